From an optimization exercise on the open Yosys and OpenROAD flow, aimed at small area, a short achievable clock period and few clock cycles; shortcuts taken in it are not production practice.
Where RTL was checked, it was by simulation tests only, not by an equivalence proof against the original.
Order is by start time. A run may have started before the one above it ended, and the first run may already hold edits.
Not every run is shown, and edits may drop behaviour that the tests do not exercise.
For run 3, only the layout was checked, not whether the RTL still works.
Power is estimated from default activity; no workload was simulated.

--- design/flow/config.mk ---
export PLATFORM = sky130hd
export DESIGN_NAME = PLProc
export DESIGN_NICKNAME = PLProc
export VERILOG_FILES = /design/flow/design.v
export SDC_FILE = /design/flow/constraint.sdc
export NUM_CORES = 4
export LEC_CHECK = 0
export CAP_MARGIN = 20
export CORE_MARGIN = 2
export CORE_UTILIZATION = 40
export SLEW_MARGIN = 20
--- design/flow/constraint.sdc ---
create_clock -name core_clock -period 8.5 [get_ports {clk}]
set_input_delay 1.7000 -clock core_clock [delete_from_list [all_inputs] [get_ports {clk}]]
set_output_delay 1.7000 -clock core_clock [all_outputs]
set_load 0.01 [all_outputs]
--- design/flow/design.v ---
module Adder(a, b, out);
   parameter bitwidth = 32;
   input[bitwidth-1: 0] a,b;
   output[bitwidth-1:0] out;
   reg[bitwidth-1:0] out;
   always @(a,b) begin
      out = a+b;
   end
endmodule
module Alu(a,b,alu_func, cmp_func, flag, out);
   parameter bitwidth = 32;
   input signed [bitwidth-1:0]a,b;
   input[3:0] alu_func;
   input[3:0] cmp_func;
   output flag;
   reg flag;
   output signed [bitwidth-1:0] out;
   reg signed [bitwidth-1:0] out;
   always @(a,b,alu_func) begin
      case(alu_func)
        4'b0111: out = a + b;      
        4'b0110: out = a - b;      
        4'b0000: out = a & b;      
        4'b0001: out = a | b;      
        4'b0010: out = a ^ b;      
        4'b1000: out = ~(a & b);   
        4'b1001: out = ~(a | b);   
        4'b1010: out = ~(a ^ b);   
        4'b1111: out = (b<<(bitwidth/2));  
        default: out = {bitwidth{1'b0}};
      endcase  
   end  
   always @(out, cmp_func) begin
      case(cmp_func)
        4'b0000: flag = 1'b1;               
        4'b0011: flag = 1'b0;               
        4'b0101: flag = (out != {bitwidth{1'b0}}) ? 1'b1 : 1'b0;    
        4'b0110: flag = (out == {bitwidth{1'b0}}) ? 1'b1 : 1'b0;    
        4'b1001:
          flag = ($signed(out) < $signed({bitwidth{1'b0}}))  ? 1'b1 : 1'b0;    
        4'b1010:
          flag = ($signed(out) >= $signed({bitwidth{1'b0}})) ? 1'b1 : 1'b0;    
        4'b1100:
          flag = ($signed(out) <= $signed({bitwidth{1'b0}})) ? 1'b1 : 1'b0;    
        4'b1111:
          flag = ($signed(out) > $signed({bitwidth{1'b0}}))  ? 1'b1 : 1'b0;    
        default: flag = 1'b0;
      endcase  
   end  
endmodule
module Decoder(inst, op_code, func_code, rd, rs1, rs2, imm);
      parameter bitwidth=32;
      input[bitwidth-1:0] inst;
      output[3:0] op_code,func_code,rd,rs1,rs2;
      reg[3:0] op_code,func_code,rd,rs1,rs2;
      output[15:0] imm;
      reg[15:0] imm;
      always @(inst) 
      begin
         op_code = inst[31:28];
         func_code = inst[27:24];
         rd  = inst[23:20];
         rs1 = inst[19:16];
         rs2 = inst[15:12];
         imm = inst[15:0];
      end
endmodule
module SignExtension(dIn, dOut);
  parameter IN_BIT_WIDTH = 16;
  parameter OUT_BIT_WIDTH = 32;
  input [(IN_BIT_WIDTH-1):0]  dIn;
  output[(OUT_BIT_WIDTH-1):0] dOut;
  assign dOut = {{(OUT_BIT_WIDTH - IN_BIT_WIDTH){dIn[IN_BIT_WIDTH-1]}}, dIn};
endmodule
module Shiftbit(din,dout);
   parameter bitwidth = 32;
   parameter shift_by = 2;
   input[bitwidth-1:0] din;
   output[bitwidth-1:0] dout;
   reg[bitwidth-1:0] dout;
   always @(din) begin
      dout = din<<shift_by;
   end
endmodule
module Multiplexer2bit(a,b,selector,out);
   parameter bitwidth = 32;
   input[bitwidth-1:0] a;
   input[bitwidth-1:0] b;
   input selector;
   output[bitwidth-1:0] out;
   reg[bitwidth-1:0] out;
   always @ (a,b,selector,out)
     begin
        case (selector)
          1'b0 : out = a;
          1'b1 : out = b;
          default: out = {bitwidth{1'b0}};
        endcase  
     end  
endmodule
module Multiplexer4bit(a,b,c,d,selector,out);
   parameter bitwidth = 32;
   input[bitwidth-1:0] a;
   input[bitwidth-1:0] b;
   input[bitwidth-1:0] c;
   input[bitwidth-1:0] d;
   input[1:0] selector;
   output[bitwidth-1:0] out;
   reg[bitwidth-1:0] out;
   always @ (a,b,c,d,selector,out)
     begin
        case (selector)
          4'b00 : out = a;
          4'b01 : out = b;
          4'b10 : out = c;
          4'b11 : out = d;
          default: out = {bitwidth{1'b0}};
        endcase  
     end  
endmodule
module Register(clk, reset, wrtEn, dataIn, dataOut);
	parameter BIT_WIDTH = 32;
	parameter RESET_VALUE = 0;
	input clk, reset, wrtEn;
	input[BIT_WIDTH - 1: 0] dataIn;
	output[BIT_WIDTH - 1: 0] dataOut;
    reg[BIT_WIDTH - 1: 0] dataOut;
	always @(posedge clk) begin
		if (reset == 1'b1)
			dataOut <= RESET_VALUE;
		else if (wrtEn == 1'b1)
			dataOut <= dataIn;
	end
endmodule
module RegisterFile(clk, reset, reg_wr_en, wr_select, reg_select1, reg_select2,
                    reg_data1, reg_data2, wr_data);
   parameter bitwidth = 32;
   input clk, reset, reg_wr_en;
   input[3:0] reg_select1, reg_select2 , wr_select;
   input[bitwidth-1:0] wr_data;
   output[bitwidth - 1:0] reg_data1, reg_data2;
   reg[bitwidth - 1:0] reg_data1, reg_data2;
   wire[bitwidth-1:0] regout[0:15];   
   Register #(bitwidth,0) R0(clk, reset, (wr_select == 4'd0) & reg_wr_en, wr_data, regout[0]);
   Register #(bitwidth,0) R1(clk, reset, (wr_select == 4'd1) & reg_wr_en, wr_data, regout[1]);
   Register #(bitwidth,0) R2(clk, reset, (wr_select == 4'd2) & reg_wr_en, wr_data, regout[2]);
   Register #(bitwidth,0) R3(clk, reset, (wr_select == 4'd3) & reg_wr_en, wr_data, regout[3]);
   Register #(bitwidth,0) R4(clk, reset, (wr_select == 4'd4) & reg_wr_en, wr_data, regout[4]);
   Register #(bitwidth,0) R5(clk, reset, (wr_select == 4'd5) & reg_wr_en, wr_data, regout[5]);
   Register #(bitwidth,0) R6(clk, reset, (wr_select == 4'd6) & reg_wr_en, wr_data, regout[6]);
   Register #(bitwidth,0) R7(clk, reset, (wr_select == 4'd7) & reg_wr_en, wr_data, regout[7]);
   Register #(bitwidth,0) R8(clk, reset, (wr_select == 4'd8) & reg_wr_en, wr_data, regout[8]);
   Register #(bitwidth,0) R9(clk, reset, (wr_select == 4'd9) & reg_wr_en, wr_data, regout[9]);
   Register #(bitwidth,0) R10(clk, reset, (wr_select == 4'd10) & reg_wr_en, wr_data, regout[10]);
   Register #(bitwidth,0) R11(clk, reset, (wr_select == 4'd11) & reg_wr_en, wr_data, regout[11]);
   Register #(bitwidth,0) R12(clk, reset, (wr_select == 4'd12) & reg_wr_en, wr_data, regout[12]);
   Register #(bitwidth,0) R13(clk, reset, (wr_select == 4'd13) & reg_wr_en, wr_data, regout[13]);
   Register #(bitwidth,0) R14(clk, reset, (wr_select == 4'd14) & reg_wr_en, wr_data, regout[14]);
   Register #(bitwidth,0) R15(clk, reset, (wr_select == 4'd15) & reg_wr_en, wr_data, regout[15]);
   always @* begin
      case(reg_select1)
        4'b0000: reg_data1 = regout[0];
        4'b0001: reg_data1 = regout[1];
        4'b0010: reg_data1 = regout[2];
        4'b0011: reg_data1 = regout[3];
        4'b0100: reg_data1 = regout[4];
        4'b0101: reg_data1 = regout[5];
        4'b0110: reg_data1 = regout[6];
        4'b0111: reg_data1 = regout[7];
        4'b1000: reg_data1 = regout[8];
        4'b1001: reg_data1 = regout[9];
        4'b1010: reg_data1 = regout[10];
        4'b1011: reg_data1 = regout[11];
        4'b1100: reg_data1 = regout[12];
        4'b1101: reg_data1 = regout[13];
        4'b1110: reg_data1 = regout[14];
        4'b1111: reg_data1 = regout[15];
      endcase  
   end  
   always @* begin
      case(reg_select2)
        4'b0000: reg_data2 = regout[0];
        4'b0001: reg_data2 = regout[1];
        4'b0010: reg_data2 = regout[2];
        4'b0011: reg_data2 = regout[3];
        4'b0100: reg_data2 = regout[4];
        4'b0101: reg_data2 = regout[5];
        4'b0110: reg_data2 = regout[6];
        4'b0111: reg_data2 = regout[7];
        4'b1000: reg_data2 = regout[8];
        4'b1001: reg_data2 = regout[9];
        4'b1010: reg_data2 = regout[10];
        4'b1011: reg_data2 = regout[11];
        4'b1100: reg_data2 = regout[12];
        4'b1101: reg_data2 = regout[13];
        4'b1110: reg_data2 = regout[14];
        4'b1111: reg_data2 = regout[15];
      endcase  
   end  
endmodule  
module SCProcController(opcode, func, allowBr, brBaseMux, rs1Mux, rs2Mux,
                        alu2Mux, aluOp, cmpOp, wrReg, wrMem, dstRegMux);
   input [3:0] opcode;
   input [3:0] func;
   output allowBr;
   output brBaseMux;
   output rs1Mux;
   output [1:0] rs2Mux;
   output [1:0] alu2Mux;
   output [3:0] aluOp;
   output [3:0] cmpOp;
   output wrReg;
   output wrMem;
   output [1:0] dstRegMux;
   wire [7:0] inputSignals;
   reg [18:0] outputSignals;
   assign inputSignals = {{opcode}, {func}};
   assign allowBr = outputSignals[18];
   assign brBaseMux = outputSignals[17];
   assign rs1Mux = outputSignals[16];
   assign rs2Mux = outputSignals[15:14];
   assign alu2Mux = outputSignals[13:12];
   assign aluOp = outputSignals[11:8];
   assign cmpOp = outputSignals[7:4];
   assign wrReg = outputSignals[3];
   assign wrMem = outputSignals[2];
   assign dstRegMux = outputSignals[1:0];
   always @ (inputSignals) begin
      case (inputSignals)
        8'b11000111: outputSignals = 19'b0_0_0_00_00_0111_0000_1_0_00;
        8'b11000110: outputSignals = 19'b0_0_0_00_00_0110_0000_1_0_00;
        8'b11000000: outputSignals = 19'b0_0_0_00_00_0000_0000_1_0_00;
        8'b11000001: outputSignals = 19'b0_0_0_00_00_0001_0000_1_0_00;
        8'b11000010: outputSignals = 19'b0_0_0_00_00_0010_0000_1_0_00;
        8'b11001000: outputSignals = 19'b0_0_0_00_00_1000_0000_1_0_00;
        8'b11001001: outputSignals = 19'b0_0_0_00_00_1001_0000_1_0_00;
        8'b11001010: outputSignals = 19'b0_0_0_00_00_1010_0000_1_0_00;
        8'b01000111: outputSignals = 19'b0_0_0_00_01_0111_0000_1_0_00;
        8'b01000110: outputSignals = 19'b0_0_0_00_01_0110_0000_1_0_00;
        8'b01000000: outputSignals = 19'b0_0_0_00_01_0000_0000_1_0_00;
        8'b01000001: outputSignals = 19'b0_0_0_00_01_0001_0000_1_0_00;
        8'b01000010: outputSignals = 19'b0_0_0_00_01_0010_0000_1_0_00;
        8'b01001000: outputSignals = 19'b0_0_0_00_01_1000_0000_1_0_00;
        8'b01001001: outputSignals = 19'b0_0_0_00_01_1001_0000_1_0_00;
        8'b01001010: outputSignals = 19'b0_0_0_00_01_1010_0000_1_0_00;
        8'b01001111: outputSignals = 19'b0_0_0_00_01_1111_0000_1_0_00;
        8'b11010000: outputSignals = 19'b0_0_0_00_00_0110_0000_1_0_11;
        8'b11010011: outputSignals = 19'b0_0_0_00_00_0110_0011_1_0_11;
        8'b11010101: outputSignals = 19'b0_0_0_00_00_0110_0101_1_0_11;
        8'b11010110: outputSignals = 19'b0_0_0_00_00_0110_0110_1_0_11;
        8'b11011001: outputSignals = 19'b0_0_0_00_00_0110_1001_1_0_11;
        8'b11011010: outputSignals = 19'b0_0_0_00_00_0110_1010_1_0_11;
        8'b11011100: outputSignals = 19'b0_0_0_00_00_0110_1100_1_0_11;
        8'b11011111: outputSignals = 19'b0_0_0_00_00_0110_1111_1_0_11;
        8'b01010000: outputSignals = 19'b0_0_0_00_01_0110_0000_1_0_11;
        8'b01010011: outputSignals = 19'b0_0_0_00_01_0110_0011_1_0_11;
        8'b01010101: outputSignals = 19'b0_0_0_00_01_0110_0101_1_0_11;
        8'b01010110: outputSignals = 19'b0_0_0_00_01_0110_0110_1_0_11;
        8'b01011001: outputSignals = 19'b0_0_0_00_01_0110_1001_1_0_11;
        8'b01011010: outputSignals = 19'b0_0_0_00_01_0110_1010_1_0_11;
        8'b01011100: outputSignals = 19'b0_0_0_00_01_0110_1100_1_0_11;
        8'b01011111: outputSignals = 19'b0_0_0_00_01_0110_1111_1_0_11;
        8'b01110000: outputSignals = 19'b0_0_0_00_01_0111_0000_1_0_01;
        8'b00110000: outputSignals = 19'b0_0_0_01_01_0111_0000_0_1_00;
        8'b00100000: outputSignals = 19'b1_0_1_10_00_0110_0000_0_0_00;
        8'b00100001: outputSignals = 19'b1_0_1_10_10_0110_0101_0_0_00;
        8'b00100010: outputSignals = 19'b1_0_1_10_10_0110_0110_0_0_00;
        8'b00100011: outputSignals = 19'b1_0_1_10_00_0110_0011_0_0_00;
        8'b00100101: outputSignals = 19'b1_0_1_10_00_0110_0101_0_0_00;
        8'b00100110: outputSignals = 19'b1_0_1_10_00_0110_0110_0_0_00;
        8'b00101000: outputSignals = 19'b1_0_1_10_10_0110_1100_0_0_00;
        8'b00101001: outputSignals = 19'b1_0_1_10_00_0110_1001_0_0_00;
        8'b00101010: outputSignals = 19'b1_0_1_10_00_0110_1010_0_0_00;
        8'b00101011: outputSignals = 19'b1_0_1_10_00_0110_1111_0_0_00;
        8'b00101100: outputSignals = 19'b1_0_1_10_11_0110_1100_0_0_00;
        8'b00101101: outputSignals = 19'b1_0_1_10_10_0110_1001_0_0_00;
        8'b00101110: outputSignals = 19'b1_0_1_10_10_0110_1010_0_0_00;
        8'b00101111: outputSignals = 19'b1_0_1_10_10_0110_1111_0_0_00;
        8'b01100000: outputSignals = 19'b1_1_0_00_00_0000_0000_1_0_10;
        default: outputSignals = 19'b0_0_00_00_0000_0000_0_0_00;
      endcase  
   end
endmodule  
module DataForward(dcd_rs1, dcd_rs2, 
				   wrReg_EX, exe_rd, 
				   wrReg_MEM, mem_rd, 
				   wrReg_WB, wb_rd, 
				   dcd_data1_sel, dcd_data2_sel);
    input [3:0] dcd_rs1;     
    input [3:0] dcd_rs2;     
    input [3:0] exe_rd;      
	input wrReg_EX;
    input [3:0] mem_rd;      
	input wrReg_MEM;
    input [3:0] wb_rd;       
	input wrReg_WB;
    output reg [1:0] dcd_data1_sel;  
    output reg [1:0] dcd_data2_sel;  
    always @(*) begin
        if (wrReg_EX && dcd_rs1 == exe_rd) begin
            dcd_data1_sel <= 1;
        end else if (wrReg_MEM && dcd_rs1 == mem_rd) begin
            dcd_data1_sel <= 2;
        end else if (wrReg_WB && dcd_rs1 == wb_rd) begin
            dcd_data1_sel <= 3;
        end else begin
            dcd_data1_sel <= 0;
        end
        if (wrReg_EX && dcd_rs2 == exe_rd) begin
            dcd_data2_sel <= 1;
        end else if (wrReg_MEM && dcd_rs2 == mem_rd) begin
            dcd_data2_sel <= 2;
        end else if (wrReg_WB && dcd_rs2 == wb_rd) begin
            dcd_data2_sel <= 3;
        end else begin
            dcd_data2_sel <= 0;
        end
    end
endmodule
module ForwardSet(reg_forward_sel,
			      regData,
				  aluResult_EX, pcIncremented_EX, condRegResult_EX, dstRegMuxSel_EX,
				  dataMemOut, 
				  wrRegData_WB,
				  dataOut);
   parameter bitwidth = 32;
   input[bitwidth-1:0] regData;
   input[bitwidth-1:0] aluResult_EX;
   input[bitwidth-1:0] pcIncremented_EX;
   input[bitwidth-1:0] condRegResult_EX;
   input[1:0] dstRegMuxSel_EX;
   input[bitwidth-1:0] dataMemOut;
   input[bitwidth-1:0] wrRegData_WB;
   input[1:0] reg_forward_sel;
   reg [bitwidth-1:0] Ex_result;
   output reg [bitwidth-1:0] dataOut;
   always @ (*) begin
		case (dstRegMuxSel_EX)
          4'b00 : Ex_result <= aluResult_EX;
          default : Ex_result <= aluResult_EX;
		  4'b10 : Ex_result <= pcIncremented_EX; 
          4'b11 : Ex_result <= condRegResult_EX;
        endcase
        case (reg_forward_sel)
          4'b00 : dataOut <= regData;
		  4'b01 : dataOut <= Ex_result;	
          4'b10 : dataOut <= dataMemOut;
          4'b11 : dataOut <= wrRegData_WB;		  
          default : dataOut <= regData;
        endcase
   end
endmodule
module SetFlushStall(reg1_forward_sel, reg2_forward_sel, takeBr, opcode_EX,
					 stall, flush);
   input reg1_forward_sel;
   input reg2_forward_sel;
   input takeBr;
   input [3:0] opcode_EX;
   output reg stall;
   output reg flush;
   always @(*) begin
		stall <= 1'b0;
		flush <= 1'b0;
		if(opcode_EX == 4'b0111) begin
			if(reg1_forward_sel == 1 || reg2_forward_sel == 1) begin
				stall <= 1'b1;
				flush <= 1'b1;
			end
		end
		else if(takeBr == 1'b1) begin
				flush <= 1'b1;
		end
		else begin
		    stall <= 1'b0;
				flush <= 1'b0;
		end
   end
endmodule
module IFLatch (clk, reset, flush, stall, 
				pcIncrementedIn, instIn, 
				pcIncrementedOut, instOut);
	parameter DATA_BIT_WIDTH = 32;
	parameter RESET_VALUE = 0;
	input clk;
	input reset;
	input flush;
	input stall;
	input[DATA_BIT_WIDTH - 1: 0] pcIncrementedIn;
	input[DATA_BIT_WIDTH - 1: 0] instIn;
	output reg [DATA_BIT_WIDTH - 1: 0] pcIncrementedOut;
	output reg [DATA_BIT_WIDTH - 1: 0] instOut;
	always @ (posedge clk) begin
        if (reset) begin
			pcIncrementedOut <= RESET_VALUE;
			instOut <= RESET_VALUE;
        end else if (stall) begin
        end else if (flush) begin
			pcIncrementedOut <= RESET_VALUE;
			instOut <= RESET_VALUE;
		end else begin
			pcIncrementedOut <= pcIncrementedIn;
			instOut <= instIn;
		end
	end
endmodule
module IDLatch (clk, reset, flush, stall,
				pcIncrementedIn, regData1In, regData2In, immvalIn, regWriteNoIn, opcodeIn,
				allowBrIn, brBaseMuxSelIn, alu2MuxSelIn, aluOpIn, cmpOpIn, wrMemIn, wrRegIn, dstRegMuxSelIn,
				pcIncrementedOut, regData1Out, regData2Out, immvalOut, regWriteNoOut, opcodeOut,
				allowBrOut, brBaseMuxSelOut, alu2MuxSelOut, aluOpOut, cmpOpOut, wrMemOut, wrRegOut, dstRegMuxSelOut);
	parameter DATA_BIT_WIDTH = 32;
	parameter RESET_VALUE = 0;
	parameter Mux4bit = 2;
	input clk, reset, flush, stall;
	input[DATA_BIT_WIDTH - 1: 0] pcIncrementedIn;
	input[DATA_BIT_WIDTH - 1:0] regData1In, regData2In;
	input[DATA_BIT_WIDTH - 1:0] immvalIn;
	input [3:0] regWriteNoIn;
	input [3:0] opcodeIn;
	input allowBrIn;
	input brBaseMuxSelIn;
	input [Mux4bit-1:0] alu2MuxSelIn;
	input [3:0] aluOpIn;
    input [3:0] cmpOpIn;
	input wrMemIn;
    input wrRegIn;
    input [1:0] dstRegMuxSelIn;
	output reg [DATA_BIT_WIDTH - 1: 0] pcIncrementedOut;
	output reg [DATA_BIT_WIDTH - 1:0] regData1Out, regData2Out;
	output reg [DATA_BIT_WIDTH - 1:0] immvalOut;
	output reg [3:0] regWriteNoOut;
	output reg [3:0] opcodeOut;
	output reg allowBrOut;
	output reg brBaseMuxSelOut;
	output reg [Mux4bit-1:0] alu2MuxSelOut;
	output reg [3:0] aluOpOut;
    output reg [3:0] cmpOpOut;
	output reg wrMemOut;
    output reg wrRegOut;
    output reg [1:0] dstRegMuxSelOut;
	always @ (posedge clk) begin
		if(reset || flush) begin
			pcIncrementedOut <= RESET_VALUE;
			regData1Out <= RESET_VALUE;
			regData2Out <= RESET_VALUE;
			immvalOut <= RESET_VALUE;
			regWriteNoOut <= RESET_VALUE;
			allowBrOut <= RESET_VALUE; 
			brBaseMuxSelOut <= RESET_VALUE;
			alu2MuxSelOut <= RESET_VALUE;
			aluOpOut <= RESET_VALUE;
			cmpOpOut <= RESET_VALUE;
			wrMemOut <= RESET_VALUE;
			wrRegOut <= RESET_VALUE;
			dstRegMuxSelOut <= RESET_VALUE;
			opcodeOut <= RESET_VALUE;
		end 
		else if(stall) begin
		end
		else begin
			pcIncrementedOut <= pcIncrementedIn;
			regData1Out <= regData1In;
			regData2Out <= regData2In;
			immvalOut <= immvalIn;
			regWriteNoOut <= regWriteNoIn;
			allowBrOut <= allowBrIn;
			brBaseMuxSelOut <= brBaseMuxSelIn;
			alu2MuxSelOut <= alu2MuxSelIn;
			aluOpOut <= aluOpIn;
			cmpOpOut <= cmpOpIn;
			wrMemOut <= wrMemIn;
			wrRegOut <= wrRegIn;
			dstRegMuxSelOut <= dstRegMuxSelIn;
			opcodeOut <= opcodeIn;
		end
	end
endmodule
module EXLatch (clk, reset,
				pcIncrementedIn, aluResultIn, condRegResultIn, regData2In, regWriteNoIn,
				wrMemIn, wrRegIn, dstRegMuxSelIn,
				pcIncrementedOut, aluResultOut, condRegResultOut, regData2Out, regWriteNoOut,
				wrMemOut, wrRegOut, dstRegMuxSelOut);
	parameter DATA_BIT_WIDTH = 32;
	parameter RESET_VALUE = 0;
	parameter Mux4bit = 2;
	input clk, reset;
	input[DATA_BIT_WIDTH - 1: 0] pcIncrementedIn;
	input[DATA_BIT_WIDTH - 1:0] aluResultIn;
	input[DATA_BIT_WIDTH - 1:0] condRegResultIn;
	input[DATA_BIT_WIDTH - 1:0] regData2In;
	input [3:0] regWriteNoIn;	
	input wrMemIn;
    input wrRegIn;
    input [1:0] dstRegMuxSelIn;
	output reg [DATA_BIT_WIDTH - 1: 0] pcIncrementedOut;
	output reg [DATA_BIT_WIDTH - 1:0] aluResultOut;
	output reg [DATA_BIT_WIDTH - 1:0] condRegResultOut; 
	output reg [DATA_BIT_WIDTH - 1:0] regData2Out; 
	output reg [3:0] regWriteNoOut;	
	output reg wrMemOut;
    output reg wrRegOut;
    output reg [1:0] dstRegMuxSelOut;
	always @ (posedge clk) begin
		if(reset) begin
			pcIncrementedOut <= RESET_VALUE;
			aluResultOut <= RESET_VALUE;
			condRegResultOut <= RESET_VALUE;
			regData2Out <= RESET_VALUE;
			regWriteNoOut <= RESET_VALUE;			
			wrMemOut <= RESET_VALUE;
			wrRegOut <= RESET_VALUE;
			dstRegMuxSelOut <= RESET_VALUE;
		end 
		else begin
			pcIncrementedOut <= pcIncrementedIn;
			aluResultOut <= aluResultIn;
			condRegResultOut <= condRegResultIn;
			regData2Out <= regData2In;
			regWriteNoOut <= regWriteNoIn;			
			wrMemOut <= wrMemIn;
			wrRegOut <= wrRegIn;
			dstRegMuxSelOut <= dstRegMuxSelIn;
		end
	end
endmodule
module MEMLatch (clk, reset,
				wrRegDataIn, regWriteNoIn,
				wrRegIn,
				wrRegDataOut, regWriteNoOut,
				wrRegOut);
	parameter DATA_BIT_WIDTH = 32;
	parameter RESET_VALUE = 0;
	parameter Mux4bit = 2;
	input clk, reset;
	input[DATA_BIT_WIDTH - 1: 0] wrRegDataIn;
	input [3:0] regWriteNoIn;	
    input wrRegIn;
	output reg [DATA_BIT_WIDTH - 1: 0] wrRegDataOut;
	output reg [3:0] regWriteNoOut;	
    output reg wrRegOut;
	always @ (posedge clk) begin
		if(reset) begin
			wrRegDataOut <= RESET_VALUE;
			regWriteNoOut <= RESET_VALUE;						
			wrRegOut <= RESET_VALUE;
		end
		else begin
			wrRegDataOut <= wrRegDataIn;
			regWriteNoOut <= regWriteNoIn;						
			wrRegOut <= wrRegIn;
		end
	end
endmodule
module PLProc(clk, reset_n, imem_addr, imem_rdata,
              dmem_addr, dmem_wdata, dmem_we, dmem_rdata);
   input  clk;
   input  reset_n;
   output [31:0] imem_addr;
   input  [31:0] imem_rdata;
   output [31:0] dmem_addr;
   output [31:0] dmem_wdata;
   output dmem_we;
   input  [31:0] dmem_rdata;
   parameter DBITS         				 = 32;
   parameter INST_SIZE      			 = 32'd4;
   parameter INST_BIT_WIDTH				 = 32;
   parameter START_PC       			 = 32'h40;
   parameter REG_INDEX_BIT_WIDTH 		 = 4;
   parameter IMEM_ADDR_BIT_WIDTH 		 = 11;
   parameter IMEM_DATA_BIT_WIDTH 		 = INST_BIT_WIDTH;
   parameter IMEM_PC_BITS_HI     		 = IMEM_ADDR_BIT_WIDTH + 2;
   parameter IMEM_PC_BITS_LO     		 = 2;
   wire reset;                   
   wire flush;
   wire stall;
   wire [DBITS - 1:0] pcIn;      
   wire [DBITS - 1:0] pcOut;     
   wire [DBITS - 1:0] pcIncremented;  
   wire [DBITS - 1:0] pcIncremented_ID;  
   wire [DBITS - 1:0] pcIncremented_EX;  
   wire [DBITS - 1:0] pcIncremented_MEM;  
   wire [DBITS - 1:0] brBase;         
   wire [DBITS - 1:0] brBaseOffset;   
   wire [IMEM_DATA_BIT_WIDTH - 1: 0] instWord;  
   wire [IMEM_DATA_BIT_WIDTH - 1: 0] instWord_ID;  
   wire [3:0] opcode;                           
   wire [3:0] opcode_EX;
   wire [3:0] func;                             
   wire [3:0] rd;                               
   wire [3:0] rs1;                              
   wire [3:0] rs2;                              
   wire [15:0] immediate;                       
   wire [DBITS - 1:0] immval;                   
   wire [DBITS - 1:0] immval_EX;                
   wire [DBITS - 1:0] instOffset;               
   wire rs1MuxSel;                              
   wire [1:0] rs2MuxSel;                        
   wire [1:0] alu2MuxSel;                       
   wire [1:0] alu2MuxSel_EX;                       
   wire [3:0] aluOp;                            
   wire [3:0] aluOp_EX;                            
   wire [3:0] cmpOp;                            
   wire [3:0] cmpOp_EX;                            
   wire brBaseMuxSel;                           
   wire brBaseMuxSel_EX;                           
   wire [1:0] dstRegMuxSel;                     
   wire [1:0] dstRegMuxSel_EX;                     
   wire [1:0] dstRegMuxSel_MEM;                     
   wire allowBr;                                
   wire allowBr_EX;                                
   wire takeBr;                                 
   wire takeBr_EX;                                 
   wire wrMem;                                  
   wire wrMem_EX;                                  
   wire wrMem_MEM;                                  
   wire wrReg;                                  
   wire wrReg_EX;                                  
   wire wrReg_MEM;                                  
   wire wrReg_WB;                                  
   wire [3:0] regWriteNo;                       
   wire [3:0] regWriteNo_EX;                       
   wire [3:0] regWriteNo_MEM;                       
   wire [3:0] regWriteNo_WB;                       
   wire [3:0] regRead1No;                       
   wire [3:0] regRead2No;                       
   wire [DBITS - 1:0] regData1;                 
   wire [DBITS - 1:0] regData1_forwarded;                 
   wire [DBITS - 1:0] regData1_EX;                 
   wire [DBITS - 1:0] regData2;                 
   wire [DBITS - 1:0] regData2_forwarded;                 
   wire [DBITS - 1:0] regData2_EX;                 
   wire [DBITS - 1:0] regData2_MEM;                 
   wire [DBITS - 1:0] wrRegData;                
   wire [DBITS - 1:0] wrRegData_WB;                
   wire [DBITS - 1:0] a;                        
   wire [DBITS - 1:0] b;                        
   wire [DBITS - 1:0] aluResult;                
   wire [DBITS - 1:0] aluResult_MEM;                
   wire condFlag;                               
   wire [DBITS - 1:0] condRegResult;            
   wire [DBITS - 1:0] condRegResult_MEM;            
   wire [DBITS - 1:0] dataMemOut;               
   assign reset = ~reset_n;
	IFLatch ifLatch	(
						.clk				(clk),
						.reset 				(reset),
						.flush 				(flush),
						.stall 				(stall),
						.pcIncrementedIn 	(pcIncremented),
						.instIn 			(instWord),
						.pcIncrementedOut   (pcIncremented_ID),
						.instOut			(instWord_ID)		
					);
	IDLatch idLatch (
						.clk					(clk),
						.reset 					(reset),
						.flush 					(flush),
						.stall 					(stall),
						.pcIncrementedIn		(pcIncremented_ID),
						.regData1In				(regData1_forwarded),
						.regData2In				(regData2_forwarded),
						.immvalIn				(immval),
						.regWriteNoIn			(regWriteNo),
						.opcodeIn				(opcode),
						.allowBrIn				(allowBr),
						.brBaseMuxSelIn			(brBaseMuxSel),
						.alu2MuxSelIn			(alu2MuxSel),
						.aluOpIn				(aluOp[3:0]),
						.cmpOpIn				(cmpOp[3:0]),
						.wrMemIn				(wrMem),
						.wrRegIn				(wrReg),
						.dstRegMuxSelIn		(dstRegMuxSel),
						.pcIncrementedOut		(pcIncremented_EX),
						.regData1Out			(regData1_EX),
						.regData2Out			(regData2_EX),
						.immvalOut				(immval_EX),
						.regWriteNoOut			(regWriteNo_EX),
						.opcodeOut				(opcode_EX),
						.allowBrOut				(allowBr_EX),
						.brBaseMuxSelOut		(brBaseMuxSel_EX),
						.alu2MuxSelOut			(alu2MuxSel_EX),
						.aluOpOut				(aluOp_EX[3:0]),
						.cmpOpOut				(cmpOp_EX[3:0]),
						.wrMemOut				(wrMem_EX),
						.wrRegOut				(wrReg_EX),
						.dstRegMuxSelOut		(dstRegMuxSel_EX)					
					);
	EXLatch exLatch (	
						.clk					(clk),
						.reset 					(reset),
						.pcIncrementedIn		(pcIncremented_EX),
						.aluResultIn			(aluResult),
						.condRegResultIn		(condRegResult),
						.regData2In				(regData2_EX),
						.regWriteNoIn			(regWriteNo_EX),
						.wrMemIn 				(wrMem_EX),
						.wrRegIn 				(wrReg_EX),
						.dstRegMuxSelIn			(dstRegMuxSel_EX),
						.pcIncrementedOut 		(pcIncremented_MEM),
						.aluResultOut			(aluResult_MEM),
						.condRegResultOut		(condRegResult_MEM),
						.regData2Out			(regData2_MEM),
						.regWriteNoOut			(regWriteNo_MEM),
						.wrMemOut 				(wrMem_MEM),
						.wrRegOut 				(wrReg_MEM),
						.dstRegMuxSelOut		(dstRegMuxSel_MEM)
					);
	MEMLatch memLatch	(
							.clk					(clk),
							.reset 					(reset),
							.wrRegDataIn			(wrRegData),
							.regWriteNoIn			(regWriteNo_MEM),
							.wrRegIn				(wrReg_MEM),
							.wrRegDataOut			(wrRegData_WB),
							.regWriteNoOut			(regWriteNo_WB),
							.wrRegOut				(wrReg_WB)
						);
	wire [1:0] reg1_forward_sel;
	wire [1:0] reg2_forward_sel;
	DataForward forwarding	(
								.dcd_rs1				(regRead1No),
								.dcd_rs2 				(regRead2No),
								.wrReg_EX 				(wrReg_EX),
								.exe_rd 				(regWriteNo_EX),
								.wrReg_MEM 				(wrReg_MEM),
								.mem_rd 				(regWriteNo_MEM),
								.wrReg_WB 				(wrReg_WB),
								.wb_rd 					(regWriteNo_WB),
								.dcd_data1_sel 			(reg1_forward_sel),
								.dcd_data2_sel			(reg2_forward_sel)
							);
		ForwardSet forwardedDataSet1(  .reg_forward_sel				(reg1_forward_sel),
									   .regData 					(regData1),
									   .aluResult_EX 				(aluResult),
									   .pcIncremented_EX 			(pcIncremented_EX),
									   .condRegResult_EX 			(condRegResult),
									   .dstRegMuxSel_EX			 	(dstRegMuxSel_EX),
									   .dataMemOut 					(wrRegData),
									   .wrRegData_WB				(wrRegData_WB),
									   .dataOut						(regData1_forwarded)
								   );
	    ForwardSet forwardedDataSet2(  .reg_forward_sel				(reg2_forward_sel),
									   .regData 					(regData2),
									   .aluResult_EX 				(aluResult),
									   .pcIncremented_EX 			(pcIncremented_EX),
									   .condRegResult_EX 			(condRegResult),
									   .dstRegMuxSel_EX			 	(dstRegMuxSel_EX),
									   .dataMemOut 					(wrRegData),
									   .wrRegData_WB				(wrRegData_WB),
									   .dataOut						(regData2_forwarded)
								   );
		SetFlushStall setFlushStall(
										.reg1_forward_sel						(reg1_forward_sel), 
										.reg2_forward_sel						(reg2_forward_sel), 
										.takeBr									(takeBr), 
										.opcode_EX								(opcode_EX),
										.stall									(stall), 
										.flush									(flush)
									);
   wire pcWrEn;
   assign pcWrEn = 1'b1 & (~stall);
   Register #(DBITS, START_PC) pc(clk, reset, pcWrEn, pcIn, pcOut);  
   Adder #(DBITS) pcIncrementer(pcOut, 32'd4, pcIncremented); 
   Multiplexer2bit #(DBITS) brBaseMux(pcIncremented_EX, regData1_EX, brBaseMuxSel_EX, brBase);
   Adder #(DBITS) brOffsetAdder(brBase, instOffset, brBaseOffset);
   assign takeBr = allowBr_EX & condFlag;
   Multiplexer2bit #(DBITS) nextPcMux(pcIncremented, brBaseOffset, takeBr, pcIn);
   assign imem_addr = pcOut;
   assign instWord = imem_rdata;
   Decoder #(IMEM_DATA_BIT_WIDTH) decoder(instWord_ID, opcode, func, rd, rs1, rs2, immediate);
   SignExtension #(16, DBITS) immSext(immediate, immval);
   Shiftbit #(DBITS, 2) instOffsetShift(immval_EX, instOffset);
   SCProcController controller( 
                               .allowBr         (allowBr),
                               .brBaseMux       (brBaseMuxSel),
                               .rs1Mux          (rs1MuxSel),
                               .rs2Mux          (rs2MuxSel),
                               .alu2Mux         (alu2MuxSel[1:0]),
                               .aluOp           (aluOp[3:0]),
                               .cmpOp           (cmpOp[3:0]),
                               .wrReg           (wrReg),
                               .wrMem           (wrMem),
                               .dstRegMux       (dstRegMuxSel[1:0]),
                               .opcode          (opcode[3:0]),
                               .func            (func[3:0]));
   assign regWriteNo = rd;
   Multiplexer2bit #(4) rs1Mux(rs1, rd, rs1MuxSel, regRead1No);
   Multiplexer4bit #(4) rs2Mux(rs2, rd, rs1, 4'b0, rs2MuxSel, regRead2No);
   RegisterFile #(DBITS) regFile(clk, reset, wrReg_WB, regWriteNo_WB, regRead1No,
                                 regRead2No, regData1, regData2, wrRegData_WB);
   assign condRegResult = {{DBITS - 1{1'b0}} ,{condFlag}};
   Multiplexer4bit #(DBITS) dstRegMux(aluResult_MEM, dataMemOut, pcIncremented_MEM,
                                      condRegResult_MEM, dstRegMuxSel_MEM, wrRegData);
   Alu #(DBITS) procAlu(a, b, aluOp_EX, cmpOp_EX, condFlag, aluResult);
   assign a = regData1_EX;
   Multiplexer4bit #(DBITS) alu2Mux(regData2_EX, immval_EX, 32'b0, 32'b0, alu2MuxSel_EX, b);
   assign dmem_addr = aluResult_MEM;
   assign dmem_wdata = regData2_MEM;
   assign dmem_we = wrMem_MEM;
   assign dataMemOut = dmem_rdata;
endmodule
--- design/flow/run.sh ---
#!/bin/bash
# synth_recipe.tcl (not shown) runs the flow's synth.tcl, then flattens the netlist and writes it again
# the make line also repeats each setting of config.mk as NAME=value (left out here)
make -C /OpenROAD-flow-scripts/flow DESIGN_CONFIG=/design/flow/config.mk WORK_HOME=/design/flow/orfs CLKGATE_MAP_FILE= SYNTH_SCRIPT=/design/flow/synth_recipe.tcl finish
==> impl_metrics.toml, run 1 <==
[finish]
final_cell_mix = "1249 x nand2_1, 881 x dfxtp_1, 711 x a21oi_1"
instances_no_fill = 7348
syn_to_final_growth_pct = 13.6
nNetsFinal = 5949
layout_commonest_cell = "nand2_1"
drive_gt1_share_pct = 7.41

[clock_tree]
cts_made_buffers = 97
cts_buffer_depth = 3
clkSlewWorstSetupHoldPaths_ns = 0.06
numClockSinks = 886
cts_resized = 0
cts_tree = "built"
postCtsSetupBuffers = 0
root_buffer = "clkbuf_16"
insertion_delay_ns = 0.73
ctsHoldBuffers = 0
htreeDepth = 3

[timing]
setup_viol = 0
slew_viol_final = 0
worst_slew_pin_slew_ns = 1.25
clock_skew_ns = 0.0390
max_freq_ghz = 0.138
min_period_over_period_pct = 85.3
slew_headroom_pct = 16.7
hold_violations = 0
tns_ns = 0
period_needed_ns = 7.25
rsz0062_at_grt = "no"

[worst_setup_path]
cp-end-kind = "flip-flop"
r2r-start = "idLatch.alu2MuxSelOut[0]"
cp_slowest_cell = "dfxtp_1"
cpPeakStageDelay_ns = 0.42
crit_required_ns = 9.06
critical_path_class = "reg2reg"
arrival_ns = 7.81
startpoint_type = "flip-flop"
r2r-end = "idLatch.cmpOpOut[0]"
reg2regPathDepth = 28
setup.worst_path.start = "idLatch.alu2MuxSelOut[0]"
r2r_setup_slack_ns = 1.25
cp-endpoint = "idLatch.cmpOpOut[0]"
cp_max_fo = 81

[global_routing]
global_route.usage.total_pct = 36.8
grt_pass1_vias = 43800
grt_max_degree = 215
antenna_found_initial = 9
grt_pass1_wl_um = 317000
overflow = 0

[placement]
place_congestion = 1.05
dpl.cell_count = 7172
portBuffers = 162
dp_hpwl_um = 144000

[synthesis]
synth_seq_cells = 886
ys_types = 99
synth_edf_count = 0
ys_warn_count = 21
syn_area_sq_um = 45900
ys_async_sr_fraction_pct = 0
yosysSeqAreaShare_pct = 38.7
syn-instance-count = 5883
syn_nets = 6073
postSynthAreaPerCell_sq_um = 7.80
ys.flop_type = "dfxtp_1"

[status]
status = "finished clean"

[floorplanning]
fp.dieH_um = 343
fp.dieW_um = 343
floorplan.initialDensity_pct = 40.2
top_level_ports = 163
dieArea_sq_um = 117000
fp.coreArea_sq_um = 114000
rows = 124

[power_and_ir_drop]
power_density_nw_per_um2 = 199
p_leak_nw = 17.7
peakVddDrop_v = 0.000171

[worst_hold_path]
holdCritPathClass = "reg2reg"
hold_start = "ifLatch.pcIncrementedOut[2]"

[routing]
vias = 47500
drc = 0
ant_nets = 0
routed_wl_um = 225000
dr.pass1.iters = 7
viasPerCell = 6.47
initialDrtViolationCount = 7933
wire_per_inst_um = 30.7

[flow_run]
maxCapViolCount = 0
logic make-up after synthesis:
family,share of synthesized area [%]
compound gates,26.0
xor+xnor,3.23
fa+ha+maj,3.42
buf+inv,5.42
flops,38.7
mux,2.53
simple gates,20.8
metrics by stage:
stage | instance area [sq um] | utilization [%] | hold WS [ns] | setup slack, ns | power [W]
final | 52100 | 45.7 | 0.445 | 1.25 | 0.0104
after global routing | 52100 | 45.7 | 0.452 | 0.709 | 0.0107
after CTS | 52100 | 45.7 | 0.448 | 1.35 | 0.0104
after detailed placement | 48800 | 42.8 | 0.434 | 1.37 | 0.00602
after global placement | 48800 | 42.8 | 0.427 | 1.44 | 0.00604
after floorplan | 45900 | - | 0.406 | 2.55 | 0.00536
report_power, final:
part           internal (W)  switching [W]
clock network       0.00251        0.00187
registers           0.00422       0.000139
logic              0.000544        0.00111
total               0.00728        0.00311
layout make-up:
class,instances,area (sq um)
inverter,110,420
tap,1512,1890
fill,11300,61900
timing repair buffer,298,2720
clock buffer,141,2850
clock inverter,30,395
antenna,5,12.5
sequential,886,17700
multi-input combinational,4366,26100
critical path: cells and delay by family (launching register included):
family | cells | cell delay (ns)
DFF | 1 | 0.42
and+or+nand+nor | 10 | 2.22
xor gates and xnor gates | 1 | 0.15
adders and majority gates | 1 | 0.37
buffers and inverters | 3 | 0.86
AOI/OAI and AO/OA | 13 | 2.98
cells in the mapped netlist (all sizes together) (108+ instances only):
library cell  number  share of area, %
nand3            109               1.2
and2             175               2.4
a21oi            713               7.8
o21ai            200               2.2
nand2           1249                10
a22oi            341               5.6
xnor2            130               2.5
clkbuf           446               3.7
ha               122               3.3
nor2             252               2.1
inv              108              0.88
dfxtp            886                39
worst min-delay path by stage:
stage | slack [ns] | endpoint | depth (start not counted)
6_report | 0.44 | ifLatch.pcIncrementedOut[2] | 2
3_3_place_gp | 0.43 | ifLatch.pcIncrementedOut[18] | 2
2_1_floorplan | 0.41 | exLatch.wrMemOut | 1
4_1_cts | 0.45 | ifLatch.pcIncrementedOut[2] | 2
5_1_grt | 0.45 | exLatch.wrMemOut | 1
3_5_place_dp | 0.43 | ifLatch.pcIncrementedOut[2] | 2
routing by layer:
metal  global-route usage [%]  vias up  routed length, um
met3                     9.65      928              25900
met2                     55.9     3332              96200
met5                    0.200        -                107
met4                     23.0        6              17100
li1                         -    20700                  -
met1                     46.5    22600              86000
Testbench counts, summed over its fixed seeds: cycles 147,806.
==> run 2, diff against run 1 <==
==> design/flow/design.v (replaced) <==
module PLProc(clk, reset_n, imem_addr, imem_rdata,
              dmem_addr, dmem_wdata, dmem_we, dmem_rdata);
   input  clk;
   input  reset_n;
   output [31:0] imem_addr;
   input  [31:0] imem_rdata;
   output [31:0] dmem_addr;
   output [31:0] dmem_wdata;
   output dmem_we;
   input  [31:0] dmem_rdata;
   wire rst = ~reset_n;
   wire [31:0] inst = imem_rdata;
   wire [3:0]  op  = inst[31:28];
   wire [3:0]  fn  = inst[27:24];
   wire [3:0]  rd  = inst[23:20];
   wire [3:0]  rs1 = inst[19:16];
   wire [3:0]  rs2 = inst[15:12];
   wire [15:0] imm = inst[15:0];
   wire [31:0] sext = {{16{imm[15]}}, imm};
   wire alu_fn  = (fn == 4'b0111) | (fn == 4'b0110) | (fn == 4'b0000) |
                  (fn == 4'b0001) | (fn == 4'b0010) | (fn == 4'b1000) |
                  (fn == 4'b1001) | (fn == 4'b1010);
   wire cmp_fn  = (fn == 4'b0000) | (fn == 4'b0011) | (fn == 4'b0101) |
                  (fn == 4'b0110) | (fn == 4'b1001) | (fn == 4'b1010) |
                  (fn == 4'b1100) | (fn == 4'b1111);
   wire br_fn   = (fn != 4'b0100) & (fn != 4'b0111);
   wire br_reg  = (fn == 4'b0000) | (fn == 4'b0011) | (fn == 4'b0101) |
                  (fn == 4'b0110) | (fn == 4'b1001) | (fn == 4'b1010) |
                  (fn == 4'b1011);
   wire fn0     = (fn == 4'b0000);
   wire d_alur  = (op == 4'b1100) & alu_fn;
   wire d_alui  = (op == 4'b0100) & alu_fn;
   wire d_mvhi  = (op == 4'b0100) & (fn == 4'b1111);
   wire d_cmpr  = (op == 4'b1101) & cmp_fn;
   wire d_cmpi  = (op == 4'b0101) & cmp_fn;
   wire d_lw    = (op == 4'b0111) & fn0;
   wire d_sw    = (op == 4'b0011) & fn0;
   wire d_br    = (op == 4'b0010) & br_fn;
   wire d_jal   = (op == 4'b0110) & fn0;
   wire d_sub   = (fn == 4'b0110);
   wire d_logic = (d_alur | d_alui) & ~fn[2];      
   wire d_wr    = d_alur | d_alui | d_mvhi | d_cmpr | d_cmpi | d_lw | d_jal;
   wire d_cmp   = d_cmpr | d_cmpi;
   reg  [3:0] d_cc;
   always @* begin
      if (op[1]) begin               
         case (fn)
           4'b1011: d_cc = 4'b1111;
           4'b0001: d_cc = 4'b0101;
           4'b0010: d_cc = 4'b0110;
           4'b1000: d_cc = 4'b1100;
           4'b1100: d_cc = 4'b1100;
           4'b1101: d_cc = 4'b1001;
           4'b1110: d_cc = 4'b1010;
           default: d_cc = fn;
         endcase
      end else
         d_cc = fn;                  
   end
   wire d_cz = (d_cc == 4'b0000) | (d_cc == 4'b0110) | (d_cc == 4'b1010) | (d_cc == 4'b1100);
   wire d_cn = (d_cc == 4'b0000) | (d_cc == 4'b0101) | (d_cc == 4'b1001) | (d_cc == 4'b1100);
   wire d_cp = (d_cc == 4'b0000) | (d_cc == 4'b0101) | (d_cc == 4'b1010) | (d_cc == 4'b1111);
   wire [3:0] idx_a = rs1;
   wire [3:0] idx_b = inst[31] ? rs2 : rd;
   reg        v2;                    
   reg [31:0] op1, op2, sd;
   reg        cin;
   reg        e_wr, e_sw, e_lw, e_br, e_jal, e_cmp, e_logic, e_neg;
   reg        e_cz, e_cn, e_cp;
   reg [1:0]  e_lf;                  
   reg        e_linv;                
   reg [3:0]  e_rd;
   reg [31:0] pc;
   reg  [31:0] rf [0:15];
   wire [31:0] result;
   wire        rf_we = v2 & e_wr;
   wire [31:0] rf_wd = result & {32{reset_n}};
   integer i;
   always @(posedge clk) begin
      for (i = 0; i < 16; i = i + 1)
         if (rst | (rf_we & (e_rd == i)))
            rf[i] <= rf_wd;
   end
   wire [31:0] ra = rf[idx_a];
   wire [31:0] rb = rf[idx_b];
   wire fwd_a = rf_we & (e_rd == idx_a);
   wire fwd_b = rf_we & (e_rd == idx_b);
   wire [31:0] va = fwd_a ? result : ra;
   wire [31:0] vb = fwd_b ? result : rb;
   wire zero_a = d_mvhi | (d_br & ~br_reg);
   wire use_b  = d_alur | d_cmpr | d_br;
   wire inv_b  = (d_alur & d_sub) | (d_alui & d_sub) | d_cmp | d_br;
   wire [31:0] immv = d_mvhi ? {imm, 16'h0000} :
                      d_jal  ? {sext[29:0], 2'b00} : sext;
   wire [31:0] n_op1 = zero_a ? 32'h0 : va;
   wire [31:0] n_op2 = (use_b ? vb : immv) ^ {32{inv_b}};
   wire [31:0] n_sd  = d_br ? sext : vb;
   wire e_taken;
   wire [31:0] sum;
   wire [31:0] br_tgt;
   always @(posedge clk) begin
      if (rst) begin
         v2 <= 1'b0;
         pc <= 32'h40;
      end else begin
         v2 <= ~e_taken;
         pc <= e_taken ? (e_jal ? sum : br_tgt) : pc + 32'd4;
      end
      op1    <= n_op1;
      op2    <= n_op2;
      sd     <= n_sd;
      cin    <= inv_b;
      e_wr   <= d_wr;
      e_sw   <= d_sw;
      e_lw   <= d_lw;
      e_br   <= d_br;
      e_jal  <= d_jal;
      e_cmp  <= d_cmp;
      e_logic<= d_logic;
      e_neg  <= d_br;
      e_cz   <= d_cz;
      e_cn   <= d_cn;
      e_cp   <= d_cp;
      e_lf   <= fn[1:0];
      e_linv <= fn[3];
      e_rd   <= rd;
   end
   assign sum = op1 + op2 + {31'b0, cin};
   wire [31:0] lg0 = (e_lf == 2'b00) ? (op1 & op2) :
                     (e_lf == 2'b01) ? (op1 | op2) : (op1 ^ op2);
   wire [31:0] lg  = lg0 ^ {32{e_linv}};
   wire s_z  = (sum == 32'h0);
   wire s_lo = (sum[30:0] == 31'h0);
   wire s_n  = sum[31];
   wire d_z  = s_z;
   wire d_n  = e_neg ? (~s_z & (~s_n | s_lo)) : s_n;
   wire flag = (e_cz & d_z) | (e_cn & d_n) | (e_cp & ~d_z & ~d_n);
   assign br_tgt = pc + {sd[29:0], 2'b00};
   assign e_taken = v2 & (e_jal | (e_br & flag));
   assign result = e_lw    ? dmem_rdata :
                   e_jal   ? pc :
                   e_cmp   ? {31'b0, flag} :
                   e_logic ? lg : sum;
   assign imem_addr  = pc;
   assign dmem_addr  = sum;
   assign dmem_wdata = sd;
   assign dmem_we    = v2 & e_sw;
endmodule
==> impl_metrics.toml, run 2 <==
[synthesis]
syn-instance-count = 3222
syn_nets = 3385
yosysSeqAreaShare_pct = 53.6
yosys.area.top_type = "edfxtp_1"
ys_async_sr_fraction_pct = 0
syn_area_sq_um = 34200
ys.flop_type = "edfxtp_1"
synth_top_area_share_pct = 45.0
synth_seq_cells = 659
yosys.cell_count.top_type = "edfxtp_1"
yosys-top-cells-count = "512 x edfxtp_1, 332 x a22oi_1, 285 x a21oi_1, 246 x nor2_1, 183 x clkbuf_1"
ys_types = 81
synth_area_leaders = "edfxtp_1 45%, dfxtp_1 8.6%, a22oi_1 7.3%, a21oi_1 4.2%, ha_1 3.4%"
synth_edf_count = 512
ys_warn_count = 2
postSynthAreaPerCell_sq_um = 10.6

[timing]
fin_ws_ns = 2.55
hold_ws_ns = 0.562
period_needed_ns = 5.95
worst_slew_pin_slew_ns = 1.24
rsz0062_at_grt = "no"
clock_skew_ns = 0.0249
max_freq_ghz = 0.168
min_period_over_period_pct = 70.0
hold_violations = 0
tns_ns = 0
slew_headroom_pct = 17.0
setup_viol = 0
slew_viol_final = 0

[routing]
wl_met1_um = 51900
wl_met3_um = 18500
wire_per_inst_um = 30.6
wl_met2_um = 61000
viasPerCell = 6.56
ant_nets = 0
drc = 0
routed_wl_um = 138000
routed.top_layer = "met5"
initialDrtViolationCount = 4688
vias = 29500
dr.pass1.iters = 8

[floorplanning]
floorplan.initialDensity_pct = 40.3
dieArea_sq_um = 87800
fp.coreArea_sq_um = 84900
rows = 107
fp.dieH_um = 296
top_level_ports = 163
fp.dieW_um = 296

[flow_run]
maxCapViolCount = 0

[clock_tree]
htreeDepth = 3
cts_resized = 0
postCtsSetupBuffers = 0
cts_buffer_depth = 3
insertion_delay_ns = 0.63
clkSlewWorstSetupHoldPaths_ns = 0.06
numClockSinks = 659
cts_made_buffers = 72
ctsHoldBuffers = 0
cts_tree = "built"
root_buffer = "clkbuf_16"

[finish]
largest_reg_flops = 512
multi_input_area_sq_um = 14900
syn_to_final_growth_pct = 16.4
layout_commonest_cell = "edfxtp_1"
nNetsFinal = 3463
fillCellCount = 7877
instances_no_fill = 4502
fin_util_pct = 46.9
regArea_sq_um = 18300
drive_gt1_share_pct = 8.82
top_register = "rf"
final_cell_mix = "512 x edfxtp_1, 332 x a22oi_1, 284 x a21oi_1"

[power_and_ir_drop]
p_leak_nw = 14.3
peakVddDrop_v = 0.000138
power_density_nw_per_um2 = 300

[global_routing]
global_route.usage.total_pct = 30.6
grt_max_degree = 65
grt_pass1_vias = 27800
grt_pass1_wl_um = 195000
overflow = 0
antenna_found_initial = 4

[worst_hold_path]
hold_start = "pc[1]"
holdCritPathClass = "reg2reg"

[placement]
dp_hpwl_um = 87500
place_congestion = 0.986
dpl.cell_count = 4369
pre_cts_ws_ns = 2.52
portBuffers = 162

[worst_setup_path]
cp_max_fo = 9
arrival_ns = 4.25
r2r-start = "op1[0]"
setup.worst_path.start = "op1[10]"
critical_path_class = "reg2out"
cp-end-kind = "output pin"
startpoint_type = "flip-flop"
crit_required_ns = 6.80

[status]
status = "finished clean"
## run 2: cell types whose count changed in the layout (fill, tap and decap cells not counted), moves of 97 or more
| cell | previous run | this run |
|---|---|---|
| a21oi_1 | 711 | 284 |
| and2_1 | 175 | 30 |
| dfxtp_1 | 881 | 141 |
| edfxtp_1 | 0 | 512 |
| nand2_1 | 1249 | 163 |
| o21ai_0 | 196 | 99 |
## run 2: layout make-up
| cell class | count | area share [%] |
|---|---|---|
| well taps | 1144 | 3.60 |
| repair buffers | 242 | 5.60 |
| inverters | 131 | 1.24 |
| flip-flops and latches | 659 | 46.1 |
| clock buffers | 91 | 5.00 |
| multi-input cells | 2194 | 37.4 |
| diodes | 1 | 0.00629 |
| clock inverters | 40 | 1.11 |
## run 2: cells by family (layout without fill, tap and decap cells)
kind of cell               count (synthesis)  count (layout)  synth area share (%)
buffers and inverters                    369             504                  4.22
other                                      0               1                     0
AOI/OAI and AO/OA                       1182            1182                  23.7
xor gates and xnor gates                 151             151                  3.87
DFF                                      659             659                  53.6
adders and majority gates                 97              97                  3.62
muxes                                     22              22                 0.699
and+or+nand+nor                          742             742                  10.3
## run 2: worst paths after layout
check | to | slack, ns | depth (start not counted)
setup / recovery | dmem_addr[31] | 2.55 | 11
setup reg to reg | rf[11][0] | 2.70 | 15
hold reg to reg | pc[1] | 0.56 | 2
hold / removal | pc[1] | 0.56 | 2
## run 2: report_power, final
group | leakage [nW] | switching (W) | internal [W]
clock | 1.18 | 0.00139 | 0.00187
sequential | 6.45 | 0.000499 | 0.00457
combinational | 6.72 | 0.00234 | 0.00125
## run 2: worst max-delay path: stages, from the launching register on
cell             delay, ns
dfxtp_1               0.33
inv_1                 0.05
ha_1                  0.40
a21oi_1               0.30
o21ai_0               0.27
a32oi_1               0.32
nand3_2               0.23
a41oi_2               0.30
nor3b_1               0.09
a211oi_2              0.60
inv_1                 0.18
clkdlybuf4s50_1       0.54
## run 2: metrics by stage
stage,area (sq um),total power (W)
2_1_floorplan,34200,0.00697
3_3_place_gp,37300,0.00857
3_5_place_dp,37300,0.00858
4_1_cts,39800,0.0118
5_1_grt,39800,0.0123
6_report,39800,0.0119
## run 2: per-layer routing
metal  vias to the layer above  GRT usage [%]
li1                      12600              -
met1                     14100           39.6
met2                      2358           48.1
met3                       463           8.26
met4                         4           13.1
met5                         -              0
Testbench counts for the RTL of run 2, summed over its fixed seeds: cycles 128,337.
==> run 3, diff against run 2 <==
--- a/design/flow/design.v
+++ b/design/flow/design.v
@@ -64,6 +64,11 @@
    wire [3:0] idx_b = inst[31] ? rs2 : rd;
-   reg        v2;                    
+   wire zero_a = d_mvhi | (d_br & ~br_reg);
+   wire use_a  = d_alur | d_alui | d_cmp | d_lw | d_sw | d_jal | (d_br & br_reg);
+   wire use_b  = d_alur | d_cmpr | d_br;
+   wire inv_b  = (d_alur & d_sub) | (d_alui & d_sub) | d_cmp | d_br;
+   reg [31:0] pc;                    
+   reg        v2;
    reg [31:0] op1, op2, sd;
    reg        cin;
-   reg        e_wr, e_sw, e_lw, e_br, e_jal, e_cmp, e_logic, e_neg;
+   reg        e_wr, e_sw, e_lw, e_br, e_jal, e_cmp, e_logic, e_neg, e_sdl;
    reg        e_cz, e_cn, e_cp;
@@ -72,7 +77,10 @@
    reg [3:0]  e_rd;
-   reg [31:0] pc;
+   reg        v3, m_wr, m_lw, m_sw;
+   reg [3:0]  m_rd;
+   reg [31:0] m_x;                   
+   reg [31:0] m_sd;                  
    reg  [31:0] rf [0:15];
-   wire [31:0] result;
-   wire        rf_we = v2 & e_wr;
-   wire [31:0] rf_wd = result & {32{reset_n}};
+   wire [31:0] m_res = m_lw ? dmem_rdata : m_x;
+   wire        rf_we = v3 & m_wr;
+   wire [31:0] rf_wd = m_res & {32{reset_n}};
    integer i;
@@ -80,14 +88,31 @@
       for (i = 0; i < 16; i = i + 1)
-         if (rst | (rf_we & (e_rd == i)))
+         if (rst | (rf_we & (m_rd == i)))
             rf[i] <= rf_wd;
    end
+   wire [31:0] sum = op1 + op2 + {31'b0, cin};
+   wire [31:0] lg0 = (e_lf == 2'b00) ? (op1 & op2) :
+                     (e_lf == 2'b01) ? (op1 | op2) : (op1 ^ op2);
+   wire [31:0] lg  = lg0 ^ {32{e_linv}};
+   wire s_z  = (sum == 32'h0);
+   wire s_lo = (sum[30:0] == 31'h0);
+   wire s_n  = sum[31];
+   wire d_z  = s_z;
+   wire d_n  = e_neg ? (~s_z & (~s_n | s_lo)) : s_n;
+   wire flag = (e_cz & d_z) | (e_cn & d_n) | (e_cp & ~d_z & ~d_n);
+   wire [31:0] br_tgt = pc + {sd[29:0], 2'b00};
+   wire        taken  = v2 & (e_jal | (e_br & flag));
+   wire [31:0] e_res = e_jal   ? pc :
+                       e_cmp   ? {31'b0, flag} :
+                       e_logic ? lg : sum;
+   wire e_fw = v2 & e_wr & ~e_lw;    
+   wire e_ld = v2 & e_lw;            
+   wire m_fw = v3 & m_wr;
    wire [31:0] ra = rf[idx_a];
    wire [31:0] rb = rf[idx_b];
-   wire fwd_a = rf_we & (e_rd == idx_a);
-   wire fwd_b = rf_we & (e_rd == idx_b);
-   wire [31:0] va = fwd_a ? result : ra;
-   wire [31:0] vb = fwd_b ? result : rb;
-   wire zero_a = d_mvhi | (d_br & ~br_reg);
-   wire use_b  = d_alur | d_cmpr | d_br;
-   wire inv_b  = (d_alur & d_sub) | (d_alui & d_sub) | d_cmp | d_br;
+   wire [31:0] va = (e_fw & (e_rd == idx_a)) ? e_res :
+                    (m_fw & (m_rd == idx_a)) ? m_res : ra;
+   wire [31:0] vb = (e_fw & (e_rd == idx_b)) ? e_res :
+                    (m_fw & (m_rd == idx_b)) ? m_res : rb;
+   wire stall = e_ld & ((use_a & (e_rd == idx_a)) | (use_b & (e_rd == idx_b)));
+   wire sdl   = e_ld & (e_rd == idx_b);    
    wire [31:0] immv = d_mvhi ? {imm, 16'h0000} :
@@ -97,12 +122,11 @@
    wire [31:0] n_sd  = d_br ? sext : vb;
-   wire e_taken;
-   wire [31:0] sum;
-   wire [31:0] br_tgt;
    always @(posedge clk) begin
       if (rst) begin
+         pc <= 32'h40;
          v2 <= 1'b0;
-         pc <= 32'h40;
+         v3 <= 1'b0;
       end else begin
-         v2 <= ~e_taken;
-         pc <= e_taken ? (e_jal ? sum : br_tgt) : pc + 32'd4;
+         pc <= taken ? (e_jal ? sum : br_tgt) : stall ? pc : pc + 32'd4;
+         v2 <= ~taken & ~stall;
+         v3 <= v2;
       end
@@ -120,2 +144,3 @@
       e_neg  <= d_br;
+      e_sdl  <= sdl;
       e_cz   <= d_cz;
@@ -126,23 +151,13 @@
       e_rd   <= rd;
+      m_wr   <= e_wr;
+      m_lw   <= e_lw;
+      m_sw   <= e_sw;
+      m_rd   <= e_rd;
+      m_x    <= e_res;
+      m_sd   <= e_sdl ? dmem_rdata : sd;
    end
-   assign sum = op1 + op2 + {31'b0, cin};
-   wire [31:0] lg0 = (e_lf == 2'b00) ? (op1 & op2) :
-                     (e_lf == 2'b01) ? (op1 | op2) : (op1 ^ op2);
-   wire [31:0] lg  = lg0 ^ {32{e_linv}};
-   wire s_z  = (sum == 32'h0);
-   wire s_lo = (sum[30:0] == 31'h0);
-   wire s_n  = sum[31];
-   wire d_z  = s_z;
-   wire d_n  = e_neg ? (~s_z & (~s_n | s_lo)) : s_n;
-   wire flag = (e_cz & d_z) | (e_cn & d_n) | (e_cp & ~d_z & ~d_n);
-   assign br_tgt = pc + {sd[29:0], 2'b00};
-   assign e_taken = v2 & (e_jal | (e_br & flag));
-   assign result = e_lw    ? dmem_rdata :
-                   e_jal   ? pc :
-                   e_cmp   ? {31'b0, flag} :
-                   e_logic ? lg : sum;
    assign imem_addr  = pc;
-   assign dmem_addr  = sum;
-   assign dmem_wdata = sd;
-   assign dmem_we    = v2 & e_sw;
+   assign dmem_addr  = m_x;
+   assign dmem_wdata = m_sd;
+   assign dmem_we    = v3 & m_sw;
 endmodule
--- a/design/flow/config.mk
+++ b/design/flow/config.mk
@@ -7,2 +7,3 @@
 export LEC_CHECK = 0
+export ABC_CLOCK_PERIOD_IN_PS = 2800
 export CAP_MARGIN = 20
@@ -10,2 +11,3 @@
 export CORE_UTILIZATION = 40
+export SETUP_SLACK_MARGIN = 5
 export SLEW_MARGIN = 20
==> impl_metrics.toml, run 3 <==
[routing]
ant_nets = 0
initialDrtViolationCount = 5219
viasPerCell = 6.66
wire_per_inst_um = 32.7
drc = 0
dr.pass1.iters = 6
routed_wl_um = 166000
vias = 33800

[timing]
setup_viol = 0
tns_ns = 0
clock_skew_ns = 0.0271
period_needed_ns = 4.65
max_freq_ghz = 0.215
slew_headroom_pct = 21.1
hold_violations = 0
slew_viol_final = 0
worst_slew_pin_slew_ns = 1.15
min_period_over_period_pct = 54.7
rsz0062_at_grt = "yes"
fin_ws_ns = 3.85

[clock_tree]
ctsHoldBuffers = 0
clkSlewWorstSetupHoldPaths_ns = 0.06
cts_made_buffers = 78
cts_tree = "built"
numClockSinks = 732
root_buffer = "clkbuf_16"
cts_buffer_depth = 3
insertion_delay_ns = 0.65
htreeDepth = 3

[synthesis]
synth_area_leaders = "edfxtp_1 41%, dfxtp_1 12%, a22oi_1 7.5%, a21oi_1 3.4%, ha_1 3.1%"
synth_top_area_share_pct = 41.1
ys_async_sr_fraction_pct = 0
syn_area_sq_um = 37400
synth_edf_count = 512
synth_seq_cells = 732
syn_nets = 3652
ys_types = 87
yosys.cell_count.top_type = "edfxtp_1"
yosys.area.top_type = "edfxtp_1"
ys_warn_count = 2
syn-instance-count = 3489
postSynthAreaPerCell_sq_um = 10.7
ys.flop_type = "edfxtp_1"
yosys-top-cells-count = "512 x edfxtp_1, 374 x a22oi_1, 254 x a21oi_1, 235 x nor2_1"
yosysSeqAreaShare_pct = 52.8

[worst_setup_path]
path_cells = "fa_2 > fa_2 > a21oi_4 > o2111a_2 > xor2_4 > o211ai_1 > a2111oi_4 > o221ai_2 > or4_4 > or3_4 > a221o_2 > buf_6 > a21oi_2 > a211oi_2"
cp-end-kind = "flip-flop"
cp_slowest_cell = "or4_4"
crit_required_ns = 8.97
arrival_ns = 5.12
reg2regPathDepth = 14
critPathTopFamily = "compound AO/OA/AOI/OAI gates"
startpoint_type = "flip-flop"
r2r_setup_slack_ns = 3.85
cp_max_fo = 8
r2r-start = "cin"
cpPeakStageDelay_ns = 0.56
worst-path-buf-inv = 1
cpMostUsedCell = "fa_2"
critical_path_class = "reg2reg"
r2r-end = "pc[24]"

[floorplanning]
floorplan.initialDensity_pct = 40.2
top_level_ports = 163
fp.dieW_um = 310
fp.dieH_um = 310
rows = 112
fp.coreArea_sq_um = 93000
dieArea_sq_um = 96000

[finish]
syn_to_final_growth_pct = 28.3
final_cell_mix = "512 x edfxtp_1, 295 x a22oi_1, 215 x nor2_1"
drive_gt1_share_pct = 24.8
nNetsFinal = 3914
top_register = "rf"
instances_no_fill = 5068
layout_commonest_cell = "edfxtp_1"
largest_reg_flops = 512

[global_routing]
grt_pass1_vias = 32000
overflow = 0
grt_pass1_wl_um = 230000
global_route.usage.total_pct = 33.3
antenna_found_initial = 6
grt_max_degree = 65

[power_and_ir_drop]
p_clk_share_pct = 26.6
p_leak_nw = 17.1
p_comb_share_pct = 31.4
sw_frac_of_total_pct = 35.7
peakVddDrop_v = 0.000143
sequentialPowerShare_pct = 41.9
power.net_switching_w = 0.00450
total_power_w = 0.0126
p_int_w = 0.00811
power_density_nw_per_um2 = 263

[placement]
place_congestion = 0.954
dp_hpwl_um = 98000
pre_cts_ws_ns = 2.46
dpl.cell_count = 4730
portBuffers = 162

[worst_hold_path]
holdCritPathClass = "reg2reg"
hold_end = "m_sw"
hold_path_depth = 0
hold_start = "e_sw"

[status]
status = "finished clean"

[flow_run]
maxCapViolCount = 0
==> run 3: what timing repair did <==
action                                 4_1_cts  5_1_grt
setup buffers                              131       49
gates resized for setup                    430      186
gates cloned                                11        4
pin swaps                                  119      162
endpoints found under the hold margin        0        0
setup endpoints to repair                  162      400
==> run 3: power groups by stage <==
stage          combinational (W)  sequential (W)  clock [W]
2_1_floorplan            0.00190         0.00512          0
3_3_place_gp             0.00323         0.00530          0
3_5_place_dp             0.00324         0.00530          0
4_1_cts                  0.00361         0.00524    0.00337
5_1_grt                  0.00414         0.00533    0.00351
6_report                 0.00396         0.00529    0.00336
==> run 3: how the worst max path moves through the flow <==
stage                               from       to  slack [ns]  depth (start not counted)
after floorplan                      cin   pc[18]        4.38                         14
after global placement    imem_rdata[31]  op2[29]        2.50                         14
after detailed placement  imem_rdata[31]  op2[15]        2.46                         14
after CTS                         op1[0]   pc[30]        3.86                         14
after global routing                 cin   pc[14]        3.68                         16
final                                cin   pc[24]        3.85                         14
==> run 3: per-stage QoR <==
stage	instance area [sq um]	util, %	hold slack, ns
global route	48000	51.6	0.355
detailed placement	41400	44.4	0.326
floorplan	38700	-	0.310
finish	48000	51.6	0.332
global placement	41400	44.4	0.313
CTS	46800	50.3	0.333
==> run 3: layout make-up <==
class / instances / area (sq um)
diodes: 2 / 5.00
clock buffers: 108 / 2140
clock inverters: 33 / 348
fillers: 8081 / 45000
inverters: 114 / 428
multi-input cells: 2389 / 19000
flip-flops and latches: 732 / 19800
well taps: 1254 / 1570
repair buffers: 436 / 4710
==> run 3: logic make-up (layout without fill, tap and decap cells) <==
kind of cell | count (synthesis) | count (layout) | synth area share, %
AOI/OAI and AO/OA | 1216 | 1217 | 22.9
and+or+nand+nor | 808 | 811 | 10.4
DFF | 732 | 732 | 52.8
buffers and inverters | 372 | 691 | 3.80
xor gates and xnor gates | 151 | 151 | 3.53
muxes | 113 | 113 | 3.21
adders and majority gates | 97 | 97 | 3.30
other | 0 | 2 | 0
==> run 3: worst register-to-register path, stage by stage, from the launching register on <==
cell and delay, ns:
dfxtp_2 0.32, fa_2 0.43, fa_2 0.47, a21oi_4 0.18
o2111a_2 0.27, xor2_4 0.21, o211ai_1 0.21, a2111oi_4 0.38
o221ai_2 0.16, or4_4 0.56, or3_4 0.40, a221o_2 0.47
buf_6 0.18, a21oi_2 0.17, a211oi_2 0.06
==> run 3: per-layer routing <==
layer	up-vias	routed length (um)	part of all wire, %	track usage, %
li1	14100	-	-	-
met1	16400	59800	36	41.5
met2	2637	72700	44	51.4
met3	661	21600	13	9.96
met4	10	11500	6.9	19.4
met5	-	58	0.035	0
==> run 4, diff against run 3 <==
--- a/design/flow/design.v
+++ b/design/flow/design.v
@@ -77,3 +77,3 @@
    reg [3:0]  e_rd;
-   reg        v3, m_wr, m_lw, m_sw;
+   reg        v3, m_wr, m_lw, m_we;
    reg [3:0]  m_rd;
@@ -91,3 +91,4 @@
    end
-   wire [31:0] sum = op1 + op2 + {31'b0, cin};
+   wire [31:0] sum;
+   KSAdd32 adder(.a(op1), .b(op2), .ci(cin), .s(sum));
    wire [31:0] lg0 = (e_lf == 2'b00) ? (op1 & op2) :
@@ -95,7 +96,8 @@
    wire [31:0] lg  = lg0 ^ {32{e_linv}};
-   wire s_z  = (sum == 32'h0);
-   wire s_lo = (sum[30:0] == 31'h0);
+   wire [31:0] ab_p = op1 ^ op2;
+   wire [31:0] ab_o = op1 | op2;
+   wire s_lo = &(ab_p[30:0] ~^ {ab_o[29:0], cin});
    wire s_n  = sum[31];
-   wire d_z  = s_z;
-   wire d_n  = e_neg ? (~s_z & (~s_n | s_lo)) : s_n;
+   wire d_z  = s_lo & ~s_n;
+   wire d_n  = e_neg ? ~(s_n ^ s_lo) : s_n;
    wire flag = (e_cz & d_z) | (e_cn & d_n) | (e_cp & ~d_z & ~d_n);
@@ -115,3 +117,4 @@
                     (m_fw & (m_rd == idx_b)) ? m_res : rb;
-   wire stall = e_ld & ((use_a & (e_rd == idx_a)) | (use_b & (e_rd == idx_b)));
+   wire stall = e_ld & ((e_rd == idx_a) |
+                        ((e_rd == idx_b) & (inst[31] | (op == 4'b0010))));
    wire sdl   = e_ld & (e_rd == idx_b);    
@@ -127,2 +130,3 @@
          v3 <= 1'b0;
+         m_we <= 1'b0;
       end else begin
@@ -131,2 +135,3 @@
          v3 <= v2;
+         m_we <= v2 & e_sw;
       end
@@ -153,3 +158,2 @@
       m_lw   <= e_lw;
-      m_sw   <= e_sw;
       m_rd   <= e_rd;
@@ -161,3 +165,28 @@
    assign dmem_wdata = m_sd;
-   assign dmem_we    = v3 & m_sw;
+   assign dmem_we    = m_we;
 endmodule
+module KSAdd32(a, b, ci, s);
+   input  [31:0] a, b;
+   input         ci;
+   output [31:0] s;
+   wire [31:0] p = a ^ b;
+   wire [31:0] g0 = {a[31:1] & b[31:1], (a[0] & b[0]) | (p[0] & ci)};
+   wire [31:0] p0 = p;
+   wire [31:0] g1, p1, g2, p2, g3, p3, g4, p4, g5, p5;
+   genvar i;
+   generate
+      for (i = 0; i < 32; i = i + 1) begin : lv
+         if (i >= 1)  begin assign g1[i] = g0[i] | (p0[i] & g0[i-1]);   assign p1[i] = p0[i] & p0[i-1];   end
+         else         begin assign g1[i] = g0[i];                       assign p1[i] = p0[i];             end
+         if (i >= 2)  begin assign g2[i] = g1[i] | (p1[i] & g1[i-2]);   assign p2[i] = p1[i] & p1[i-2];   end
+         else         begin assign g2[i] = g1[i];                       assign p2[i] = p1[i];             end
+         if (i >= 4)  begin assign g3[i] = g2[i] | (p2[i] & g2[i-4]);   assign p3[i] = p2[i] & p2[i-4];   end
+         else         begin assign g3[i] = g2[i];                       assign p3[i] = p2[i];             end
+         if (i >= 8)  begin assign g4[i] = g3[i] | (p3[i] & g3[i-8]);   assign p4[i] = p3[i] & p3[i-8];   end
+         else         begin assign g4[i] = g3[i];                       assign p4[i] = p3[i];             end
+         if (i >= 16) begin assign g5[i] = g4[i] | (p4[i] & g4[i-16]);  assign p5[i] = p4[i] & p4[i-16];  end
+         else         begin assign g5[i] = g4[i];                       assign p5[i] = p4[i];             end
+      end
+   endgenerate
+   assign s = p ^ {g5[30:0], ci};
+endmodule
==> impl_metrics.toml, run 4 <==
[status]
status = "finished clean"

[worst_setup_path]
critical_path_class = "in2reg"
reg2regPathDepth = 14
r2r_setup_slack_ns = 4.91
cp-end-kind = "flip-flop"
cp_slowest_cell = "o32ai_4"
arrival_ns = 4.37
crit_required_ns = 9.00
startpoint_type = "primary input"
cpPeakStageDelay_ns = 0.40
cp_max_fo = 8
r2r-end = "op2[20]"
path_cells = "buf_16 > buf_12 > nand3b_1 > buf_4 > buf_6 > a22oi_2 > buf_6 > clkbuf_16 > buf_12 > buf_4 > a22oi_2 > nand2_2 > o32ai_4 > mux2_4 > nand2_4 > a31oi_2 > xnor2_1"
r2r-start = "op2[0]"

[placement]
dp_hpwl_um = 106000
place_congestion = 1.02
dpl_cell_area_sq_um = 41300
dpl.cell_count = 4821
portBuffers = 162
pre_cts_ws_ns = 2.46

[routing]
drc = 0
wire_per_inst_um = 35.8
initialDrtViolationCount = 6315
routed_wl_um = 188000
dr.pass1.iters = 9
routed.top_layer = "met5"
wl_met1_um = 63200
wl_met3_um = 25500
vias = 35800
viasPerCell = 6.82
ant_nets = 0
wl_met2_um = 81100

[finish]
stdcell_area_sq_um = 50000
drive_gt1_share_pct = 25.4
instances_no_fill = 5246
nNetsFinal = 4076
syn_to_final_growth_pct = 30.9
top_register = "rf"
largest_reg_flops = 512
layout_commonest_cell = "edfxtp_1"
final_cell_mix = "512 x edfxtp_1, 333 x a22oi_1, 220 x nand2_1"

[worst_hold_path]
holdCritPathClass = "reg2reg"
hold_path_depth = 0
hold_end = "m_wr"
hold_start = "e_wr"

[floorplanning]
rows = 113
floorplan.initialDensity_pct = 40.3
dieArea_sq_um = 98000
top_level_ports = 163
fp.dieW_um = 313
fp.dieH_um = 313
fp.coreArea_sq_um = 94900

[timing]
max_freq_ghz = 0.259
rsz0062_at_grt = "yes"
hold_violations = 0
min_period_over_period_pct = 45.5
slew_viol_final = 0
period_needed_ns = 3.87
fin_ws_ns = 4.63
tns_ns = 0
slew_headroom_pct = 25.7
worst_slew_pin_slew_ns = 1.11
setup_viol = 0
clock_skew_ns = 0.0381

[synthesis]
syn_area_sq_um = 38200
ys.flop_type = "edfxtp_1"
ys_types = 99
synth_area_leaders = "edfxtp_1 40%, dfxtp_1 12%, a22oi_1 7.6%, ha_1 3.1%, a21oi_1 2.7%"
synth_top_area_share_pct = 40.3
syn-instance-count = 3573
yosysSeqAreaShare_pct = 51.8
ys_warn_count = 2
yosys-top-cells-count = "512 x edfxtp_1, 386 x a22oi_1, 246 x nand2_1, 225 x nor2_1, 220 x dfxtp_1"
yosys.cell_count.top_type = "edfxtp_1"
synth_edf_count = 512
postSynthAreaPerCell_sq_um = 10.7
ys_async_sr_fraction_pct = 0
syn_nets = 3737
yosys.area.top_type = "edfxtp_1"
synth_seq_cells = 732

[clock_tree]
numClockSinks = 732
root_buffer = "clkbuf_16"
cts_made_buffers = 79
cts_buffer_depth = 3
htreeDepth = 3
cts_tree = "built"
insertion_delay_ns = 0.66
clkSlewWorstSetupHoldPaths_ns = 0.06

[power_and_ir_drop]
power_density_nw_per_um2 = 264
peakVddDrop_v = 0.000173
p_leak_nw = 18.4

[global_routing]
grt_pass1_vias = 33600
grt_max_degree = 65
antenna_found_initial = 13
global_route.usage.total_pct = 36.2
grt_pass1_wl_um = 253000
overflow = 0

[flow_run]
maxCapViolCount = 0
run 4: cell count changes after synthesis, moves of 17 or more:
cell / delta
nand2_1: +80
clkbuf_1: -65
buf_2: +58
a21oi_1: -49
xor2_1: +39
nor3_1: -29
nand3_1: -26
o221ai_1: -23
o22ai_1: +23
o21ai_0: +18
a221oi_1: -17
run 4: critical path, delay by kind of cell:
family	cells	cell delay, ns
xor+xnor	1	0.09
buf+inv	8	1.13
compound gates	4	0.84
mux	1	0.24
simple gates	3	0.36
run 4: cells by family (layout without fill, tap and decap cells):
kind of cell             after synthesis  in the layout  synth area share (%)
AND/OR/NAND/NOR                      860            862                  11.0
flip-flops                           732            732                  51.8
buffers and inverters                390            791                  4.30
multiplexers                         114            114                  3.16
other                                  0              2                     0
adder cells (fa/ha/maj)               98             98                  3.29
AO/OA/AOI/OAI                       1195           1198                  22.2
XOR/XNOR                             184            184                  4.22
run 4: cell type report:
cell class                 count  area [sq um]
fill                        8032         44900
inverter                     125           473
multi-input combinational   2456         19400
clock inverter                48           574
tap                         1265          1580
antenna                        2          5.00
clock buffer                 100          2190
timing repair buffer         518          5930
sequential                   732         19800
run 4: power breakdown:
part | total (W) | switching [W] | leakage [nW] | internal, W
logic | 0.00422 | 0.00262 | 9.98 | 0.00159
clock network | 0.00369 | 0.00154 | 1.33 | 0.00215
registers | 0.00530 | 0.000566 | 7.07 | 0.00473
total | 0.0132 | 0.00473 | 18.4 | 0.00847
run 4: routing by layer:
layer	GRT usage, %	vias up
li1	-	14400
met1	42.1	17300
met2	55.6	3143
met3	11.9	924
met4	27.6	20
met5	0	-
run 4: repair_timing:
action                     CTS  global route
cloned                      30             3
hold buffers                 0             0
pin swaps                  164           167
gates resized for setup    532           199
setup endpoints to repair  388           199
setup buffers              161            81
run 4: metrics by stage:
stage	utilization, %	power [W]	hold slack (ns)
floorplan	-	0.00699	0.331
global placement	43.6	0.00861	0.366
detailed placement	43.6	0.00860	0.353
CTS	50.9	0.0127	0.372
global route	52.7	0.0135	0.382
finish	52.7	0.0132	0.376
run 4: worst max-delay path by stage:
stage,startpoint,end,slack (ns)
floorplan,imem_rdata[31],op2[27],4.61
global placement,imem_rdata[31],op2[18],2.55
CTS,imem_rdata[31],op2[0],4.81
global route,imem_rdata[31],op2[21],4.64
detailed placement,imem_rdata[31],op2[18],2.46
finish,imem_rdata[31],op2[23],4.63
Testbench counts for the RTL of run 4, summed over its fixed seeds: cycles 130,139.
==> run 5, diff against run 4 <==
--- a/design/flow/config.mk
+++ b/design/flow/config.mk
@@ -13 +13,2 @@
 export SLEW_MARGIN = 20
+export TNS_END_PERCENT = 5
==> impl_metrics.toml, run 5 <==
[routing]
routed_wl_um = 176000
drc = 0
vias = 34300
wire_per_inst_um = 34.4
viasPerCell = 6.72
ant_nets = 0
dr.pass1.iters = 6
initialDrtViolationCount = 5482

[clock_tree]
numClockSinks = 732
htreeDepth = 3
ctsHoldBuffers = 0
root_buffer = "clkbuf_16"
cts_buffer_depth = 3
cts_made_buffers = 78
insertion_delay_ns = 0.65
cts_tree = "built"
clkSlewWorstSetupHoldPaths_ns = 0.06

[finish]
nNetsFinal = 3936
fillCellCount = 8391
syn_to_final_growth_pct = 23.1
top_register = "rf"
layout_commonest_cell = "edfxtp_1"
final_cell_mix = "512 x edfxtp_1, 375 x a22oi_1, 237 x nand2_1"
largest_reg_flops = 512
drive_gt1_share_pct = 17.9
instances_no_fill = 5106

[worst_setup_path]
critPathTopFamily = "compound AO/OA/AOI/OAI gates"
crit_required_ns = 9.03
cp_max_fo = 14
cp_slowest_cell = "or4_1"
cpPeakStageDelay_ns = 0.50
path_depth = 12
critical_path_class = "in2reg"
cp-end-kind = "flip-flop"
reg2regPathDepth = 12
worst-path-buf-inv = 4
path_cells = "buf_8 > buf_12 > or3b_4 > a22oi_2 > buf_4 > buf_6 > a22oi_2 > a41oi_2 > a21oi_2 > or4_1 > o2111a_1 > o311ai_1"
cpMostUsedCell = "a22oi_2"
startpoint_type = "primary input"
arrival_ns = 4.37

[timing]
clock_skew_ns = 0.0326
hold_violations = 0
tns_ns = 0
setup_viol = 0
max_freq_ghz = 0.261
slew_viol_final = 0
min_period_over_period_pct = 45.1
rsz0062_at_grt = "yes"
slew_headroom_pct = 24.0
period_needed_ns = 3.83
worst_slew_pin_slew_ns = 1.14

[synthesis]
ys.flop_type = "edfxtp_1"
yosysSeqAreaShare_pct = 51.8
ys_types = 99
synth_top_area_share_pct = 40.3
yosys.area.top_type = "edfxtp_1"
synth_edf_count = 512
ys_warn_count = 2
yosys.cell_count.top_type = "edfxtp_1"
ys_async_sr_fraction_pct = 0
yosys-top-cells-count = "512 x edfxtp_1, 386 x a22oi_1, 246 x nand2_1, 225 x nor2_1, 220 x dfxtp_1"
synth_seq_cells = 732
postSynthAreaPerCell_sq_um = 10.7
syn-instance-count = 3573
syn_area_sq_um = 38200
syn_nets = 3737
synth_area_leaders = "edfxtp_1 40%, dfxtp_1 12%, a22oi_1 7.6%, ha_1 3.1%, a21oi_1 2.7%"

[power_and_ir_drop]
p_int_w = 0.00815
p_comb_share_pct = 29.8
power.net_switching_w = 0.00448
sw_frac_of_total_pct = 35.5
power_density_nw_per_um2 = 269
total_power_w = 0.0126
p_leak_nw = 17.2
peakVddDrop_v = 0.000150
sequentialPowerShare_pct = 41.8
p_clk_share_pct = 28.4

[worst_hold_path]
hold_path_depth = 0
holdCritPathClass = "reg2reg"

[global_routing]
global_route.usage.total_pct = 34.8
antenna_found_initial = 10
overflow = 0
grt_pass1_vias = 32900
grt_pass1_wl_um = 245000
grt_max_degree = 65

[floorplanning]
fp.coreArea_sq_um = 94900
fp.dieW_um = 313
floorplan.initialDensity_pct = 40.3
fp.dieH_um = 313
top_level_ports = 163
dieArea_sq_um = 98000
rows = 113

[placement]
dp_hpwl_um = 106000
portBuffers = 162
place_congestion = 1.02
dpl.cell_count = 4818

[flow_run]
maxCapViolCount = 0

[status]
status = "finished clean"
-- run 5: cell counts after synthesis --
No cell type changed its count.
-- run 5: area by class of cell --
type | count | area [sq um] | share of cell area, %
Tap cell | 1265 | 1580 | 3.37
Clock inverter | 44 | 591 | 1.26
Timing Repair Buffer | 380 | 4240 | 9.01
Antenna cell | 6 | 15.0 | 0.0319
Sequential cell | 732 | 19800 | 42.1
Inverter | 125 | 473 | 1.01
Multi-Input combinational cell | 2455 | 18200 | 38.8
Clock buffer | 99 | 2090 | 4.45
-- run 5: routing by layer --
layer / up-vias / share of wire [%] / wire (um) / global-route usage [%]
met2: 3010 / 43 / 76100 / 52.7
met3: 812 / 13 / 22100 / 10.4
met4: 12 / 9.6 / 16900 / 28.2
met1: 16300 / 34 / 60400 / 41.1
li1: 14200 / - / - / -
met5: - / 0.094 / 165 / 0.0484
-- run 5: cell families after synthesis --
| family | Yosys count | share of synthesized area [%] |
|---|---|---|
| flip-flops | 732 | 51.8 |
| AND/OR/NAND/NOR | 860 | 11.0 |
| XOR/XNOR | 184 | 4.22 |
| AO/OA/AOI/OAI | 1195 | 22.2 |
| buffers and inverters | 390 | 4.30 |
| multiplexers | 114 | 3.16 |
| adder cells (fa/ha/maj) | 98 | 3.29 |
-- run 5: timing repair --
item	in CTS	in global routing
setup endpoints to repair	146	146
gates resized for setup	341	63
gates cloned	16	1
pin swaps	78	39
hold endpoints to repair	0	0
setup buffers	106	16
-- run 5: power groups by stage --
stage / combinational (W) / clock, W / sequential (W)
detailed placement: 0.00329 / 0 / 0.00529
global route: 0.00392 / 0.00374 / 0.00531
finish: 0.00377 / 0.00359 / 0.00528
CTS: 0.00355 / 0.00360 / 0.00523
global placement: 0.00329 / 0 / 0.00530
floorplan: 0.00188 / 0 / 0.00510
-- run 5: path summary, 6_finish.rpt --
check,start,end,slack (ns)
max reg2reg,op2[26],op1[0],4.78
min,e_wr,m_wr,0.37
min reg2reg,e_wr,m_wr,0.37
max,imem_rdata[31],op2[0],4.67
-- run 5: per-stage QoR --
step	cell area (sq um)	hold slack, ns	utilization [%]	setup slack (ns)
2_1_floorplan	38400	0.331	-	4.61
3_3_place_gp	41200	0.357	43.5	2.69
3_5_place_dp	41200	0.345	43.5	2.66
4_1_cts	46500	0.366	49.1	4.80
5_1_grt	47000	0.385	49.5	4.64
6_report	47000	0.367	49.6	4.67
==> run 6, diff against run 5 <==
--- a/design/flow/design.v
+++ b/design/flow/design.v
@@ -39,6 +39,13 @@
    wire d_jal   = (op == 4'b0110) & fn0;
-   wire d_sub   = (fn == 4'b0110);
-   wire d_logic = (d_alur | d_alui) & ~fn[2];      
    wire d_wr    = d_alur | d_alui | d_mvhi | d_cmpr | d_cmpi | d_lw | d_jal;
-   wire d_cmp   = d_cmpr | d_cmpi;
+   wire op_alu  = (op[2:0] == 3'b100);            
+   wire op_cmp  = (op[2:0] == 3'b101);            
+   wire op_br   = (op == 4'b0010);
+   wire s_cmp   = op_cmp;
+   wire s_logic = op_alu & ~fn[2];                
+   wire s_inv   = op_cmp | op_br | (op_alu & (fn == 4'b0110));
+   wire s_zeroa = (op_alu & (fn == 4'b1111)) | (op_br & ~br_reg);
+   wire s_useb  = op[3] | (~op[2] & ~op[0]);      
+   wire s_mvhi  = op_alu & (fn == 4'b1111);
+   wire s_jal   = (op == 4'b0110);
    reg  [3:0] d_cc;
@@ -64,6 +71,2 @@
    wire [3:0] idx_b = inst[31] ? rs2 : rd;
-   wire zero_a = d_mvhi | (d_br & ~br_reg);
-   wire use_a  = d_alur | d_alui | d_cmp | d_lw | d_sw | d_jal | (d_br & br_reg);
-   wire use_b  = d_alur | d_cmpr | d_br;
-   wire inv_b  = (d_alur & d_sub) | (d_alui & d_sub) | d_cmp | d_br;
    reg [31:0] pc;                    
@@ -71,4 +74,4 @@
    reg [31:0] op1, op2, sd;
-   reg        cin;
-   reg        e_wr, e_sw, e_lw, e_br, e_jal, e_cmp, e_logic, e_neg, e_sdl;
+   reg        e_inv;
+   reg        e_wr, e_sw, e_lw, e_br, e_jal, e_cmp, e_logic, e_sdl;
    reg        e_cz, e_cn, e_cp;
@@ -91,13 +94,24 @@
    end
+   reg [31:0] rfa, rfb;
+   integer k;
+   always @* begin
+      rfa = 32'h0;
+      rfb = 32'h0;
+      for (k = 0; k < 16; k = k + 1) begin
+         rfa = rfa | (rf[k] & {32{idx_a == k}});
+         rfb = rfb | (rf[k] & {32{idx_b == k}});
+      end
+   end
+   wire [31:0] opb = op2;             
    wire [31:0] sum;
-   KSAdd32 adder(.a(op1), .b(op2), .ci(cin), .s(sum));
+   KSAdd32 adder(.a(op1), .b(opb), .ci(e_inv), .s(sum));
    wire [31:0] lg0 = (e_lf == 2'b00) ? (op1 & op2) :
-                     (e_lf == 2'b01) ? (op1 | op2) : (op1 ^ op2);
+                     (e_lf == 2'b01) ? (op1 | op2) : (op1 ^ op2);    
    wire [31:0] lg  = lg0 ^ {32{e_linv}};
-   wire [31:0] ab_p = op1 ^ op2;
-   wire [31:0] ab_o = op1 | op2;
-   wire s_lo = &(ab_p[30:0] ~^ {ab_o[29:0], cin});
+   wire [31:0] ab_p = op1 ^ opb;
+   wire [31:0] ab_o = op1 | opb;
+   wire s_lo = &(ab_p[30:0] ~^ {ab_o[29:0], e_inv});
    wire s_n  = sum[31];
    wire d_z  = s_lo & ~s_n;
-   wire d_n  = e_neg ? ~(s_n ^ s_lo) : s_n;
+   wire d_n  = e_br ? ~(s_n ^ s_lo) : s_n;
    wire flag = (e_cz & d_z) | (e_cn & d_n) | (e_cp & ~d_z & ~d_n);
@@ -111,16 +125,20 @@
    wire m_fw = v3 & m_wr;
-   wire [31:0] ra = rf[idx_a];
-   wire [31:0] rb = rf[idx_b];
-   wire [31:0] va = (e_fw & (e_rd == idx_a)) ? e_res :
-                    (m_fw & (m_rd == idx_a)) ? m_res : ra;
-   wire [31:0] vb = (e_fw & (e_rd == idx_b)) ? e_res :
-                    (m_fw & (m_rd == idx_b)) ? m_res : rb;
+   wire fea = e_fw & (e_rd == idx_a);
+   wire fma = m_fw & (m_rd == idx_a) & ~fea;
+   wire feb = e_fw & (e_rd == idx_b);
+   wire fmb = m_fw & (m_rd == idx_b) & ~feb;
+   wire ra_en = ~fea & ~fma;
+   wire rb_en = ~feb & ~fmb;
+   wire [31:0] xa = (e_res & {32{fea}}) | (m_res & {32{fma}});
+   wire [31:0] xb = (e_res & {32{feb}}) | (m_res & {32{fmb}});
    wire stall = e_ld & ((e_rd == idx_a) |
-                        ((e_rd == idx_b) & (inst[31] | (op == 4'b0010))));
+                        ((e_rd == idx_b) & (inst[31] | op_br)));
    wire sdl   = e_ld & (e_rd == idx_b);    
-   wire [31:0] immv = d_mvhi ? {imm, 16'h0000} :
-                      d_jal  ? {sext[29:0], 2'b00} : sext;
-   wire [31:0] n_op1 = zero_a ? 32'h0 : va;
-   wire [31:0] n_op2 = (use_b ? vb : immv) ^ {32{inv_b}};
-   wire [31:0] n_sd  = d_br ? sext : vb;
+   wire [31:0] immv = s_mvhi ? {imm, 16'h0000} :
+                      s_jal  ? {sext[29:0], 2'b00} : sext;
+   wire [31:0] n_op1 = (rfa & {32{ra_en & ~s_zeroa}}) | (xa & {32{~s_zeroa}});
+   wire [31:0] n_op2 = ((rfb & {32{rb_en & s_useb}}) |
+                        (xb & {32{s_useb}}) | (immv & {32{~s_useb}})) ^ {32{s_inv}};
+   wire [31:0] n_sd  = (rfb & {32{rb_en & ~op_br}}) |
+                       (xb & {32{~op_br}}) | (sext & {32{op_br}});
    always @(posedge clk) begin
@@ -140,3 +158,3 @@
       sd     <= n_sd;
-      cin    <= inv_b;
+      e_inv  <= s_inv;
       e_wr   <= d_wr;
@@ -146,5 +164,4 @@
       e_jal  <= d_jal;
-      e_cmp  <= d_cmp;
-      e_logic<= d_logic;
-      e_neg  <= d_br;
+      e_cmp  <= s_cmp;
+      e_logic<= s_logic;
       e_sdl  <= sdl;
==> design/flow/flow/run.sh (new file) <==
#!/bin/bash
# Layout flow: the standard flow (standard.sh), with the port buffers that
# buffer_ports inserts on every input and output made sky130_fd_sc_hd__buf_2
# instead of the default delay-cell buffer. Everything else is unchanged.
set -euo pipefail
bash standard.sh "BUFFER_PORTS_ARGS=-buffer_cell sky130_fd_sc_hd__buf_2" finish > flow_make.log 2>&1
==> design/flow/standard.sh (new file) <==
#!/bin/bash
# synth_recipe.tcl (not shown) runs the flow's synth.tcl, then flattens the netlist and writes it again
# the make line also repeats each setting of config.mk as NAME=value (left out here)
make -C /OpenROAD-flow-scripts/flow DESIGN_CONFIG=/design/flow/config.mk WORK_HOME=/design/flow/orfs CLKGATE_MAP_FILE= SYNTH_SCRIPT=/design/flow/synth_recipe.tcl "${@:-finish}"
--- a/design/flow/config.mk
+++ b/design/flow/config.mk
@@ -7,3 +7,2 @@
 export LEC_CHECK = 0
-export ABC_CLOCK_PERIOD_IN_PS = 2800
 export CAP_MARGIN = 20
removed: design/flow/run.sh
==> impl_metrics.toml, run 6 <==
[status]
status = "finished clean"

[synthesis]
synthMuxAreaShare_pct = 4.00
synth_area_leaders = "edfxtp_1 40%, dfxtp_1 12%, a22oi_1 7.4%, ha_1 3.1%, nor2_1 2.9%"
yosys.cell_count.top_type = "edfxtp_1"
syn_nets = 3728
synth_simple_gate_area_share_pct = 11.0
synth_top_family_by_area = "compound AO/OA/AOI/OAI gates"
synth_compound_area_share_pct = 21.3
postSynthAreaPerCell_sq_um = 10.7
synth_seq_cells = 732
ys_warn_count = 2
synth_fa_ha_area_share_pct = 3.31
yosysSeqAreaShare_pct = 52.1
yosys-top-cells-count = "512 x edfxtp_1, 374 x a22oi_1, 290 x nor2_1, 220 x dfxtp_1, 216 x nand2_1"
synth_top_area_share_pct = 40.5
syn-instance-count = 3564
yosys.area.top_type = "edfxtp_1"
synth_edf_count = 512
ys_async_sr_fraction_pct = 0
ys.flop_type = "edfxtp_1"
ys_types = 80
syn_area_sq_um = 38000
synthXorXnorAreaFrac_pct = 4.26

[worst_setup_path]
crit_required_ns = 9.03
cp_max_fo = 15
critical_path_class = "in2reg"
startpoint_type = "primary input"
cp-end-kind = "flip-flop"
arrival_ns = 4.27

[global_routing]
grt_pass1_wl_um = 230000
antenna_found_initial = 13
overflow = 0
global_route.usage.total_pct = 32.5
grt_pass1_vias = 31600
grt_max_degree = 65

[timing]
tns_ns = 0
clock_skew_ns = 0.0306
worst_slew_pin_slew_ns = 1.32
min_period_over_period_pct = 44.0
period_needed_ns = 3.74
hold_violations = 0
setup_viol = 0
max_freq_ghz = 0.267
slew_headroom_pct = 9.67
hold_ws_ns = 0.358
slew_viol_final = 0
rsz0062_at_grt = "yes"

[worst_hold_path]
holdCritPathClass = "reg2reg"

[placement]
place_congestion = 1.03
dp_hpwl_um = 102000
portBuffers = 162
dpl.cell_count = 4807

[clock_tree]
root_buffer = "clkbuf_16"
insertion_delay_ns = 0.66
cts_tree = "built"
numClockSinks = 732
htreeDepth = 3
cts_made_buffers = 80
clkSlewWorstSetupHoldPaths_ns = 0.06
cts_buffer_depth = 3

[finish]
largest_reg_flops = 512
fillCellCount = 8442
syn_to_final_growth_pct = 19.6
layout_commonest_cell = "edfxtp_1"
multi_input_area_sq_um = 18200
nNetsFinal = 3881
regArea_sq_um = 19800
final_cell_mix = "512 x edfxtp_1, 346 x a22oi_1, 274 x nor2_1"
top_register = "rf"
instances_no_fill = 5050
fin_util_pct = 48.1
drive_gt1_share_pct = 20.8

[routing]
viasPerCell = 6.73
vias = 34000
wire_per_inst_um = 33.5
drc = 0
dr.pass1.iters = 9
routed_wl_um = 169000
ant_nets = 0
initialDrtViolationCount = 6371

[power_and_ir_drop]
p_leak_nw = 17.1
p_comb_share_pct = 30.0
power.net_switching_w = 0.00456
p_int_w = 0.00809
p_clk_share_pct = 28.3
total_power_w = 0.0127
power_density_nw_per_um2 = 278
sw_frac_of_total_pct = 36.0
peakVddDrop_v = 0.000147
sequentialPowerShare_pct = 41.8

[floorplanning]
dieArea_sq_um = 97500
fp.coreArea_sq_um = 94600
rows = 113
top_level_ports = 163
fp.dieH_um = 312
floorplan.initialDensity_pct = 40.2
fp.dieW_um = 312

[flow_run]
maxCapViolCount = 0
==> run 6: changes by cell type in the layout (fill, tap and decap cells not counted), sizes merged, moves of 21 or more <==
cell,change
clkdlybuf4s50,-142
buf,+102
nor2,+64
a22o,+43
nand3,+42
a221oi,+40
nand4,-40
nand2,-33
a21oi,-32
mux2i,+30
o22ai,-26
o22a,-21
==> run 6: final cells by class <==
class / instances / share of cell area [%]
antenna: 6 / 0.0330
clock buffer: 105 / 4.79
clock inverter: 39 / 1.03
inverter: 117 / 0.972
multi-input combinational: 2451 / 40.0
sequential: 732 / 43.6
tap: 1265 / 3.48
timing repair buffer: 335 / 6.13
==> run 6: path summary, 6_finish.rpt <==
kind,from,to,slack (ns),depth (start not counted)
worst max-delay path,imem_rdata[31],sd[24],4.76,14
worst min-delay path,e_wr,m_wr,0.36,0
worst max register to register,op2[0],sd[24],4.93,15
worst min register to register,e_wr,m_wr,0.36,0
==> run 6: metrics by stage <==
step                      worst slack, ns  instance area, sq um
after floorplan                      4.62                 38400
after detailed placement             3.45                 40400
after global routing                 4.76                 45400
after CTS                            4.87                 43900
after global placement               3.43                 40400
final                                4.76                 45500
==> run 6: cells by family after synthesis <==
kind of cell	Yosys count
AOI/OAI and AO/OA	1134
and+or+nand+nor	888
DFF	732
buffers and inverters	382
xor gates and xnor gates	185
muxes	145
adders and majority gates	98
==> run 6: what timing repair did <==
action / in CTS / in global routing
pin swaps: 15 / 60
gates cloned: 3 / 10
buffers inserted: 23 / 57
endpoints found under the setup margin: 137 / 264
gates resized for setup: 127 / 233
hold buffers: 0 / 0
==> run 6: worst max-delay path: stages <==
cell and delay, ns:
buf_16 0.13, nand3b_1 0.31, buf_4 0.22, a22oi_2 0.22
buf_4 0.19, clkbuf_16 0.22, a22o_1 0.16, a221oi_1 0.05
o211ai_1 0.26, buf_4 0.20, nor2_1 0.05, a21oi_2 0.14
nor3_2 0.06, nor3_2 0.31
==> run 6: power by group through the flow <==
| stage | Combinational [W] | Clock, W | Sequential, W |
|---|---|---|---|
| detailed placement | 0.00327 | 0 | 0.00530 |
| global route | 0.00396 | 0.00372 | 0.00532 |
| CTS | 0.00341 | 0.00359 | 0.00524 |
| global placement | 0.00326 | 0 | 0.00532 |
| floorplan | 0.00199 | 0 | 0.00511 |
| finish | 0.00379 | 0.00358 | 0.00529 |
==> run 6: layer usage <==
layer | up-vias | part of all wire (%) | GRT usage (%)
met5 | - | 0.048 | 0
met4 | 14 | 7.2 | 17.6
met3 | 766 | 14 | 10.1
met2 | 2953 | 42 | 49.1
met1 | 16300 | 36 | 41.6
li1 | 13900 | - | -
Testbench counts for the RTL of run 6, summed over its fixed seeds: cycles 130,139.
==> run 7, diff against run 6 <==
==> design/flow/flow/run.sh (replaced) <==
#!/bin/bash
# Layout flow: the standard flow (standard.sh) with two changes:
#  - the buffers that buffer_ports puts on every input and output port are
#    sky130_fd_sc_hd__buf_2 instead of the default delay-cell buffer;
#  - clock tree synthesis clusters up to 30 sinks within 50 um per leaf
#    buffer and inserts no dummy loads.
# Everything else (synthesis, floorplan, power grid, placement, routing) is
# the standard flow. make's output goes to flow_make.log; ORFS keeps each
# step's log under orfs/logs.
set -euo pipefail
bash standard.sh \
  "BUFFER_PORTS_ARGS=-buffer_cell sky130_fd_sc_hd__buf_2" \
  "CTS_ARGS=-sink_clustering_enable -repair_clock_nets -dont_use_dummy_load -sink_clustering_size 30 -sink_clustering_max_diameter 50" \
  finish > flow_make.log 2>&1
--- a/design/flow/config.mk
+++ b/design/flow/config.mk
@@ -9,3 +9,3 @@
 export CORE_MARGIN = 2
-export CORE_UTILIZATION = 40
+export CORE_UTILIZATION = 55
 export SETUP_SLACK_MARGIN = 5
==> impl_metrics.toml, run 7 <==
[status]
status = "finished clean"

[placement]
portBuffers = 162
dp_hpwl_um = 97300
dpl_cell_area_sq_um = 39900
pre_cts_ws_ns = 3.65
place_congestion = 0.972

[synthesis]
yosys-top-cells-count = "512 x edfxtp_1, 374 x a22oi_1, 290 x nor2_1, 220 x dfxtp_1, 216 x nand2_1"
yosys.area.top_type = "edfxtp_1"
syn_area_sq_um = 38000
postSynthAreaPerCell_sq_um = 10.7
synth_top_area_share_pct = 40.5
syn-instance-count = 3564
ys_warn_count = 2
synth_area_leaders = "edfxtp_1 40%, dfxtp_1 12%, a22oi_1 7.4%, ha_1 3.1%, nor2_1 2.9%"
synth_seq_cells = 732
yosys.cell_count.top_type = "edfxtp_1"
synth_edf_count = 512
ys.flop_type = "edfxtp_1"
syn_nets = 3728
yosysSeqAreaShare_pct = 52.1
ys_async_sr_fraction_pct = 0
ys_types = 80

[timing]
tns_ns = 0
slew_headroom_pct = 11.3
rsz0062_at_grt = "yes"
fin_ws_ns = 4.78
worst_slew_pin_slew_ns = 1.29
period_needed_ns = 3.72
setup_viol = 0
max_freq_ghz = 0.269
clock_skew_ns = 0.0662
hold_violations = 0
min_period_over_period_pct = 43.7
slew_viol_final = 0

[finish]
regArea_sq_um = 19800
final_cell_mix = "512 x edfxtp_1, 348 x a22oi_1, 270 x nor2_1"
stdcell_area_sq_um = 44100
fin_util_pct = 64.4
syn_to_final_growth_pct = 16.0
nNetsFinal = 3869
fillCellCount = 5284
top_register = "rf"
multi_input_area_sq_um = 18100
drive_gt1_share_pct = 20.0
layout_commonest_cell = "edfxtp_1"
largest_reg_flops = 512

[floorplanning]
top_level_ports = 163
fp.dieW_um = 267
fp.dieH_um = 267
fp.coreArea_sq_um = 68500
dieArea_sq_um = 71200
floorplan.initialDensity_pct = 55.5
rows = 96

[worst_setup_path]
worst-path-buf-inv = 4
critical_path_class = "in2reg"
cp_max_fo = 12
crit_required_ns = 8.96
startpoint_type = "primary input"
arrival_ns = 4.17
cp_slowest_cell = "nor4_2"
path_depth = 13
r2r_setup_slack_ns = 4.86
cpPeakStageDelay_ns = 0.44
cpMostUsedCell = "nand2_1"
setup.worst_path.start = "imem_rdata[31]"
cp-end-kind = "flip-flop"
r2r-end = "op1[30]"
critPathTopFamily = "simple AND/OR/NAND/NOR gates"
r2r-start = "op2[0]"
reg2regPathDepth = 14
cp-endpoint = "op2[5]"
path_cells = "buf_16 > or3b_4 > a22oi_2 > buf_4 > clkbuf_16 > buf_12 > a22oi_1 > nand2_1 > nor4_2 > nand2_1 > a31oi_1 > o22ai_1 > xor2_1"

[worst_hold_path]
holdCritPathClass = "reg2reg"

[global_routing]
grt_pass1_wl_um = 221000
global_route.usage.total_pct = 43.2
antenna_found_initial = 3
overflow = 0
grt_max_degree = 65
grt_pass1_vias = 31700

[flow_run]
maxCapViolCount = 0

[routing]
wire_per_inst_um = 35.0
dr.pass1.iters = 8
viasPerCell = 7.32
drc = 0
ant_nets = 0
initialDrtViolationCount = 5682
vias = 33600
routed_wl_um = 161000

[clock_tree]
cts_buffer_depth = 3
cts_tree = "built"
clkSlewWorstSetupHoldPaths_ns = 0.06
numClockSinks = 732
insertion_delay_ns = 0.64
htreeDepth = 3
root_buffer = "clkbuf_16"
cts_made_buffers = 76

[power_and_ir_drop]
p_leak_nw = 16.7
power_density_nw_per_um2 = 270
total_power_w = 0.0119
peakVddDrop_v = 0.000239
==> run 7: cell counts after synthesis <==
No cell type changed its count.
==> run 7: logic make-up (layout without fill, tap and decap cells) <==
family	after synthesis	after routing	share of synthesized area [%]
compound gates	1134	1134	21.3
xor+xnor	185	185	4.26
fa+ha+maj	98	98	3.31
buf+inv	382	521	4.03
flops	732	732	52.1
mux	145	145	4.00
other cells	0	3	0
simple gates	888	888	11.0
==> run 7: per-stage QoR <==
step | instances | hold slack [ns]
floorplan | 3564 | 0.331
global placement | 4418 | 0.349
detailed placement | 4418 | 0.352
CTS | 4535 | 0.370
global route | 4585 | 0.372
finish | 4588 | 0.372
==> run 7: layer usage <==
metal  track usage [%]  routed length [um]  share of wire, %
met1              54.6               57100                36
met2              66.6               70600                44
met3              12.0               21500                13
met4              25.0               11400               7.1
met5                 0                  13            0.0081
==> run 7: report_power, final <==
group / internal (W) / switching, W
combinational: 0.00133 / 0.00250
clock: 0.00156 / 0.00127
sequential: 0.00473 / 0.000518
==> run 7: cell type report <==
type	instances	share of cell area (%)
timing repair buffer	328	6.10
inverter	117	1.00
tap	882	2.50
multi-input combinational	2450	41.1
clock buffer	76	4.32
antenna	3	0.0170
sequential	732	45.0
==> run 7: worst min path at each step <==
stage,startpoint,end,slack [ns],depth (start not counted)
global route,e_wr,m_wr,0.37,0
CTS,e_wr,m_wr,0.37,0
detailed placement,e_wr,m_wr,0.35,0
floorplan,e_wr,m_wr,0.33,0
global placement,e_wr,m_wr,0.35,0
finish,e_wr,m_wr,0.37,0
==> run 7: repair_timing <==
action                                  in CTS  in global routing
gates cloned                                 3                  8
resized for setup                          156                177
endpoints found under the hold margin        0                  0
setup buffers                               38                 41
hold buffers                                 0                  0
pin swaps                                   25                 55
endpoints found under the setup margin     163                629
==> run 8, diff against run 7 <==
--- a/design/flow/design.v
+++ b/design/flow/design.v
@@ -10,3 +10,4 @@
    input  [31:0] dmem_rdata;
-   wire rst = ~reset_n;
+   reg rst;
+   always @(posedge clk) rst <= ~reset_n;
    wire [31:0] inst = imem_rdata;
@@ -77,2 +78,3 @@
    reg        e_cz, e_cn, e_cp;
+   reg        e_bnx;                 
    reg [1:0]  e_lf;                  
@@ -87,3 +89,3 @@
    wire        rf_we = v3 & m_wr;
-   wire [31:0] rf_wd = m_res & {32{reset_n}};
+   wire [31:0] rf_wd = m_res & {32{~rst}};
    integer i;
@@ -94,2 +96,5 @@
    end
+   wire e_fw = v2 & e_wr & ~e_lw;    
+   wire e_ld = v2 & e_lw;            
+   wire m_fw = v3 & m_wr;
    reg [31:0] rfa, rfb;
@@ -100,4 +105,4 @@
       for (k = 0; k < 16; k = k + 1) begin
-         rfa = rfa | (rf[k] & {32{idx_a == k}});
-         rfb = rfb | (rf[k] & {32{idx_b == k}});
+         rfa = rfa | (rf[k] & {32{(idx_a == k) & ~(e_fw & (e_rd == k)) & ~(m_fw & (m_rd == k))}});
+         rfb = rfb | (rf[k] & {32{(idx_b == k) & ~(e_fw & (e_rd == k)) & ~(m_fw & (m_rd == k))}});
       end
@@ -118,3 +123,3 @@
    wire [31:0] br_tgt = pc + {sd[29:0], 2'b00};
-   wire        taken  = v2 & (e_jal | (e_br & flag));
+   wire        taken  = v2 & (e_jal | (e_br & ~e_bnx & flag));
    wire [31:0] e_res = e_jal   ? pc :
@@ -122,5 +127,2 @@
                        e_logic ? lg : sum;
-   wire e_fw = v2 & e_wr & ~e_lw;    
-   wire e_ld = v2 & e_lw;            
-   wire m_fw = v3 & m_wr;
    wire fea = e_fw & (e_rd == idx_a);
@@ -129,4 +131,2 @@
    wire fmb = m_fw & (m_rd == idx_b) & ~feb;
-   wire ra_en = ~fea & ~fma;
-   wire rb_en = ~feb & ~fmb;
    wire [31:0] xa = (e_res & {32{fea}}) | (m_res & {32{fma}});
@@ -138,7 +138,7 @@
                       s_jal  ? {sext[29:0], 2'b00} : sext;
-   wire [31:0] n_op1 = (rfa & {32{ra_en & ~s_zeroa}}) | (xa & {32{~s_zeroa}});
-   wire [31:0] n_op2 = ((rfb & {32{rb_en & s_useb}}) |
-                        (xb & {32{s_useb}}) | (immv & {32{~s_useb}})) ^ {32{s_inv}};
-   wire [31:0] n_sd  = (rfb & {32{rb_en & ~op_br}}) |
-                       (xb & {32{~op_br}}) | (sext & {32{op_br}});
+   wire [31:0] va = rfa | xa;
+   wire [31:0] vb = rfb | xb;
+   wire [31:0] n_op1 = va & {32{~s_zeroa}};
+   wire [31:0] n_op2 = (s_useb ? vb : immv) ^ {32{s_inv}};
+   wire [31:0] n_sd  = op_br ? sext : vb;
    always @(posedge clk) begin
@@ -168,2 +168,3 @@
       e_cz   <= d_cz;
+      e_bnx  <= (imm == 16'h0000);
       e_cn   <= d_cn;
==> impl_metrics.toml, run 8 <==
[worst_setup_path]
path_cells = "buf_2 > nand2b_1 > and4b_1 > buf_4 > a22oi_1 > o2111ai_1 > a211oi_1 > nor2_1"
critical_path_class = "in2reg"
arrival_ns = 4.26
critPathTopFamily = "simple AND/OR/NAND/NOR gates"
cp_slowest_cell = "buf_4"
cp_max_fo = 28
worst-path-buf-inv = 2
cpPeakStageDelay_ns = 0.62
startpoint_type = "primary input"
cp-end-kind = "flip-flop"
crit_required_ns = 8.95

[global_routing]
grt_pass1_vias = 32000
overflow = 0
grt_max_degree = 72
antenna_found_initial = 5
grt_pass1_wl_um = 229000
global_route.usage.total_pct = 45.8

[routing]
ant_nets = 0
wire_per_inst_um = 37.8
routed_wl_um = 169000
dr.pass1.iters = 9
viasPerCell = 7.59
vias = 34000
initialDrtViolationCount = 6424
drc = 0

[timing]
period_needed_ns = 3.81
clock_skew_ns = 0.126
tns_ns = 0
slew_headroom_pct = 21.4
fin_ws_ns = 4.69
slew_viol_final = 0
worst_slew_pin_slew_ns = 1.15
rsz0062_at_grt = "yes"
hold_violations = 0
min_period_over_period_pct = 44.9
setup_viol = 0
max_freq_ghz = 0.262

[finish]
final_cell_mix = "512 x edfxtp_1, 241 x a22oi_1, 235 x nor2_1"
layout_commonest_cell = "edfxtp_1"
largest_reg_flops = 512
drive_gt1_share_pct = 21.9
fillCellCount = 5181
nNetsFinal = 3773
instances_no_fill = 4484
top_register = "rf"
syn_to_final_growth_pct = 18.4

[placement]
pre_cts_ws_ns = 3.28
dp_hpwl_um = 99900
place_congestion = 1.01
dpl.cell_count = 4269
portBuffers = 162

[power_and_ir_drop]
peakVddDrop_v = 0.000216
p_leak_nw = 16.3
power_density_nw_per_um2 = 275

[synthesis]
yosys.cell_count.top_type = "edfxtp_1"
syn_nets = 3566
syn-instance-count = 3402
synth_seq_cells = 734
synth_edf_count = 512
postSynthAreaPerCell_sq_um = 11.0
synth_top_area_share_pct = 40.9
ys_warn_count = 2
synth_area_leaders = "edfxtp_1 41%, dfxtp_1 12%, a22oi_1 4.8%, ha_1 3.1%, a22o_1 2.7%"
ys_async_sr_fraction_pct = 0
yosysSeqAreaShare_pct = 52.7
yosys.area.top_type = "edfxtp_1"
ys.flop_type = "edfxtp_1"
ys_types = 91
syn_area_sq_um = 37600
yosys-top-cells-count = "512 x edfxtp_1, 244 x nor2_1, 241 x a22oi_1, 222 x dfxtp_1, 208 x clkbuf_1"

[floorplanning]
dieArea_sq_um = 70400
fp.dieH_um = 265
fp.coreArea_sq_um = 67400
rows = 95
top_level_ports = 163
floorplan.initialDensity_pct = 55.8
fp.dieW_um = 265

[status]
status = "finished clean"

[clock_tree]
numClockSinks = 734
cts_made_buffers = 78
cts_tree = "built"
clkSlewWorstSetupHoldPaths_ns = 0.05
insertion_delay_ns = 0.70
cts_buffer_depth = 3
root_buffer = "clkbuf_16"
ctsHoldBuffers = 0
htreeDepth = 3

[flow_run]
maxCapViolCount = 0

[worst_hold_path]
holdCritPathClass = "reg2reg"
[run 8: report_power, final]
part / total (W) / internal [W] / switching, W
logic: 0.00402 / 0.00146 / 0.00256
registers: 0.00528 / 0.00474 / 0.000540
clock network: 0.00293 / 0.00160 / 0.00133
[run 8: final cells by class]
class | instances | area, sq um | area share, %
Clock buffer | 78 | 1950 | 4.39
Tap cell | 873 | 1090 | 2.45
Antenna cell | 4 | 10.0 | 0.0225
Sequential cell | 734 | 19900 | 44.6
Multi-Input combinational cell | 2300 | 18100 | 40.7
Timing Repair Buffer | 383 | 3060 | 6.88
Inverter | 112 | 425 | 0.956
[run 8: through the flow]
step / power, W / hold WS, ns / instance area (sq um) / utilization [%]
floorplan: 0.00700 / 0.355 / 38000 / -
finish: 0.0122 / 0.424 / 44500 / 66.0
detailed placement: 0.00846 / 0.410 / 39600 / 58.8
CTS: 0.0117 / 0.424 / 43400 / 64.4
global placement: 0.00840 / 0.418 / 39600 / 58.8
global route: 0.0125 / 0.440 / 44500 / 66.0
[run 8: cells by family (layout without fill, tap and decap cells)]
group / Yosys count / after routing / share of synthesized area, %
AO/OA/AOI/OAI: 1124 / 1126 / 22.2
AND/OR/NAND/NOR: 775 / 775 / 10.1
flip-flops: 734 / 734 / 52.7
buffers and inverters: 370 / 573 / 3.89
XOR/XNOR: 176 / 176 / 4.10
multiplexers: 125 / 125 / 3.60
adder cells (fa/ha/maj): 98 / 98 / 3.34
other: 0 / 4 / 0
[run 8: path summary, 6_finish.rpt]
check	startpoint	endpoint	slack (ns)	cells past startpoint
setup / recovery	imem_rdata[16]	op1[6]	4.69	8
hold / removal	e_sw	m_we	0.42	1
setup reg to reg	op1[7]	pc[7]	4.82	13
hold reg to reg	e_sw	m_we	0.42	1
[run 8: routing by layer]
layer,routed length (um),vias to the layer above,share of wire [%],global-route usage (%)
li1,-,13600,-,-
met1,58800,16400,35,57.0
met2,70800,3209,42,67.0
met3,26900,807,16,18.5
met4,12800,6,7.6,27.0
met5,97,-,0.057,0.347
[run 8: timing repair]
item                                   CTS  global route
setup buffers                           69            47
pin swaps                               63            63
cloned                                   7             9
gates resized for setup                240           111
endpoints found under the hold margin    0             0
setup endpoints to repair              138           126
Testbench counts for the RTL of run 8, summed over its fixed seeds: cycles 129,623.
==> run 9, diff against run 8 <==
--- a/design/flow/design.v
+++ b/design/flow/design.v
@@ -77,3 +77,3 @@
    reg        e_wr, e_sw, e_lw, e_br, e_jal, e_cmp, e_logic, e_sdl;
-   reg        e_cz, e_cn, e_cp;
+   reg        e_t00, e_t01, e_t10, e_t11;    
    reg        e_bnx;                 
@@ -119,5 +119,3 @@
    wire s_n  = sum[31];
-   wire d_z  = s_lo & ~s_n;
-   wire d_n  = e_br ? ~(s_n ^ s_lo) : s_n;
-   wire flag = (e_cz & d_z) | (e_cn & d_n) | (e_cp & ~d_z & ~d_n);
+   wire flag = s_n ? (s_lo ? e_t11 : e_t01) : (s_lo ? e_t10 : e_t00);
    wire [31:0] br_tgt = pc + {sd[29:0], 2'b00};
@@ -128,5 +126,6 @@
    wire fea = e_fw & (e_rd == idx_a);
-   wire fma = m_fw & (m_rd == idx_a) & ~fea;
+   wire m_fw2 = m_fw & ~(e_fw & (e_rd == m_rd));
+   wire fma = m_fw2 & (m_rd == idx_a);
    wire feb = e_fw & (e_rd == idx_b);
-   wire fmb = m_fw & (m_rd == idx_b) & ~feb;
+   wire fmb = m_fw2 & (m_rd == idx_b);
    wire [31:0] xa = (e_res & {32{fea}}) | (m_res & {32{fma}});
@@ -167,6 +166,7 @@
       e_sdl  <= sdl;
-      e_cz   <= d_cz;
+      e_t10  <= d_cz;
+      e_t11  <= d_cn;
+      e_t00  <= d_br ? d_cn : d_cp;
+      e_t01  <= d_br ? d_cp : d_cn;
       e_bnx  <= (imm == 16'h0000);
-      e_cn   <= d_cn;
-      e_cp   <= d_cp;
       e_lf   <= fn[1:0];
==> impl_metrics.toml, run 9 <==
[routing]
dr.pass1.iters = 13
vias = 33900
wire_per_inst_um = 37.6
drc = 0
ant_nets = 0
routed_wl_um = 167000
viasPerCell = 7.63
initialDrtViolationCount = 6884

[power_and_ir_drop]
peakVddDrop_v = 0.000242
p_leak_nw = 15.7
power_density_nw_per_um2 = 276

[synthesis]
synth_top_area_share_pct = 41.3
yosys.cell_count.top_type = "edfxtp_1"
synth_edf_count = 512
ys.flop_type = "edfxtp_1"
postSynthAreaPerCell_sq_um = 10.9
ys_types = 84
syn-instance-count = 3424
yosys.area.top_type = "edfxtp_1"
yosys-top-cells-count = "512 x edfxtp_1, 288 x a22oi_1, 242 x nand2_1, 223 x dfxtp_1, 217 x clkbuf_1"
ys_async_sr_fraction_pct = 0
synth_area_leaders = "edfxtp_1 41%, dfxtp_1 12%, a22oi_1 5.8%, ha_1 3.2%, xnor2_1 2.6%"
ys_warn_count = 2
syn_nets = 3588
yosysSeqAreaShare_pct = 53.3
syn_area_sq_um = 37200
synth_seq_cells = 735

[global_routing]
grt_pass1_vias = 32300
grt_pass1_wl_um = 232000
antenna_found_initial = 13
global_route.usage.total_pct = 46.5
overflow = 0
grt_max_degree = 57

[floorplanning]
top_level_ports = 163
dieArea_sq_um = 69800
fp.dieW_um = 264
fp.coreArea_sq_um = 67000
rows = 95
fp.dieH_um = 264
floorplan.initialDensity_pct = 55.5

[timing]
rsz0062_at_grt = "yes"
period_needed_ns = 3.86
min_period_over_period_pct = 45.4
hold_ws_ns = 0.424
max_freq_ghz = 0.259
slew_headroom_pct = 20.0
setup_viol = 0
clock_skew_ns = 0.0999
worst_slew_pin_slew_ns = 1.17
hold_violations = 0
slew_viol_final = 0
tns_ns = 0

[worst_setup_path]
cp-end-kind = "flip-flop"
arrival_ns = 4.23
crit_required_ns = 8.87
cpPeakStageDelay_ns = 0.71
critical_path_class = "in2reg"
cp_max_fo = 29
cp_slowest_cell = "nand4_1"
r2r_setup_slack_ns = 4.73
cpMostUsedCell = "nor2_1"
path_cells = "buf_2 > nand2_1 > nor2_1 > nand4_1 > o21ai_4 > buf_4 > nor2_1"
reg2regPathDepth = 11
startpoint_type = "primary input"

[clock_tree]
cts_tree = "built"
insertion_delay_ns = 0.66
numClockSinks = 735
root_buffer = "clkbuf_16"
cts_made_buffers = 70
cts_buffer_depth = 3
clkSlewWorstSetupHoldPaths_ns = 0.05
htreeDepth = 3

[worst_hold_path]
holdCritPathClass = "reg2reg"
hold_path_depth = 1

[finish]
final_cell_mix = "512 x edfxtp_1, 287 x a22oi_1, 230 x nand2_1"
top_register = "rf"
fillCellCount = 5200
fin_util_pct = 63.8
largest_reg_flops = 512
nNetsFinal = 3733
drive_gt1_share_pct = 17.7
syn_to_final_growth_pct = 14.8
layout_commonest_cell = "edfxtp_1"

[flow_run]
maxCapViolCount = 0

[placement]
place_congestion = 1.00
portBuffers = 162
dp_hpwl_um = 104000

[status]
status = "finished clean"
## run 9: area by class of cell
type	instances	area, sq um	area share [%]
well taps	873	1090	2.56
clock buffers	70	1750	4.10
diodes	10	25.0	0.0585
flip-flops and latches	735	19900	46.5
multi-input cells	2320	17100	40.0
inverters	112	420	0.984
repair buffers	330	2510	5.87
## run 9: worst max-delay path, delay by kind of cell
family | cells | cell delay (ns)
buffers and inverters | 2 | 0.83
and+or+nand+nor | 4 | 1.24
AOI/OAI and AO/OA | 1 | 0.40
## run 9: where the power goes
part           total, W  switching, W  internal [W]
Sequential      0.00528      0.000541       0.00474
Clock           0.00269       0.00125       0.00144
Combinational   0.00382       0.00254       0.00128
Total            0.0118       0.00433       0.00746
## run 9: routing by layer
layer	share of wire (%)	GRT usage [%]	up-vias
met3	15	17.6	933
met4	8.3	29.4	8
met1	34	57.4	16100
met2	42	68.7	3375
li1	-	-	13600
met5	0.053	0	-
## run 9: worst paths after layout
kind,startpoint,to
worst max-delay path,imem_rdata[25],op1[10]
worst min-delay path,e_sw,m_we
worst max register to register,m_rd[2],op2[25]
worst min register to register,e_sw,m_we
## run 9: repair_timing
item | in CTS | in global routing
gates cloned | 3 | 4
pin swaps | 48 | 24
endpoints found under the setup margin | 134 | 119
buffers inserted | 51 | 18
hold buffers | 0 | 0
endpoints found under the hold margin | 0 | 0
gates resized for setup | 185 | 56
## run 9: kinds of logic after synthesis
family                     synth area share (%)
buffers and inverters                      3.79
and+or+nand+nor                            10.9
xor gates and xnor gates                   4.26
adders and majority gates                  3.37
DFF                                        53.3
AOI/OAI and AO/OA                          21.4
muxes                                      3.02
## run 9: through the flow
| step | cells | cell area (sq um) | worst slack (ns) | power, W |
|---|---|---|---|---|
| after floorplan | 3424 | 37400 | 4.62 | 0.00698 |
| after global placement | 4293 | 39200 | 3.51 | 0.00849 |
| after detailed placement | 4294 | 39200 | 3.38 | 0.00853 |
| after CTS | 4418 | 42300 | 4.86 | 0.0115 |
| after global routing | 4441 | 42700 | 4.67 | 0.0121 |
| final | 4450 | 42700 | 4.64 | 0.0118 |
Testbench counts for the RTL of run 9, summed over its fixed seeds: cycles 129,623.
==> run 10, diff against run 9 <==
--- a/design/flow/design.v
+++ b/design/flow/design.v
@@ -45,5 +45,5 @@
    wire s_cmp   = op_cmp;
-   wire s_logic = op_alu & ~fn[2];                
+   wire s_logic = op_alu & ~(fn[2] & ~fn[3]);     
    wire s_inv   = op_cmp | op_br | (op_alu & (fn == 4'b0110));
-   wire s_zeroa = (op_alu & (fn == 4'b1111)) | (op_br & ~br_reg);
+   wire s_zf    = op_br & ~br_reg;                
    wire s_useb  = op[3] | (~op[2] & ~op[0]);      
@@ -78,2 +78,3 @@
    reg        e_t00, e_t01, e_t10, e_t11;    
+   reg        e_zf;                  
    reg        e_bnx;                 
@@ -113,3 +114,4 @@
    wire [31:0] lg0 = (e_lf == 2'b00) ? (op1 & op2) :
-                     (e_lf == 2'b01) ? (op1 | op2) : (op1 ^ op2);    
+                     (e_lf == 2'b01) ? (op1 | op2) :
+                     (e_lf == 2'b10) ? (op1 ^ op2) : op2;    
    wire [31:0] lg  = lg0 ^ {32{e_linv}};
@@ -119,3 +121,6 @@
    wire s_n  = sum[31];
-   wire flag = s_n ? (s_lo ? e_t11 : e_t01) : (s_lo ? e_t10 : e_t00);
+   wire z_all = &op2;
+   wire flag_z = z_all ? e_t10 : (op2[31] ? e_t00 : e_t01);
+   wire flag = s_n ? (e_zf ? flag_z : (s_lo ? e_t11 : e_t01))
+                   : (e_zf ? flag_z : (s_lo ? e_t10 : e_t00));
    wire [31:0] br_tgt = pc + {sd[29:0], 2'b00};
@@ -139,3 +144,3 @@
    wire [31:0] vb = rfb | xb;
-   wire [31:0] n_op1 = va & {32{~s_zeroa}};
+   wire [31:0] n_op1 = va;
    wire [31:0] n_op2 = (s_useb ? vb : immv) ^ {32{s_inv}};
@@ -168,7 +173,8 @@
       e_t11  <= d_cn;
-      e_t00  <= d_br ? d_cn : d_cp;
-      e_t01  <= d_br ? d_cp : d_cn;
+      e_t00  <= (d_br & br_reg) ? d_cn : d_cp;
+      e_t01  <= (d_br & br_reg) ? d_cp : d_cn;
+      e_zf   <= s_zf;
       e_bnx  <= (imm == 16'h0000);
       e_lf   <= fn[1:0];
-      e_linv <= fn[3];
+      e_linv <= fn[3] & ~fn[2];
       e_rd   <= rd;
==> impl_metrics.toml, run 10 <==
[timing]
worst_slew_pin_slew_ns = 1.22
tns_ns = 0
slew_headroom_pct = 18.6
clock_skew_ns = 0.0735
slew_viol_final = 0
hold_violations = 0
max_freq_ghz = 0.259
rsz0062_at_grt = "yes"
setup_viol = 0
period_needed_ns = 3.86
min_period_over_period_pct = 45.4

[clock_tree]
ctsHoldBuffers = 0
clkSlewWorstSetupHoldPaths_ns = 0.07
numClockSinks = 736
htreeDepth = 3
cts_tree = "built"
cts_buffer_depth = 3
insertion_delay_ns = 0.65
cts_made_buffers = 78
root_buffer = "clkbuf_16"

[finish]
nNetsFinal = 3654
drive_gt1_share_pct = 19.6
final_cell_mix = "512 x edfxtp_1, 301 x a22oi_1, 205 x dfxtp_1"
top_register = "rf"
fillCellCount = 5177
largest_reg_flops = 512
syn_to_final_growth_pct = 15.7
layout_commonest_cell = "edfxtp_1"
instances_no_fill = 4368
stdcell_area_sq_um = 43200

[synthesis]
yosysSeqAreaShare_pct = 53.2
syn_area_sq_um = 37300
syn-instance-count = 3342
yosys-top-cells-count = "512 x edfxtp_1, 304 x a22oi_1, 224 x dfxtp_1, 214 x nor2_1, 202 x nand2_1"
ys.flop_type = "edfxtp_1"
ys_warn_count = 2
synth_seq_cells = 736
synth_top_area_share_pct = 41.2
syn_nets = 3506
postSynthAreaPerCell_sq_um = 11.2
synth_edf_count = 512
yosys.cell_count.top_type = "edfxtp_1"
synth_area_leaders = "edfxtp_1 41%, dfxtp_1 12%, a22oi_1 6.1%, ha_1 3.2%, xnor2_1 2.9%"
yosys.area.top_type = "edfxtp_1"
ys_types = 83
ys_async_sr_fraction_pct = 0

[global_routing]
overflow = 0
antenna_found_initial = 7
grt_pass1_vias = 32000
grt_pass1_wl_um = 233000
global_route.usage.total_pct = 46.9
grt_max_degree = 50

[worst_setup_path]
critical_path_class = "in2reg"
worst-path-buf-inv = 2
cp-end-kind = "flip-flop"
critPathTopFamily = "simple AND/OR/NAND/NOR gates"
cp_max_fo = 32
crit_required_ns = 8.90
startpoint_type = "primary input"
cpPeakStageDelay_ns = 0.55
cp_slowest_cell = "nor2_1"
path_cells = "buf_2 > nand2b_1 > a2111oi_2 > buf_4 > nand2_1 > o21ai_0 > a221oi_1 > nand4_1 > nor2_1 > o21ai_0"
arrival_ns = 4.26
cpMostUsedCell = "o21ai_0"

[power_and_ir_drop]
p_clk_share_pct = 24.3
power.net_switching_w = 0.00434
p_comb_share_pct = 30.7
sequentialPowerShare_pct = 45.0
peakVddDrop_v = 0.000213
sw_frac_of_total_pct = 36.4
p_int_w = 0.00758
power_density_nw_per_um2 = 276
p_leak_nw = 15.9

[floorplanning]
top_level_ports = 163
dieArea_sq_um = 69900
floorplan.initialDensity_pct = 55.6
fp.dieH_um = 264
rows = 95
fp.coreArea_sq_um = 67200
fp.dieW_um = 264

[placement]
portBuffers = 162
dpl_cell_area_sq_um = 39700
dp_hpwl_um = 105000
place_congestion = 1.07
dpl.cell_count = 4229

[worst_hold_path]
holdCritPathClass = "reg2reg"

[routing]
dr.pass1.iters = 11
viasPerCell = 7.72
routed_wl_um = 169000
initialDrtViolationCount = 7081
ant_nets = 0
vias = 33700
drc = 0
wire_per_inst_um = 38.7

[flow_run]
maxCapViolCount = 0

[status]
status = "finished clean"
==> run 10: cell count changes in the layout (fill, tap and decap cells not counted), sizes merged, moves of 21 or more <==
cell and change:
a211o +21, a211oi -33, a21oi -30, buf -22
inv +21, mux4 +32, nand2 -39
==> run 10: path summary, 6_finish.rpt <==
kind                        from       to  slack [ns]  cells past startpoint
setup / recovery  imem_rdata[19]  op1[20]        4.64                     10
hold / removal              e_wr     m_wr        0.49                      0
setup reg to reg              v2  op1[24]        4.67                     10
hold reg to reg             e_wr     m_wr        0.49                      0
==> run 10: power groups by stage <==
stage                     Combinational, W  Sequential [W]  Clock [W]
after floorplan                    0.00196         0.00514          0
after global placement             0.00322         0.00536          0
after detailed placement           0.00326         0.00537          0
after CTS                          0.00342         0.00531    0.00289
after global routing               0.00379         0.00539    0.00303
final                              0.00366         0.00537    0.00290
==> run 10: stage by stage <==
stage / utilization [%] / hold slack, ns / setup WS (ns) / power [W]
final: 64.3 / 0.487 / 4.64 / 0.0119
after CTS: 63.7 / 0.460 / 4.83 / 0.0116
after floorplan: - / 0.326 / 4.83 / 0.00710
after detailed placement: 59.2 / 0.419 / 3.29 / 0.00864
after global routing: 64.3 / 0.496 / 4.68 / 0.0122
after global placement: 59.2 / 0.416 / 3.39 / 0.00858
==> run 10: what timing repair did <==
action | 4_1_cts | 5_1_grt
cloned | 4 | 1
endpoints found under the setup margin | 115 | 117
resized for setup | 134 | 58
buffers inserted | 37 | 12
pin swaps | 24 | 17
==> run 10: final cells by class <==
cell class	instances	area, sq um	share of cell area (%)
multi-input cells	2235	17400	40.4
clock buffers	78	1950	4.52
repair buffers	303	2290	5.31
flip-flops and latches	736	19900	46.0
diodes	7	17.5	0.0406
inverters	136	519	1.20
well taps	873	1090	2.53
==> run 10: kinds of logic after synthesis <==
logic type | share of synthesized area (%)
AO/OA/AOI/OAI | 20.2
AND/OR/NAND/NOR | 10.3
flip-flops | 53.2
buffers and inverters | 3.95
XOR/XNOR | 4.51
multiplexers | 4.43
adder cells (fa/ha/maj) | 3.37
==> run 10: routing by layer <==
metal  global-route usage (%)  share of wire [%]  wire [um]  vias up
met5                   0.0693              0.095        160        -
met4                     31.2                8.5      14400        2
met3                     19.5                 16      27500      935
met2                     68.2                 42      70200     3326
met1                     57.1                 34      56700    16100
li1                         -                  -          -    13300
Testbench counts for the RTL of run 10, summed over its fixed seeds: cycles 129,623.
==> run 11, diff against run 10 <==
--- a/design/flow/config.mk
+++ b/design/flow/config.mk
@@ -12,2 +12,2 @@
 export SLEW_MARGIN = 20
-export TNS_END_PERCENT = 5
+export TNS_END_PERCENT = 30
==> impl_metrics.toml, run 11 <==
[status]
status = "finished clean"

[synthesis]
ys_types = 83
syn-instance-count = 3342
yosys-top-cells-count = "512 x edfxtp_1, 304 x a22oi_1, 224 x dfxtp_1, 214 x nor2_1, 202 x nand2_1"
synth_top_area_share_pct = 41.2
yosysSeqAreaShare_pct = 53.2
syn_area_sq_um = 37300
yosys.area.top_type = "edfxtp_1"
ys.flop_type = "edfxtp_1"
ys_async_sr_fraction_pct = 0
syn_nets = 3506
yosys.cell_count.top_type = "edfxtp_1"
synth_area_leaders = "edfxtp_1 41%, dfxtp_1 12%, a22oi_1 6.1%, ha_1 3.2%, xnor2_1 2.9%"
synth_seq_cells = 736
postSynthAreaPerCell_sq_um = 11.2
synth_edf_count = 512
ys_warn_count = 2

[global_routing]
antenna_found_initial = 13
grt_pass1_vias = 32400
top_usage_layer = "met2"
grt_use_met1_pct = 58.6
grtUsageMet2_pct = 69.4
global_route.usage.total_pct = 48.6
grt_pass1_wl_um = 240000
overflow = 0
grt_max_degree = 46
grt.met3_usage_pct = 21.9

[timing]
tns_ns = 0
fin_ws_ns = 4.82
clock_skew_ns = 0.0862
worst_slew_pin_slew_ns = 1.13
setup_viol = 0
slew_viol_final = 0
slew_headroom_pct = 22.7
max_freq_ghz = 0.272
period_needed_ns = 3.68
hold_violations = 0
rsz0062_at_grt = "yes"
min_period_over_period_pct = 43.2

[finish]
instances_no_fill = 4438
stdcell_area_sq_um = 44800
top_register = "rf"
syn_to_final_growth_pct = 20.0
largest_reg_flops = 512
nNetsFinal = 3717
final_cell_mix = "512 x edfxtp_1, 300 x a22oi_1, 196 x nor2_1"
drive_gt1_share_pct = 23.9
layout_commonest_cell = "edfxtp_1"

[power_and_ir_drop]
p_leak_nw = 16.3
power_density_nw_per_um2 = 273
total_power_w = 0.0122
peakVddDrop_v = 0.000213

[routing]
viasPerCell = 7.76
wire_per_inst_um = 40.0
vias = 34400
dr.pass1.iters = 14
ant_nets = 0
drc = 0
initialDrtViolationCount = 7616
routed_wl_um = 178000

[placement]
pre_cts_ws_ns = 3.29
dpl_cell_area_sq_um = 39800
portBuffers = 162
dpl.cell_count = 4225
place_congestion = 1.03
dp_hpwl_um = 107000

[worst_setup_path]
r2r_setup_slack_ns = 4.92
reg2regPathDepth = 11
arrival_ns = 4.13
startpoint_type = "primary input"
cp-end-kind = "flip-flop"
crit_required_ns = 8.96
r2r-start = "e_rd[0]"
cp_max_fo = 6
r2r-end = "op2[28]"
critical_path_class = "in2reg"

[clock_tree]
numClockSinks = 736
insertion_delay_ns = 0.67
htreeDepth = 3
clkSlewWorstSetupHoldPaths_ns = 0.07
cts_made_buffers = 75
cts_tree = "built"
root_buffer = "clkbuf_16"
cts_buffer_depth = 3

[floorplanning]
fp.dieW_um = 264
fp.coreArea_sq_um = 67200
top_level_ports = 163
rows = 95
floorplan.initialDensity_pct = 55.6
fp.dieH_um = 264
dieArea_sq_um = 69900

[worst_hold_path]
hold_end = "m_wr"
holdCritPathClass = "reg2reg"
hold_start = "e_wr"
hold_path_depth = 0

[flow_run]
maxCapViolCount = 0
## run 11: changes by cell type in the layout (fill, tap and decap cells not counted), moves of 13 or more
cell     delta
ha_4       +15
ha_1       -15
dfxtp_1    -13
buf_12     +16
buf_4      +27
a21oi_1    -14
a21oi_2    +14
## run 11: worst max path at each step
stage | slack, ns | end | depth (start not counted) | startpoint
after detailed placement | 3.29 | op2[13] | 11 | imem_rdata[31]
after global placement | 3.24 | op2[13] | 11 | imem_rdata[31]
after CTS | 4.92 | op2[26] | 9 | imem_rdata[29]
final | 4.82 | op2[5] | 14 | imem_rdata[22]
after global routing | 4.85 | op2[14] | 13 | imem_rdata[31]
after floorplan | 4.83 | op2[28] | 11 | imem_rdata[31]
## run 11: where the power goes
part / internal, W / total, W / switching (W)
Clock: 0.00154 / 0.00283 / 0.00129
Combinational: 0.00143 / 0.00403 / 0.00260
Sequential: 0.00475 / 0.00539 / 0.000633
Total: 0.00772 / 0.0122 / 0.00452
## run 11: timing repair
item,4_1_cts,5_1_grt
pin swaps,45,57
hold buffers,0,0
cloned,6,9
gates resized for setup,216,171
setup buffers,66,43
setup endpoints to repair,126,97
## run 11: logic make-up after synthesis
kind of cell    Yosys count  share of synthesized area, %
compound gates         1029                          20.2
simple gates            795                          10.3
flops                   736                          53.2
buf+inv                 372                          3.95
xor+xnor                192                          4.51
mux                     120                          4.43
fa+ha+maj                98                          3.37
## run 11: layout make-up
type | count | area [sq um]
clock buffers | 75 | 1880
fillers | 4950 | 22400
inverters | 136 | 524
repair buffers | 369 | 3190
flip-flops and latches | 736 | 19900
well taps | 873 | 1090
multi-input cells | 2235 | 18200
diodes | 14 | 35.0
## run 11: stage by stage
stage | hold WS [ns] | util [%]
2_1_floorplan | 0.326 | -
3_3_place_gp | 0.400 | 59.2
3_5_place_dp | 0.396 | 59.2
4_1_cts | 0.415 | 64.6
5_1_grt | 0.442 | 66.6
6_report | 0.427 | 66.7
## run 11: layer usage
metal,routed length (um),vias up
li1,-,13500
met3,29900,1017
met1,58900,16400
met5,161,-
met4,16700,12
met2,72000,3579
## run 11: worst max-delay path: stages
cell and delay [ns]:
buf_12 0.11, buf_6 0.11, nor2_4 0.12, a22oi_2 0.13, buf_4 0.16, nor3_4 0.52
buf_12 0.25, buf_4 0.13, buf_4 0.12, a22oi_1 0.10, nand4_1 0.11, a211o_1 0.27
a21oi_2 0.11, xnor2_1 0.17

afterwards: timing with drivers on the ports:
How much do the figures lean on ideal ports? The routed layouts below were timed once more, with nothing changed but the port constraints.
Step 1, drivers: a clkbuf_16 drives clk and a buf_2 each remaining input, both assumed.
Step 2 adds t to the input delays and takes it off the output delays; t is the mean of the earliest and latest rising clock arrival at the registers after step 1. Input paths then give back, and output paths get back, about the clock's delay inside the block.
a / b / c = ideal / step 1 / step 2; a / b = the first two.
run	t, ns	slack for setup (ns)	worst setup path after step 2	clock arrival spread, ns
run 1	0.779	1.250 / 1.250 / 1.250	register to register	0.048 / 0.048
run 2	0.696	2.552 / 2.478 / 2.204	input to register	0.025 / 0.025
run 3	0.712	3.855 / 3.855 / 3.480	input to register	0.028 / 0.027
run 4	0.710	4.633 / 4.618 / 3.908	input to register	0.041 / 0.041
run 5	0.704	4.668 / 4.700 / 3.996	input to register	0.035 / 0.034
run 6	0.719	4.759 / 4.643 / 3.924	input to register	0.033 / 0.032
run 7	0.679	4.784 / 4.709 / 4.029	input to register	0.075 / 0.075
run 8	0.711	4.688 / 4.697 / 3.987	input to register	0.133 / 0.133
run 9	0.672	4.643 / 4.661 / 3.989	input to register	0.108 / 0.108
run 10	0.680	4.640 / 4.668 / 3.998	input to register	0.078 / 0.078
run 11	0.694	4.825 / 4.713 / 4.019	input to register	0.094 / 0.093
After both steps setup and hold are still met in every run listed. For run 6, which loses most, drivers alone change the setup slack by -0.116 ns; drivers and shift together by -0.835 ns.
